What follows belongs to an exercise in optimizing a design on an open flow for small area; a production flow would make more cautious choices. The RTL was checked by simulation tests, not by an equivalence proof against the original design. The runs stand in the order in which they began. Some may have run side by side, so a run need not build on the results above it, and the first need not be the original design. Not every run is shown, and edits may drop behaviour that the tests do not exercise. Power figures rest on the tool's default switching activity, not on a simulated workload.

==> design.v <==
`timescale 1ns / 1ps
module ad_mux(D0, D1, D2, D3, D4, D5, D6, D7, select, Y);
input  [ 3:0] D0;
input  [ 3:0] D1;
input  [ 3:0] D2;
input  [ 3:0] D3;
input  [ 3:0] D4;
input  [ 3:0] D5;
input  [ 3:0] D6;
input  [ 3:0] D7;
input  [ 2:0] select;
output reg [ 3:0] Y;
always @ *
	case(select)
		3'b000:  Y = D0;
		3'b001:  Y = D1;
		3'b010:  Y = D2;
		3'b011:  Y = D3;
		3'b100:  Y = D4;
		3'b101:  Y = D5;
		3'b110:  Y = D6;
		3'b111:  Y = D7;
		default: Y = D0;
	endcase 
endmodule
`timescale 1ns / 1ps
module hex_to_7seg(state, hex_out);
	input      [3:0] state;
	output reg [6:0] hex_out;
	always @(*)
		case (state)
			4'h0: hex_out = 7'b0000001;
			4'h1: hex_out = 7'b1001111;
			4'h2: hex_out = 7'b0010010;
			4'h3: hex_out = 7'b0000110;
			4'h4: hex_out = 7'b1001100;
			4'h5: hex_out = 7'b0100100;
			4'h6: hex_out = 7'b0100000;
			4'h7: hex_out = 7'b0001111;
			4'h8: hex_out = 7'b0000000;
			4'h9: hex_out = 7'b0000100;
			4'hA: hex_out = 7'b0001000;
			4'hB: hex_out = 7'b1100000;
			4'hC: hex_out = 7'b0110001;
			4'hD: hex_out = 7'b1000010;
			4'hE: hex_out = 7'b0110000;
			default: hex_out = 7'b0111000;
		endcase
endmodule
`timescale 1ns / 1ps
module Pixel_clk(clk_in, reset, tick);
	input  clk_in, reset;
	output tick;
	reg [13:0] count;
	assign tick = (count == 14'd12499);
	always @(posedge clk_in, posedge reset)
		if (reset)     count <= 14'd0;
		else if (tick) count <= 14'd0;
		else           count <= count + 14'd1;
endmodule
`timescale 1ns / 1ps
module Pixel_controller(clk, reset, tick, anodes, select);
	input        clk, reset, tick;
	output reg [7:0] anodes;
	output reg [2:0] select;
	reg [2:0] state;
	always @(posedge clk, posedge reset)
		if (reset)     state <= 3'd0;
		else if (tick) state <= state + 3'd1;
	always @(*) begin
		select = state;
		case (state)
			3'd0: anodes = 8'b11111110;
			3'd1: anodes = 8'b11111101;
			3'd2: anodes = 8'b11111011;
			3'd3: anodes = 8'b11110111;
			3'd4: anodes = 8'b11101111;
			3'd5: anodes = 8'b11011111;
			3'd6: anodes = 8'b10111111;
			default: anodes = 8'b01111111;
		endcase
	end
endmodule
`timescale 1ns / 1ps
module Display_controller(clk, reset, d0, d1, d2, d3, d4, d5, d6, d7, anodes, 
								 hex_out);
		input clk, reset;
		input  [3:0] d0, d1, d2, d3, d4, d5, d6, d7;
		output [6:0] hex_out; 
		output [7:0] anodes;
		wire   [3:0] y; 
		wire		  ticking;
		wire [2:0] select;
		Pixel_clk	ld_clk(.clk_in(clk), .reset(reset),.tick(ticking));
		Pixel_controller led_controller(.clk(clk), .reset(reset), .anodes(anodes), 
												  .select(select),.tick (ticking));
		ad_mux     mux(.D0(d0), .D1(d1), .D2(d2), .D3(d3),.D4(d4), 
								.D5(d5), .D6(d6), .D7(d7), .select(select),  .Y(y));
		hex_to_7seg	seg(.state(y), .hex_out(hex_out));
endmodule
`timescale 1ns / 1ps
module vga_sync(clk, reset,
					 hsync, vsync
					, pixel_x, pixel_y, video_on
					 );
	input clk, reset;
	output reg  [9:0] pixel_x, pixel_y;
	output hsync, vsync, video_on;
	wire v_scan_on, h_scan_on;	
	reg [1:0] count;
	reg [1:0] n_count;
	wire tick;
	assign tick = (count == 3) ? 1'b1: 1'b0;  
	always @ (posedge clk, posedge reset)  
		if(reset) count <= 2'b0; 
		else 	    count <= n_count;
	always @(*)
		n_count = (tick) ? 2'b0: count + 2'b1;  
	reg [9:0] H_count, nH_count;
	reg [9:0] V_count, nV_count;
	reg H_sync, V_sync;
	wire nV_sync, nH_sync;
	reg [11:0] RGB;
	wire v_end, h_end, high_signal;
	always @(posedge clk, posedge reset)
		if(reset) begin
			 H_count <= 0;
			 V_count <= 0;
			 H_sync <= 0;
			 V_sync <= 0;
		end
	else
		begin
			 H_count <= nH_count;
			 V_count <= nV_count;
			 H_sync  <= nH_sync;
			 V_sync  <= nV_sync;
		end
	assign high_signal = tick;
	assign h_end = (H_count == 799) ? 1: 0;
	assign v_end = (V_count == 524) ? 1: 0;
	always @ (*)
		if(high_signal)  
			if (h_end) nH_count = 1'b0;
				else 	  nH_count = H_count + 1'b1;
		else 
			nH_count = H_count;
	always @ (*) 
		if(h_end & high_signal)  
			if (v_end) nV_count = 1'b0;
				else    nV_count = V_count + 1'b1;
		else
			nV_count = V_count;
	assign nH_sync = (H_count >= 656 && 
							H_count <= 751);
	assign nV_sync = (V_count >= 490 && 
							V_count <= 491);
	always @(posedge clk, posedge reset)
		if (reset) begin 
			pixel_x <= 10'b0;
			pixel_y <= 10'b0;
			end
		else begin
		pixel_x <= H_count;
		pixel_y <= V_count; 
		end
	assign h_scan_on = (0<= pixel_x &&  pixel_x < 640);
	assign v_scan_on = (0<= pixel_y &&  pixel_y < 480);
	assign video_on = h_scan_on && v_scan_on;
	assign hsync   = ~H_sync;
	assign vsync   = ~V_sync; 
endmodule
`timescale 1ns / 1ps
module pong_animated(clk, reset, sw, video_on, pixl_x, pixl_y, RGB,
							color_sw,  score1_counter, score2_counter,
							cheat, test_fast);
	input  clk, reset, video_on, cheat, test_fast;
	input [3:0] sw; 
	input [11:0] color_sw; 
	input [9:0] pixl_x, pixl_y;
	output [3:0] score1_counter, score2_counter;
	reg    [3:0] score1_counter, score2_counter;	
	output[11:0] RGB; 
	reg   [11:0] RGB;
	parameter velocityP = 3;
	wire restart, restart2; 
	wire tick_60Hz; 
	assign tick_60Hz = (pixl_x == 0 ) && ((pixl_y == 481) || test_fast);
	parameter top_boundary    = 1,
				 bottom_boundary = 480, 
				 right_boundary  = 640;
	parameter 	leftpaddle = 600,
					rightpaddle = 603,
					big_pad = 400;
	wire pad_on; 
	wire [11:0] pad_rgb;
	reg [9:0] paddle_top_reg, n_paddle_top_reg;
	wire [9:0] top_pad, bot_pad; 
	assign top_pad = paddle_top_reg; 
	assign bot_pad = top_pad + 71;
	assign pad_on = (leftpaddle <= pixl_x) && (pixl_x <= rightpaddle) &&
						 (top_pad <= pixl_y) && (pixl_y <= bot_pad);
	assign pad_rgb = 12'h0F0;  
	always @ (*)
	begin
		n_paddle_top_reg = paddle_top_reg; 
		if(tick_60Hz)
			if (sw[1] & (bot_pad < 480))   
				n_paddle_top_reg = paddle_top_reg + velocityP;
			else if (sw[0] & (top_pad > 1 )) 
				n_paddle_top_reg = paddle_top_reg - velocityP;
	end
	parameter left_paddle_2 = 40,		
				 right_paddle_2 = 43; 
	wire pad_on_2; 
	wire [11:0] pad_rgb_2; 
	reg [9:0] paddle_top_reg_2, n_paddle_top_reg_2; 
	wire [9:0] top_pad_2, bot_pad_2; 
	assign top_pad_2 = paddle_top_reg_2; 
	assign bot_pad_2 = (cheat)? (top_pad_2 + big_pad) :
										 (top_pad_2 + 72 ); 
	assign pad_on_2 = (left_paddle_2 <= pixl_x) && (pixl_x<= right_paddle_2) &&
							 (top_pad_2 <= pixl_y) && (pixl_y <= bot_pad_2); 
	assign pad_rgb_2 = 12'h0F0; 
	always @ (*)
	begin
		n_paddle_top_reg_2 = paddle_top_reg_2; 
		if(tick_60Hz)
			if (sw[3]  & (bot_pad_2 < 480))      
				n_paddle_top_reg_2 = paddle_top_reg_2 + velocityP;
			else if (sw[2] & (top_pad_2 > 1 ))  
				n_paddle_top_reg_2 = paddle_top_reg_2 - velocityP;
	end
	parameter 	ball_size =  8,
					pos_speed =  1,
					neg_speed = -1; 
	wire 			ball_on;
	wire [11:0] ball_rgb; 
	wire [9:0] top_ball, bot_ball;
	wire [9:0] left_ball, right_ball;
	reg  [9:0]  ball_x_reg, ball_y_reg;
	wire [9:0]  n_ball_x_reg, n_ball_y_reg;
	reg [9:0] delta_x,  delta_y; 
	reg [9:0] n_delta_x, n_delta_y; 
	assign top_ball = ball_y_reg; 
	assign bot_ball = top_ball + ball_size -1;
	assign left_ball = ball_x_reg;
	assign right_ball = left_ball + ball_size - 1; 
	assign ball_on = (top_ball <= pixl_y)  && (pixl_y <= bot_ball) &&
						  (left_ball <= pixl_x) && (pixl_x <= right_ball); 
	assign ball_rgb = 12'hF00;  
	assign n_ball_x_reg = (tick_60Hz) ? (ball_x_reg + delta_x) : ball_x_reg; 
	assign n_ball_y_reg = (tick_60Hz) ? (ball_y_reg + delta_y) : ball_y_reg; 
	always @ (*)  
		begin
			n_delta_x = delta_x;  
			n_delta_y = delta_y; 
			if (top_ball <= 1 )  
				n_delta_y = pos_speed;  
			else if (bot_ball >= 479)  
				n_delta_y = neg_speed;  
			else if ((right_paddle_2 > left_ball) && (left_ball> left_paddle_2) &&
						(top_pad_2 <= bot_ball) && (top_ball <= bot_pad_2))
				n_delta_x = pos_speed;
			else if ((600 <= right_ball)  && (right_ball <= 603) &&
						(top_pad <= bot_ball) && (top_ball <= bot_pad))
				n_delta_x = neg_speed; 	
			end
	assign restart  = (right_ball==639) ? 1'b1 : 1'b0;
	assign restart2 = (left_ball == 1 ) ? 1'b1 : 1'b0; 
 	always @(posedge clk)
		if (reset) 
			begin
					score1_counter <= 0; 
					score2_counter <= 0;
			end
		else if (restart) 
			score1_counter <= score1_counter + 1'b1; 
		else if (restart2)
			score2_counter <= score2_counter + 1'b1; 
	always @ ( posedge clk, posedge reset)
		if(reset)
			begin
				paddle_top_reg <= 220;
				paddle_top_reg_2 <= 220; 
				ball_x_reg 		<= 36;
				ball_y_reg 		<= 0;
				delta_x 			<= 1;
				delta_y 			<= 1;			
			end 	
	else if (restart)
		 begin
				paddle_top_reg <= n_paddle_top_reg;
				paddle_top_reg_2 <= n_paddle_top_reg_2;				
				ball_x_reg 		<= 36;
				ball_y_reg 		<= 0;
				delta_x 			<= 1;
				delta_y 			<= 1;			
			end
	else if (restart2)
		 begin
				paddle_top_reg <= n_paddle_top_reg;
				paddle_top_reg_2 <= n_paddle_top_reg_2;				
				ball_x_reg 		<= 444;
				ball_y_reg 		<= 0;
				delta_x 			<= -1;
				delta_y 			<= -1;			
			end
		else 
			begin
				paddle_top_reg <= n_paddle_top_reg;
				paddle_top_reg_2 <= n_paddle_top_reg_2;
				ball_x_reg 		<= n_ball_x_reg;
				ball_y_reg 		<= n_ball_y_reg;
				delta_x 		   <= n_delta_x;
				delta_y    		<= n_delta_y; 
			end 
	always @(*)
	if (~video_on)
		RGB = 12'h000;  
	else 
		if (pad_on_2)
			RGB = pad_rgb_2; 
		else if (pad_on)
			RGB = pad_rgb;
		else if (ball_on)
			RGB = ball_rgb; 
		else 
			RGB = color_sw; 
endmodule
`timescale 1ns / 1ps
module Pong_Finished(clk, reset, button,switch, hsync, vsync, RGB,
							D0, D1, D2, D3, D4, D5, D6, D7, anodes, 
							hex_out, cheat, test_fast);
	input 		  clk, reset,cheat, test_fast;
	input  [3:0]  button; 
	input  [11:0] switch;
	input 		  D0, D1, D2, D3, D4, D5, D6, D7; 
	output [7:0] anodes;
	output [6:0] hex_out; 
	output 		 hsync, vsync; 
	output [11:0] RGB;
	wire [9:0] pix_x, pix_y;
	wire on_vid;
	reg [11:0] ps_rgb;
   wire [11:0]	ns_rgb;
	wire [3:0] counter, counter2; 
	vga_sync syncrhonization(.clk(clk), .reset(reset),
									 .hsync(hsync), .vsync(vsync),
									 .pixel_x(pix_x), .pixel_y(pix_y), 
									 .video_on(on_vid)
									 );
    pong_animated animate_me (.clk(clk),  .reset(reset), 
									  .sw(button),.video_on(on_vid), 
									  .pixl_x(pix_x), .pixl_y(pix_y),
									  .RGB(ns_rgb),
									  .color_sw(switch),
									  .score1_counter(counter),
									  .score2_counter(counter2),
									  .cheat(cheat),
									  .test_fast(test_fast)
									  );					 
 Display_controller display (.clk(clk), .reset(reset), 
									 .d0(counter2), .d1(4'b0), .d2(4'b0), 
									 .d3(4'b0), .d4(counter),.d5(4'b0), 
									 .d6(4'b0), .d7(4'b0), 
									 .anodes(anodes), 
								    .hex_out(hex_out)
									 ); 
	always @(posedge clk, posedge reset)
		if (reset) ps_rgb <= 12'hFFF;
		else ps_rgb <= ns_rgb;
	 assign RGB = ps_rgb;
endmodule
==> run.sh <==
#!/bin/bash
# synth_recipe.tcl (not shown) runs the flow's synth.tcl, then flattens the netlist and writes it again
# the make line also repeats each setting of config.mk as NAME=value (left out here)
make -C /OpenROAD-flow-scripts/flow DESIGN_CONFIG=/design/flow/config.mk WORK_HOME=/design/flow/orfs CLKGATE_MAP_FILE= SYNTH_SCRIPT=/design/flow/synth_recipe.tcl finish
==> config.mk <==
export PLATFORM = sky130hd
export DESIGN_NAME = Pong_Finished
export DESIGN_NICKNAME = Pong_Finished
export VERILOG_FILES = /design/flow/design.v
export SDC_FILE = /design/flow/constraint.sdc
export NUM_CORES = 4
export LEC_CHECK = 0
export CAP_MARGIN = 20
export CORE_MARGIN = 2
export CORE_UTILIZATION = 40
export PLACE_DENSITY = 0.6
export SLEW_MARGIN = 20
==> constraint.sdc <==
create_clock -name core_clock -period 10.0 [get_ports {clk}]
set_input_delay 2.0000 -clock core_clock [delete_from_list [all_inputs] [get_ports {clk}]]
set_output_delay 2.0000 -clock core_clock [all_outputs]
set_load 0.01 [all_outputs]
==> out/results.ini, run 1 <==
[floorplan]
die_area_mm2 = 0.0277
io_pins = 57
dieWidth_um = 167
die_y_um = 167
num_rows = 59
initial_core_util = 0.407
core_area_mm2 = 0.0260

[cts]
post_cts_buffers = 0
clock-sinks = 123
cts_root_buf = clkbuf_16
clk_latency_ps = 430
htreeDepth = 4
cts_tree = done
post_cts_resize_count = 0
cts_buffers = 17
clkTransAtPathRegs_ps = 70
postCtsHoldBufs = 0
cts.path.max_buffers = 2

[critical_path]
crit_fanout = 11
slowest_delay_ps = 750
r2r_slack_ps = 5340
critPathKind = in2reg
crit_chain = clkdlybuf4s50_1 -> a21bo_2 -> o22ai_1 -> xnor2_1 -> or4_1 -> nand3_1 -> inv_1 -> ha_1 -> a21o_1 -> a21oi_1 -> o21bai_1 -> a2111oi_0 -> o31ai_1 -> mux2i_1 -> nor2_1 -> xor2_1
cp_slowest_cell = clkdlybuf4s50_1
regToRegEndpoint = animate_me.paddle_top_reg[9]
startpoint_type = input port
r2r-start = animate_me.paddle_top_reg[0]
rr_worst_depth = 16
setup.worst_path.end_class = register
cp.arrival_ps = 6270
cp.required_ps = 10310

[power]
max-vdd-ir-drop_uv = 132
powerDensity_mw_per_mm2 = 309
total_power_mw = 3.70
p_leak_nw = 5.34

[route]
num_vias = 8495
drt-total-wl_um = 26300
drt_iter0_drc = 558
vias_per_cell = 5.53
wl_met2_um = 12500
met3_length_um = 946
wl_per_cell_um = 17.1
dr.max_layer_used = met4
dr.pass1.iters = 5
ant_nets = 0
wl_met1_um = 12400
drc_errors = 0

[min_path]
worst_hold_path_type = reg2reg
hold_start = syncrhonization.H_count[3]
hold_end = syncrhonization.pixel_x[3]
min_path_cells = 0

[yosys]
synthDistinctLibCells = 99
synthTopCellsByCount = ha_1, nand2_1, dfrtp_1
synth_edf_count = 0
ys_seq_area_frac = 0.290
synth_nets = 1343
synth_area_leader_cell = dfrtp_1
synthArstFlopShare = 0.935
synthCells = 1145
synth_area_mm2 = 0.0106
yosysMostFrequentCell = ha_1
synthTopCellsByArea = dfrtp_1, ha_1, dfstp_2
synth_area_per_cell_um2 = 9.23
synth_top_area_share = 0.216
ys_ff_latch = 123
synth-main-ff-cell = dfrtp_1
ys_warn_count = 7

[timing]
tns_ps = 0
slew_headroom = 0.289
post-route-min-period_ps = 5960
maxSlewViolCount = 0
setup_viol = 0
post-route-period-util = 0.596
timing.fmax_ghz = 0.168
rsz0062_at_grt = false
worstMarginPinSlew_ps = 1070
clock_skew_ps = 11.0
final_hold_viol_count = 0

[layout]
largest_reg_flops = 14
n_fill_cell = 2480
syn_to_final_growth_pct = 13.2
fin_area_mm2 = 0.0120
diodes = 0
reg_top3 = display.ld_clk.count (14), ps_rgb (12)
drive_gt1_frac = 0.0874
nNetsFinal = 1387
top_register = display.ld_clk.count

[global_route]
antenna_found_initial = 0
overflow = 0
grt_pass1_vias = 8388
grt_start_max_net_pins = 77
grt_pass1_wl_um = 43400
grt_usage = 0.193

[run]
cap_violations = 0

[run_status]
status = complete, no violations

[placed_design]
port-buffer-count = 48
dp_hpwl_um = 19400
dpl_cell_area_mm2 = 0.0113
place_congestion = 0.860

[area by class of cell]
cell class	instances	area (µm²)	area share
clock buffer	18	429	0.0359
clock inverter	14	161	0.0135
inverter	79	299	0.0250
multi-input combinational	911	7020	0.587
sequential	123	3070	0.257
tap	335	419	0.0350
timing repair buffer	57	568	0.0475
[how the worst max path moves through the flow]
stage	from	to	slack (ps)	depth (start not counted)
finish	cheat	animate_me.paddle_top_reg_2[9]	4040	16
global route	cheat	animate_me.paddle_top_reg_2[9]	3690	16
global placement	cheat	animate_me.paddle_top_reg_2[9]	3570	16
detailed placement	cheat	animate_me.paddle_top_reg_2[9]	3560	16
CTS	cheat	animate_me.paddle_top_reg_2[9]	4040	16
floorplan	cheat	animate_me.paddle_top_reg_2[9]	4610	15
[kinds of logic after synthesis]
family,Yosys count,synth area share
muxes,12,0.0120
buffers and inverters,111,0.0462
AOI/OAI and AO/OA,275,0.170
and+or+nand+nor,336,0.167
DFF,123,0.290
adders and majority gates,177,0.211
xor gates and xnor gates,111,0.103
[routing by layer]
layer | GRT usage | up-vias
met3 | 0.0299 | 46
met4 | 0.0588 | 0
met1 | 0.253 | 4080
met5 | 0 | -
met2 | 0.329 | 156
li1 | - | 4213
[cell usage in the layout, fill, tap and decap left out, drive strengths merged, types with 6 or more instances in the layout]
cell type      count
nor2b              8
inv               85
o21bai            12
mux2i              7
nor3              11
clkbuf            18
a21oi             87
a31oi              9
o211ai             8
o21a              12
and3              13
clkdlybuf4s50     48
nand2             95
buf                9
nor2              69
ha               166
dfrtp             91
or3               13
nand2b             9
nand4             35
nand3             25
nor4              10
o21ai             52
and2               8
dfstp             24
dfxtp              8
or2                7
o22ai              6
xnor2             67
a21o              39
o31ai              7
maj3               7
xor2              38
[through the flow]
stage / hold slack [ps] / std cells / util / worst slack (ps)
finish: 415 / 1537 / 0.460 / 4040
global route: 430 / 1537 / 0.460 / 3690
CTS: 418 / 1536 / 0.459 / 4040
detailed placement: 404 / 1504 / 0.436 / 3560
global placement: 399 / 1504 / 0.436 / 3570
floorplan: 374 / 1145 / - / 4610
[power breakdown]
group / internal (mW) / switching, mW / total (mW)
registers: 0.627 / 0.301 / 0.928
logic: 1.03 / 1.10 / 2.13
clock network: 0.374 / 0.265 / 0.638
[worst max-delay path, delay by kind of cell]
| family | cells | cell delay [ps] |
|---|---|---|
| AOI/OAI and AO/OA | 7 | 1690 |
| and+or+nand+nor | 3 | 920 |
| buffers and inverters | 2 | 920 |
| adders and majority gates | 1 | 290 |
| xor gates and xnor gates | 2 | 270 |
| muxes | 1 | 170 |
==> run 2: changes to the inputs <==
==> design.v (replaced) <==
`timescale 1ns / 1ps
module Pong_Finished(clk, reset, button, switch, hsync, vsync, RGB,
                     D0, D1, D2, D3, D4, D5, D6, D7, anodes,
                     hex_out, cheat, test_fast);
	input         clk, reset, cheat, test_fast;
	input  [3:0]  button;
	input  [11:0] switch;
	input         D0, D1, D2, D3, D4, D5, D6, D7;
	output [7:0]  anodes;
	output [6:0]  hex_out;
	output        hsync, vsync;
	output [11:0] RGB;
	function le10;
		input [9:0] a, b;
		integer i;
		reg g;
		begin
			g = 1'b1;
			for (i = 0; i < 10; i = i + 1)
				g = (~a[i] & b[i]) | (~a[i] & g) | (b[i] & g);
			le10 = g;
		end
	endfunction
	function [10:0] sub10;
		input [9:0] a, b;
		integer i;
		reg c;
		reg [9:0] s;
		begin
			c = 1'b1;
			for (i = 0; i < 10; i = i + 1) begin
				s[i] = a[i] ^ ~b[i] ^ c;
				c = (a[i] & ~b[i]) | (a[i] & c) | (~b[i] & c);
			end
			sub10 = {~c, s};
		end
	endfunction
	function [12:0] inc12;
		input [11:0] a;
		input en;
		integer i;
		reg c;
		begin
			c = en;
			for (i = 0; i < 12; i = i + 1) begin
				inc12[i] = a[i] ^ c;
				c = c & a[i];
			end
			inc12[12] = c;
		end
	endfunction
	function [9:0] step10;
		input [9:0] a;
		input en, up;
		integer i;
		reg c;
		begin
			c = en;
			for (i = 0; i < 10; i = i + 1) begin
				step10[i] = a[i] ^ c;
				c = c & ~(a[i] ^ up);
			end
		end
	endfunction
	function [8:0] step3;
		input [8:0] a;
		input dn, up;
		integer i;
		reg t;
		begin
			step3[0] = a[0] ^ (dn | up);
			step3[1] = a[1] ^ ((dn | up) & (a[0] ^ dn));
			t = dn ? (a[1] | a[0]) : (up & ~(a[1] & a[0]));
			for (i = 2; i < 9; i = i + 1) begin
				step3[i] = a[i] ^ t;
				t = t & ~(a[i] ^ dn);
			end
		end
	endfunction
	reg  [2:0] ph;
	reg  [9:0] px, py;
	wire px_step = (ph == 3'd0);
	wire px_end  = px[9] & px[8] & px[4] & px[3] & px[2] & px[1] & px[0];
	wire py_end  = py[9] & py[3] & py[2];
	wire [12:0] px_inc = inc12({2'b00, px}, px_step);
	wire [12:0] py_inc = inc12({2'b00, py}, px_step & px_end);
	always @(posedge clk, posedge reset)
		if (reset) ph <= 3'b100;
		else       ph <= {1'b0, ph[1] ^ ph[0], ~ph[0]};
	always @(posedge clk, posedge reset)
		if (reset) begin
			px <= 10'd0;
			py <= 10'd0;
		end else begin
			px <= px_inc[9:0] & ~({10'b1100100000} & {10{px_end & px_step}});
			py <= py_inc[9:0] & ~({10'b1000001101} & {10{py_end & px_end & px_step}});
		end
	assign hsync = ~(le10(10'd656, px) & le10(px, 10'd751));
	assign vsync = ~(py[9:1] == 9'd245);
	wire video_on = ~le10(10'd640, px) & ~le10(10'd480, py);
	wire tick = (px == 10'd0) && ((py == 10'd481) || test_fast);
	wire win  = (px[9:1] == 9'd0);
	reg  [8:0] pt1, pt2;        
	reg  [9:0] bx, by;          
	reg        dx, dy;          
	reg  [3:0] score1, score2;
	reg        h2s_q, h2l_q;    
	wire restart  = (bx == 10'd632);
	wire restart2 = (bx == 10'd1);
	wire dn1 = tick & button[1] & ~le10(10'd409, {1'b0, pt1});
	wire up1 = tick & ~dn1 & button[0] & (pt1[8:1] != 8'd0);
	wire dn2 = tick & button[3] &
	           ~le10(cheat ? 10'd80 : 10'd408, {1'b0, pt2});
	wire up2 = tick & ~dn2 & button[2] & (pt2[8:1] != 8'd0);
	wire by_neg = by[9];
	wire top_hit = (by[9:1] == 9'd0);
	wire bot_hit = ~by_neg & by[8] & by[7] & by[6] & (by[5] | (by[4] & by[3]));
	wire at2 = (bx == 10'd41) | (bx == 10'd42);
	wire at1 = (bx[9:2] == 8'd148) & (bx[1] | bx[0]) |           
	           (bx == 10'd596);
	wire       rside = win ? bx[9] : px[9];
	wire [8:0] sa = win ? by[8:0] : py[8:0];
	wire [8:0] sb = rside ? pt1 : pt2;
	wire [10:0] sd = sub10({1'b0, sa}, {1'b0, sb});
	wire neg   = sd[10];
	wire le71  = ~neg & le10(sd[9:0], 10'd71);
	wire le72  = ~neg & le10(sd[9:0], 10'd72);
	wire le400 = ~neg & le10(sd[9:0], 10'd400);
	wire in_rng = rside ? le71 : (cheat ? le400 : le72);
	wire near  = neg & (sd[9:3] == 7'h7F) & (sd[2:0] != 3'd0);    
	wire h1   = ~by_neg & (in_rng | near);
	wire h2s  = ~by_neg & (le72 | near);
	wire h2l  = ~by_neg & (le400 | near);
	wire hit2 = win ? h1 : (cheat ? h2l_q : h2s_q);
	wire hit1 = win & h1;
	always @(posedge clk)
		if (win) begin
			h2s_q <= h2s;
			h2l_q <= h2l;
		end
	reg dxn, dyn;
	always @(*) begin
		dxn = dx;
		dyn = dy;
		if (top_hit)           dyn = 1'b1;
		else if (bot_hit)      dyn = 1'b0;
		else if (at2 & hit2)   dxn = 1'b1;
		else if (at1 & hit1)   dxn = 1'b0;
	end
	always @(posedge clk)
		if (reset) begin
			score1 <= 4'd0;
			score2 <= 4'd0;
		end else begin
			score1 <= inc12({8'd0, score1}, restart);
			score2 <= inc12({8'd0, score2}, restart2 & ~restart);
		end
	always @(posedge clk, posedge reset)
		if (reset) begin
			pt1 <= 9'd220;
			pt2 <= 9'd220;
			bx  <= 10'd36;
			by  <= 10'd0;
			dx  <= 1'b1;
			dy  <= 1'b1;
		end else begin
			pt1 <= step3(pt1, dn1, up1);
			pt2 <= step3(pt2, dn2, up2);
			if (restart) begin
				bx <= 10'd36;  by <= 10'd0;  dx <= 1'b1; dy <= 1'b1;
			end else if (restart2) begin
				bx <= 10'd444; by <= 10'd0;  dx <= 1'b0; dy <= 1'b0;
			end else begin
				bx <= step10(bx, tick, dx);
				by <= step10(by, tick, dy);
				dx <= dxn;
				dy <= dyn;
			end
		end
	wire [10:0] db = sub10({1'b0, py[8:0]}, {1'b0, by[8:0]});
	wire [10:0] dbx = sub10(px, bx);
	wire pad_on = ((px[9:2] == 8'd150) | (px[9:2] == 8'd10)) & in_rng;
	wire ball_on = ~by_neg & ~db[10] & (db[9:3] == 7'd0) &
	               ~dbx[10] & (dbx[9:3] == 7'd0);
	reg [11:0] rgb_n, rgb_q;
	always @(*)
		if (~video_on)      rgb_n = 12'h000;
		else if (pad_on)    rgb_n = 12'h0F0;
		else if (ball_on)   rgb_n = 12'hF00;
		else                rgb_n = switch;
	always @(posedge clk, posedge reset)
		if (reset) rgb_q <= 12'hFFF;
		else       rgb_q <= rgb_n;
	assign RGB = rgb_q;
	reg [11:0] rc;
	reg [2:0]  dig;
	wire q3     = ph[1] & ph[0];
	wire rc_end = rc[11] & rc[10] & rc[5] & rc[4] & rc[2];
	wire [12:0] rc_inc = inc12(rc, q3);
	always @(posedge clk, posedge reset)
		if (reset) begin
			rc  <= 12'd0;
			dig <= 3'd0;
		end else begin
			rc  <= rc_inc[11:0] & ~({12'b110000110101} & {12{rc_end & q3}});
			dig <= inc12({9'd0, dig}, rc_end & q3);
		end
	assign anodes = ~(8'd1 << dig);
	reg [3:0] digit;
	always @(*)
		case (dig)
			3'd0:    digit = score2;
			3'd4:    digit = score1;
			default: digit = 4'd0;
		endcase
	reg [6:0] seg;
	always @(*)
		case (digit)
			4'h0: seg = 7'b0000001;
			4'h1: seg = 7'b1001111;
			4'h2: seg = 7'b0010010;
			4'h3: seg = 7'b0000110;
			4'h4: seg = 7'b1001100;
			4'h5: seg = 7'b0100100;
			4'h6: seg = 7'b0100000;
			4'h7: seg = 7'b0001111;
			4'h8: seg = 7'b0000000;
			4'h9: seg = 7'b0000100;
			4'hA: seg = 7'b0001000;
			4'hB: seg = 7'b1100000;
			4'hC: seg = 7'b0110001;
			4'hD: seg = 7'b1000010;
			4'hE: seg = 7'b0110000;
			default: seg = 7'b0111000;
		endcase
	assign hex_out = seg;
endmodule
==> run 2 against run 1 <==
Net effect:
- largest power group is now sequential cells
- cell count is 44% lower
- power shrank 58%
- register-to-register slack lost 1600 ps
- count of clock-buffer cells in the layout decreased by 7
- routed wire length decreased by 51%
- die area shrank 40%
- still clean
- synthesized area decreased by 41%
- clock skew is 3.9 ps lower
- highest routed layer unchanged
==> out/results.ini, run 2 <==
[run_status]
status = complete, no violations

[placed_design]
dp_cells = 848  ; -44%
port-buffer-count = 48  ; unchanged
dpl_cell_area_mm2 = 0.00695  ; -39%
dp_hpwl_um = 9540  ; -51%
dp_worst_setup_slack_ps = 3790  ; +229 ps
place_congestion = 0.869  ; +1.1%

[timing]
timing.fmax_ghz = 0.160  ; -4.6%
maxSlewViolCount = 0  ; unchanged
worstMarginPinSlew_ps = 1060  ; -6.46 ps
post-route-period-util = 0.625  ; +0.0289
setup_viol = 0  ; unchanged
fin_ws_ps = 3750  ; -289 ps
rsz0062_at_grt = false
holdWs_ps = 452  ; +37.3 ps
final_hold_viol_count = 0  ; unchanged
post-route-min-period_ps = 6250  ; +289 ps
slew_headroom = 0.286  ; -0.00221
clock_skew_ps = 7.17  ; -3.86 ps
tns_ps = 0  ; unchanged

[route]
vias_per_cell = 5.29  ; -4.3%
num_vias = 4570  ; -46%
drc_errors = 0  ; unchanged
dr.pass1.iters = 4  ; -1
wl_per_cell_um = 14.9  ; -13%
drt_iter0_drc = 232  ; -58%
drt-total-wl_um = 12900  ; -51%
ant_nets = 0  ; unchanged

[global_route]
antenna_found_initial = 0  ; unchanged
grt_pass1_wl_um = 22200  ; -49%
overflow = 0  ; unchanged
grt_start_max_net_pins = 67  ; -13%
grt_usage = 0.168  ; -0.0255
grt_pass1_vias = 4500  ; -46%

[cts]
cts_buffers = 9  ; -8
cts.path.max_buffers = 2  ; unchanged
postCtsHoldBufs = 0  ; unchanged
post_cts_buffers = 0  ; unchanged
cts_tree = done
clkTransAtPathRegs_ps = 70  ; about the same
clock-sinks = 100  ; -19%
cts_root_buf = clkbuf_16
htreeDepth = 3  ; -1
clk_latency_ps = 350  ; -80 ps
post_cts_resize_count = 0  ; unchanged

[layout]
final_common_cell = dfrtp_1
reg_top3 = rc (12), rgb_q (12)
multiInputGateArea_mm2 = 0.00353  ; -50%
layoutNonFillerInstCount = 864  ; -44%
n_fill_cell = 1402  ; -43%
fin_area_mm2 = 0.00725  ; -39%
final_cell_mix = dfrtp_1, nor2_1, clkdlybuf4s50_1
nNetsFinal = 743  ; -46%
diodes = 0  ; unchanged
final_core_util = 0.475  ; +0.0147
drive_gt1_frac = 0.112  ; +0.0244
syn_to_final_growth_pct = 15.5
seq_area_mm2 = 0.00251  ; -18%

[yosys]
synth_area_per_cell_um2 = 10.3  ; +12%
synthTopCellsByCount = dfrtp_1, nor2_1, ha_1
synth_edf_count = 2  ; +2
ys_warn_count = 1  ; -6
synth-main-ff-cell = dfrtp_1
synth_area_leader_cell = dfrtp_1
synthArstFlopShare = 0.900  ; -0.0350
synthCells = 608  ; -47%
synthDistinctLibCells = 72  ; -27%
yosysMostFrequentCell = dfrtp_1
synth_area_mm2 = 0.00628  ; -41%
synth_nets = 703  ; -48%
synth_top_area_share = 0.251  ; +0.0357
ys_seq_area_frac = 0.399  ; +0.109
ys_ff_latch = 100  ; -19%
synthTopCellsByArea = dfrtp_1, dfstp_2, ha_1

[min_path]
min_path_cells = 1  ; +1
worst_hold_path_type = reg2reg

[floorplan]
initial_core_util = 0.411  ; +0.00468
dieWidth_um = 129  ; -22%
io_pins = 57  ; unchanged
num_rows = 45  ; -24%
die_area_mm2 = 0.0167  ; -40%
die_y_um = 129  ; -22%
core_area_mm2 = 0.0153  ; -41%

[critical_path]
setup.worst_path.end_class = register
cp.arrival_ps = 6540  ; +270 ps
startpoint_type = register
crit_fanout = 11  ; unchanged
rr_worst_depth = 19  ; +3
cp.required_ps = 10290  ; -20 ps
critPathKind = reg2reg

[power]
powerDensity_mw_per_mm2 = 215  ; -30%
max-vdd-ir-drop_uv = 89.5  ; -32%
total_power_mw = 1.56  ; -58%
p_leak_nw = 3.08  ; -42%

[run]
cap_violations = 0  ; unchanged

## run 2: changes by cell type after synthesis, sizes merged, moves of 23 or more
| cell | change |
|---|---|
| inv | -44 |
| ha | -120 |
| dfrtp | -28 |
| nand4 | -23 |
| xnor2 | -36 |
| a21oi | -75 |
| a21o | -35 |
| nand2 | -66 |
## run 2: worst paths after layout
| check | from | end | slack, ps |
|---|---|---|---|
| min | ph[0] | ph[0] | 450 |
| max reg2reg | px[8] | rgb_q[9] | 3750 |
| min in group asynchronous | reset | pt2[8] | 2220 |
| max in group asynchronous | reset | by[9] | 6610 |
| min reg2reg | ph[0] | ph[0] | 450 |
| max | px[8] | rgb_q[9] | 3750 |
## run 2: metal layers
| metal | GRT usage | vias up | routed length, µm |
|---|---|---|---|
| li1 | - | 2225 | - |
| met1 | 0.234 | 2244 | 6380 |
| met2 | 0.259 | 78 | 5760 |
| met3 | 0.0281 | 23 | 442 |
| met4 | 0.0697 | 0 | 289 |
| met5 | 0 | - | 0 |
## run 2: critical path: stages (launching register included)
cell	delay, ps
dfrtp_1	460
nor4_4	400
a31oi_1	140
buf_4	200
mux2_2	290
ha_1	210
fa_1	380
fa_1	390
fa_1	390
fa_1	400
fa_1	410
fa_1	390
fa_1	390
fa_1	480
and3b_1	210
a41o_1	240
a22o_1	230
and4_1	170
nor2_1	220
o21a_1	170
## run 2: cell families after synthesis
family | count (synthesis) | share of synthesized area
flip-flops | 100 | 0.399
AO/OA/AOI/OAI | 101 | 0.110
multiplexers | 20 | 0.0339
AND/OR/NAND/NOR | 208 | 0.188
other | 1 | 0.000598
XOR/XNOR | 49 | 0.0684
buffers and inverters | 60 | 0.0385
adder cells (fa/ha/maj) | 69 | 0.162
## run 2: final cells by class
type,instances,area share
Timing Repair Buffer,53,0.0715
Clock inverter,5,0.00708
Multi-Input combinational cell,448,0.487
Tap cell,211,0.0364
Sequential cell,100,0.346
Clock buffer,11,0.0335
Inverter,36,0.0188
## run 2: power breakdown
group	switching (mW)	total, mW	internal, mW
logic	0.273	0.530	0.258
registers	0.170	0.676	0.507
clock network	0.152	0.352	0.199
total	0.595	1.56	0.964
==> run 3: changes to the inputs <==
--- a/design.v
+++ b/design.v
@@ -66,14 +66,16 @@
 		input [8:0] a;
 		input dn, up;
 		integer i;
-		reg t;
+		reg tu, td;
 		begin
 			step3[0] = a[0] ^ (dn | up);
 			step3[1] = a[1] ^ ((dn | up) & (a[0] ^ dn));
-			t = dn ? (a[1] | a[0]) : (up & ~(a[1] & a[0]));
+			tu = dn & (a[1] | a[0]);
+			td = up & ~(a[1] & a[0]);
 			for (i = 2; i < 9; i = i + 1) begin
-				step3[i] = a[i] ^ t;
-				t = t & ~(a[i] ^ dn);
+				step3[i] = a[i] ^ (tu | td);
+				tu = tu & a[i];
+				td = td & ~a[i];
 			end
 		end
 	endfunction
@@ -101,10 +103,11 @@
 	wire tick = (px == 10'd0) && ((py == 10'd481) || test_fast);
 	wire win  = (px[9:1] == 9'd0);
 	reg  [8:0] pt1, pt2;        
-	reg  [9:0] bx, by;          
+	reg  [9:0] bx;              
+	reg  [8:0] by;              
 	reg        dx, dy;          
 	reg  [3:0] score1, score2;
-	reg        h2s_q, h2l_q;    
+	reg        h2l_q;           
 	wire restart  = (bx == 10'd632);
 	wire restart2 = (bx == 10'd1);
 	wire dn1 = tick & button[1] & ~le10(10'd409, {1'b0, pt1});
@@ -112,14 +115,14 @@
 	wire dn2 = tick & button[3] &
 	           ~le10(cheat ? 10'd80 : 10'd408, {1'b0, pt2});
 	wire up2 = tick & ~dn2 & button[2] & (pt2[8:1] != 8'd0);
-	wire by_neg = by[9];
-	wire top_hit = (by[9:1] == 9'd0);
-	wire bot_hit = ~by_neg & by[8] & by[7] & by[6] & (by[5] | (by[4] & by[3]));
+	wire by_neg = &by;
+	wire top_hit = (by[8:1] == 8'd0);
+	wire bot_hit = (by[8:1] == 8'b11101100);      
 	wire at2 = (bx == 10'd41) | (bx == 10'd42);
 	wire at1 = (bx[9:2] == 8'd148) & (bx[1] | bx[0]) |           
 	           (bx == 10'd596);
 	wire       rside = win ? bx[9] : px[9];
-	wire [8:0] sa = win ? by[8:0] : py[8:0];
+	wire [8:0] sa = win ? by : py[8:0];
 	wire [8:0] sb = rside ? pt1 : pt2;
 	wire [10:0] sd = sub10({1'b0, sa}, {1'b0, sb});
 	wire neg   = sd[10];
@@ -129,15 +132,11 @@
 	wire in_rng = rside ? le71 : (cheat ? le400 : le72);
 	wire near  = neg & (sd[9:3] == 7'h7F) & (sd[2:0] != 3'd0);    
 	wire h1   = ~by_neg & (in_rng | near);
-	wire h2s  = ~by_neg & (le72 | near);
 	wire h2l  = ~by_neg & (le400 | near);
-	wire hit2 = win ? h1 : (cheat ? h2l_q : h2s_q);
+	wire hit2 = win ? h1 : (cheat & h2l_q);
 	wire hit1 = win & h1;
 	always @(posedge clk)
-		if (win) begin
-			h2s_q <= h2s;
-			h2l_q <= h2l;
-		end
+		if (win) h2l_q <= h2l;
 	reg dxn, dyn;
 	always @(*) begin
 		dxn = dx;
@@ -160,27 +159,27 @@
 			pt1 <= 9'd220;
 			pt2 <= 9'd220;
 			bx  <= 10'd36;
-			by  <= 10'd0;
+			by  <= 9'd0;
 			dx  <= 1'b1;
 			dy  <= 1'b1;
 		end else begin
 			pt1 <= step3(pt1, dn1, up1);
 			pt2 <= step3(pt2, dn2, up2);
 			if (restart) begin
-				bx <= 10'd36;  by <= 10'd0;  dx <= 1'b1; dy <= 1'b1;
+				bx <= 10'd36;  by <= 9'd0;   dx <= 1'b1; dy <= 1'b1;
 			end else if (restart2) begin
-				bx <= 10'd444; by <= 10'd0;  dx <= 1'b0; dy <= 1'b0;
+				bx <= 10'd444; by <= 9'd0;   dx <= 1'b0; dy <= 1'b0;
 			end else begin
 				bx <= step10(bx, tick, dx);
-				by <= step10(by, tick, dy);
+				by <= step10({1'b0, by}, tick, dy);
 				dx <= dxn;
 				dy <= dyn;
 			end
 		end
-	wire [10:0] db = sub10({1'b0, py[8:0]}, {1'b0, by[8:0]});
+	wire [10:0] db = sub10({1'b0, py[8:0]}, {1'b0, by});
 	wire [10:0] dbx = sub10(px, bx);
 	wire pad_on = ((px[9:2] == 8'd150) | (px[9:2] == 8'd10)) & in_rng;
-	wire ball_on = ~by_neg & ~db[10] & (db[9:3] == 7'd0) &
+	wire ball_on = ~db[10] & (db[9:3] == 7'd0) &
 	               ~dbx[10] & (dbx[9:3] == 7'd0);
 	reg [11:0] rgb_n, rgb_q;
 	always @(*)
==> run 3 against run 2 <==
Net effect:
- critical path depth shrank 1
- sequential cell count shrank 2
- clock power up 6.0%
- cell area shrank 1.7%
- critical endpoint is now rgb_q[4]
- largest cell class unchanged
- largest power group unchanged
- highest routed layer unchanged
==> out/results.ini, run 3 <==
[global_route]
grt_pass1_wl_um = 21600  ; -2.7%
grt_start_max_net_pins = 61  ; -9.0%
grt_usage = 0.166  ; -0.00201
grt_pass1_vias = 4439  ; -1.4%
antenna_found_initial = 0  ; unchanged
overflow = 0  ; unchanged

[timing]
clock_skew_ps = 10.9  ; +3.76 ps
maxSlewViolCount = 0  ; unchanged
slew_headroom = 0.310  ; +0.0232
rsz0062_at_grt = false
timing.fmax_ghz = 0.147  ; -8.0%
setup_viol = 0  ; unchanged
post-route-period-util = 0.679  ; +0.0540
worstMarginPinSlew_ps = 1030  ; -34.6 ps
tns_ps = 0  ; unchanged
post-route-min-period_ps = 6790  ; +540 ps
final_hold_viol_count = 0  ; unchanged

[yosys]
synth-main-ff-cell = dfrtp_1
synthArstFlopShare = 0.908  ; +0.00816
synth_area_per_cell_um2 = 10.3  ; +0.14%
synthTopCellsByCount = dfrtp_1, ha_1, nor2_1
synth_area_mm2 = 0.00617  ; -1.7%
synth_area_leader_cell = dfrtp_1
synth_edf_count = 1  ; -1
synthDistinctLibCells = 75  ; +4.2%
ys_ff_latch = 98  ; -2.0%
synthTopCellsByArea = dfrtp_1, dfstp_2, ha_1
ys_seq_area_frac = 0.397  ; -0.00212
yosysMostFrequentCell = dfrtp_1
ys_warn_count = 1  ; unchanged
synthCells = 597  ; -1.8%
synth_top_area_share = 0.251  ; about the same
synth_nets = 692  ; -1.6%

[power]
p_leak_nw = 3.01  ; -2.4%
total_power_mw = 1.49  ; -4.2%
powerDensity_mw_per_mm2 = 210  ; -2.6%
max-vdd-ir-drop_uv = 119  ; +33%

[cts]
postCtsHoldBufs = 0  ; unchanged
post_cts_resize_count = 0  ; unchanged
clkTransAtPathRegs_ps = 70  ; about the same
htreeDepth = 3  ; unchanged
cts_tree = done
cts.path.max_buffers = 2  ; unchanged
clk_latency_ps = 350  ; about the same
clock-sinks = 98  ; -2.0%
post_cts_buffers = 0  ; unchanged
cts_buffers = 9  ; unchanged
cts_root_buf = clkbuf_16

[run_status]
status = complete, no violations

[floorplan]
core_area_mm2 = 0.0151  ; -0.74%
die_area_mm2 = 0.0164  ; -1.6%
io_pins = 57  ; unchanged
dieWidth_um = 128  ; -0.82%
num_rows = 45  ; unchanged
die_y_um = 128  ; -0.82%
initial_core_util = 0.407  ; -0.00388

[critical_path]
r2r_slack_ps = 3210  ; -540 ps
setup.worst_path.end_class = register
critPathKind = reg2reg
cp.required_ps = 10280  ; about the same
startpoint_type = register
cp.arrival_ps = 7070  ; +530 ps
cp_slowest_cell = nor4_1
crit_chain = nor4_4 -> nand3_1 -> inv_1 -> mux2i_1 -> fa_1 -> fa_1 -> inv_1 -> fa_1 -> fa_1 -> fa_1 -> fa_1 -> fa_1 -> fa_1 -> or3b_2 -> a2111oi_0 -> a311oi_1 -> nor4_1 -> a21o_1
slowest_delay_ps = 630  ; +150 ps
crit_fanout = 14  ; +3
crit_top_cell = fa_1

[layout]
nNetsFinal = 729  ; -1.9%
multiInputGateArea_mm2 = 0.00349  ; -1.1%
final_core_util = 0.470  ; -0.00473
drive_gt1_frac = 0.117  ; +0.00558
syn_to_final_growth_pct = 15.4  ; about the same
final_cell_mix = dfrtp_1, clkdlybuf4s50_1, ha_1
final_common_cell = dfrtp_1
seq_area_mm2 = 0.00245  ; -2.2%
diodes = 0  ; unchanged
reg_top3 = rc (12), rgb_q (12)
n_fill_cell = 1376  ; -1.9%

[route]
drt_iter0_drc = 279  ; +20%
drt-total-wl_um = 12800  ; -0.65%
ant_nets = 0  ; unchanged
dr.pass1.iters = 4  ; unchanged
num_vias = 4550  ; -0.44%
drc_errors = 0  ; unchanged
wl_per_cell_um = 15.5  ; +3.8%
vias_per_cell = 5.50  ; +4.0%

[placed_design]
place_congestion = 0.870  ; about the same
port-buffer-count = 48  ; unchanged
dp_hpwl_um = 9700  ; +1.7%

[run]
cap_violations = 0  ; unchanged

[min_path]
worst_hold_path_type = reg2reg

## run 3: changes by cell type after synthesis, moves of 4 or more
cell,change
a21oi_1,+7
a22o_1,-7
mux2_2,-6
mux2i_1,+4
o21ai_1,-6
xnor2_1,-5
xor2_1,+4
## run 3: cells by family after synthesis
| kind of cell | share of synthesized area |
|---|---|
| AND/OR/NAND/NOR | 0.191 |
| flip-flops | 0.397 |
| AO/OA/AOI/OAI | 0.106 |
| adder cells (fa/ha/maj) | 0.166 |
| buffers and inverters | 0.0375 |
| XOR/XNOR | 0.0681 |
| multiplexers | 0.0337 |
| other | 0.000608 |
## run 3: path summary, 6_finish.rpt
| path | startpoint | endpoint | depth (start not counted) |
|---|---|---|---|
| max in group asynchronous | reset | py[3] | 3 |
| hold / removal | ph[0] | ph[0] | 1 |
| setup reg to reg | px[5] | rgb_q[4] | 18 |
| min in group asynchronous | reset | by[6] | 2 |
| hold reg to reg | ph[0] | ph[0] | 1 |
| setup / recovery | px[5] | rgb_q[4] | 18 |
## run 3: power by group
part	switching, mW	leakage, nW	internal, mW	total, mW
logic	0.244	1.70	0.225	0.469
registers	0.158	1.15	0.492	0.650
clock network	0.147	0.153	0.227	0.373
total	0.548	3.01	0.944	1.49
## run 3: final cells by class
type,instances,share of cell area
Multi-Input combinational cell,442,0.490
Sequential cell,98,0.344
Timing Repair Buffer,51,0.0706
Clock buffer,12,0.0346
Tap cell,188,0.0330
Inverter,32,0.0170
Clock inverter,4,0.0107
## run 3: metrics by stage
stage          instances  hold slack (ps)  instance area, µm²  setup slack, ps
2_1_floorplan        597              418                6170             4160
3_3_place_gp         811              432                6800             3460
3_5_place_dp         811              440                6800             3330
4_1_cts              827              449                7120             3270
5_1_grt              827              481                7120             2840
6_report             827              446                7120             3210
## run 3: critical path, delay by kind of cell (launching register included)
kind	cells	cell delay, ps
simple gates	4	1940
fa+ha+maj	8	2860
buf+inv	2	450
flops	1	450
compound gates	3	730
mux	1	310
## run 3: per-layer routing
| metal | GRT usage | share of wire | routed length [µm] | vias up |
|---|---|---|---|---|
| met5 | 0 | 0 | 0 | - |
| met4 | 0.0756 | 0.024 | 309 | 0 |
| met3 | 0.0326 | 0.045 | 580 | 22 |
| met2 | 0.258 | 0.46 | 5850 | 111 |
| met1 | 0.223 | 0.47 | 6060 | 2236 |
| li1 | - | - | - | 2181 |
==> run 4: changes to the inputs <==
==> flow/run.sh (new file) <==
#!/bin/bash
# Own layout flow: the standard layout, with two changes.
#  1. Synthesis is the standard synthesis script, except that ABC maps the
#     logic with an area-oriented script (flow/area.abc) instead of ORFS's
#     delay-oriented one. Everything before ABC (and so every register, its
#     name and its cell type) is unchanged.
#  2. Ports are buffered with sky130_fd_sc_hd__buf_1 rather than the cell
#     buffer_ports picks by default.
# Each tool's output goes to a log file in the work folder.
set -euo pipefail
W=$(pwd)
F=$W/flow

# ORFS synth.tcl with only the ABC script replaced
sed 's|log_cmd abc {\*}\$abc_args|log_cmd abc {*}[lreplace $abc_args 1 1 '"$F"'/area.abc]|' \
    "$FLOW_HOME/scripts/synth.tcl" > "$W/synth_area_orfs.tcl"
grep -q "area.abc" "$W/synth_area_orfs.tcl"
# The standard flow's synthesis script, sourcing that copy instead of ORFS's synth.tcl
sed 's|source \$::env(SCRIPTS_DIR)/synth.tcl|source '"$W"'/synth_area_orfs.tcl|' \
    "$W/synth_recipe.tcl" > "$W/synth_area.tcl"
grep -q "synth_area_orfs.tcl" "$W/synth_area.tcl"
# standard.sh with that synthesis script
sed 's|SYNTH_SCRIPT=[^ ]*|SYNTH_SCRIPT='"$W"'/synth_area.tcl|' "$W/standard.sh" > "$W/standard_area.sh"
grep -q "synth_area.tcl" "$W/standard_area.sh"

bash "$W/standard_area.sh" synth > "$W/synth.log" 2>&1
export BUFFER_PORTS_ARGS="-buffer_cell sky130_fd_sc_hd__buf_1"
bash "$W/standard.sh" > "$W/layout.log" 2>&1
test -f "$W/out/final.def"
==> flow/area.abc (new file) <==
strash
&get -n
&fraig -x
&put
scorr
dc2
strash
&get -n
&deepsyn -T 20
&put
strash
&get -n
&dch -f
&nf -R 1000
&put
==> standard.sh (new file) <==
#!/bin/bash
# synth_recipe.tcl (not shown) runs the flow's synth.tcl, then flattens the netlist and writes it again
# the make line also repeats each setting of config.mk as NAME=value (left out here)
make -C /OpenROAD-flow-scripts/flow DESIGN_CONFIG=/design/flow/config.mk WORK_HOME=/design/flow/orfs CLKGATE_MAP_FILE= SYNTH_SCRIPT=/design/flow/synth_recipe.tcl "${@:-finish}"
removed: run.sh
==> run 4 against run 3 <==
Net effect:
- maximum frequency grew 15%
- via count fell by 6.6%
- sequential share of layout area is 3.5 points higher
- register-to-register slack better by 900 ps
- critical path depth increased by 3
- critical path type unchanged
- critical endpoint unchanged
==> out/results.ini, run 4 <==
[yosys]
synth_top_area_share = 0.271  ; +0.0199
ys_seq_area_frac = 0.429  ; +0.0315
muxShareOfSynthArea = 0.0306  ; -0.00302
synth_top_family_by_area = simple AND/OR/NAND/NOR gates
synth_area_per_cell_um2 = 10.4  ; +0.21%
synthArstFlopShare = 0.908  ; unchanged
synth-compound-area-share = 0.100  ; -0.00582
synth-simple-area-share = 0.182  ; -0.00832
synth-main-ff-cell = dfrtp_1
synth_nets = 647  ; -6.5%
ys_ff_latch = 98  ; unchanged
synthDistinctLibCells = 54  ; -28%
synth_area_leader_cell = dfrtp_1
ys_warn_count = 1  ; unchanged
synthTopCellsByArea = dfrtp_1, dfstp_2, ha_1
synth_area_mm2 = 0.00572  ; -7.3%
synthAdderAreaFrac = 0.181  ; +0.0149
synthCells = 552  ; -7.5%
synthTopCellsByCount = dfrtp_1, nor2_1, ha_1
synth_edf_count = 1  ; unchanged
synth_xor_area_frac = 0.0567  ; -0.0115

[critical_path]
startpoint_type = register
critPathKind = reg2reg
crit_fanout = 19  ; +5
crit_top_cell = fa_1
cp.required_ps = 10300  ; +20 ps
cp.arrival_ps = 6190  ; -880 ps
crit_chain = nor3_1 -> nand3_1 -> nor2_1 -> buf_4 -> mux2i_1 -> ha_1 -> fa_1 -> fa_1 -> clkinv_1 -> fa_1 -> fa_1 -> fa_1 -> fa_1 -> fa_1 -> fa_1 -> nor4b_1 -> a21oi_1 -> nor2_1 -> nand4_1 -> nor2_1 -> a21o_1
setup.worst_path.end_class = register
cp_slowest_cell = fa_1
slowest_delay_ps = 470  ; -160 ps

[cts]
cts.path.max_buffers = 2  ; unchanged
htreeDepth = 3  ; unchanged
clock-sinks = 98  ; unchanged
cts_tree = done
post_cts_resize_count = 0  ; unchanged
clk_latency_ps = 360  ; about the same
clkTransAtPathRegs_ps = 70  ; about the same
post_cts_buffers = 0  ; unchanged
cts_root_buf = clkbuf_16
postCtsHoldBufs = 0  ; unchanged
cts_buffers = 9  ; unchanged

[timing]
clock_skew_ps = 9.24  ; -1.70 ps
rsz0062_at_grt = false
tns_ps = 0  ; unchanged
final_hold_viol_count = 0  ; unchanged
holdWs_ps = 479  ; +32.9 ps
slew_headroom = 0.432  ; +0.123
setup_viol = 0  ; unchanged
worstMarginPinSlew_ps = 844  ; -183 ps
post-route-min-period_ps = 5890  ; -899 ps
post-route-period-util = 0.589  ; -0.0899
timing.fmax_ghz = 0.170  ; +15%
maxSlewViolCount = 0  ; unchanged

[route]
dr.pass1.iters = 5  ; +1
num_vias = 4248  ; -6.6%
vias_per_cell = 5.29  ; -3.8%
drt_iter0_drc = 206  ; -26%
wl_per_cell_um = 14.9  ; -3.4%
drt-total-wl_um = 12000  ; -6.2%
ant_nets = 0  ; unchanged
drc_errors = 0  ; unchanged

[power]
p_clk_frac = 0.237  ; -0.013
switching_power_mw = 0.536  ; -2.1%
netSwitchingFraction = 0.381  ; +0.0134
comb_power_share = 0.300  ; -0.014
intPower_mw = 0.872  ; -7.6%
powerDensity_mw_per_mm2 = 218  ; +4.1%
p_seq_frac = 0.463  ; +0.027
p_leak_nw = 2.82  ; -6.1%
max-vdd-ir-drop_uv = 114  ; -4.5%

[floorplan]
dieWidth_um = 124  ; -3.6%
core_area_mm2 = 0.0139  ; -8.0%
num_rows = 43  ; -4.4%
die_y_um = 124  ; -3.6%
die_area_mm2 = 0.0153  ; -7.1%
io_pins = 57  ; unchanged
initial_core_util = 0.410  ; +0.00291

[global_route]
grt_usage = 0.171  ; +0.00543
antenna_found_initial = 0  ; unchanged
grt_pass1_vias = 4157  ; -6.4%
overflow = 0  ; unchanged
grt_pass1_wl_um = 20300  ; -6.0%
grt_start_max_net_pins = 57  ; -6.6%

[min_path]
worst_hold_path_type = reg2reg

[run]
cap_violations = 0  ; unchanged

[layout]
seq_area_mm2 = 0.00245  ; unchanged
diodes = 0  ; unchanged
drive_gt1_frac = 0.0819  ; -0.0355
multiInputGateArea_mm2 = 0.00315  ; -9.6%
reg_top3 = rc (12), rgb_q (12)
n_fill_cell = 1281  ; -6.9%
final_cell_mix = nor2_1, dfrtp_1, buf_1
final_core_util = 0.464  ; -0.00654
layoutNonFillerInstCount = 803  ; -2.9%
syn_to_final_growth_pct = 13.0
nNetsFinal = 713  ; -2.2%

[placed_design]
dp_hpwl_um = 8990  ; -7.4%
dp_cells = 786  ; -3.1%
port-buffer-count = 48  ; unchanged
place_congestion = 0.854  ; -1.8%

[run_status]
status = complete, no violations

-- run 4: layer usage --
layer	global-route usage	part of all wire	routed length, µm
met2	0.281	0.49	5850
met3	0.0295	0.031	370
met5	0	0	0
met4	0.0511	0.014	167
met1	0.232	0.47	5610
-- run 4: kinds of logic after synthesis --
logic type      count (synthesis)
simple gates                  207
flops                          98
compound gates                 91
fa+ha+maj                      71
xor+xnor                       37
buf+inv                        30
mux                            17
other cells                     1
-- run 4: worst paths after layout --
kind | from | end | slack [ps] | cells after the start
worst max-delay path | px[5] | rgb_q[4] | 4110 | 21
worst min-delay path | ph[0] | ph[0] | 480 | 1
worst max register to register | px[5] | rgb_q[4] | 4110 | 21
worst min register to register | ph[0] | ph[0] | 480 | 1
max in group asynchronous | reset | by[0] | 7020 | 3
min in group asynchronous | reset | rc[10] | 1860 | 2
-- run 4: final cells by class --
type | count | area share
Clock buffer | 9 | 0.0349
Clock inverter | 7 | 0.00910
Inverter | 30 | 0.0176
Multi-Input combinational cell | 424 | 0.488
Sequential cell | 98 | 0.379
Tap cell | 180 | 0.0349
Timing Repair Buffer | 55 | 0.0360
-- run 4: metrics by stage --
step                      setup WS (ps)  cell area [µm²]  total power, mW
after floorplan                    4260             5720            0.945
after global placement             4220             6170             1.05
after detailed placement           4120             6170             1.08
after CTS                          4080             6450             1.42
after global routing               3740             6460             1.52
final                              4110             6460             1.41
-- run 4: worst max-delay path, delay by kind of cell, from the launching register on --
family	cells	cell delay, ps
adders and majority gates	9	2970
buffers and inverters	2	320
and+or+nand+nor	7	1660
muxes	1	240
AOI/OAI and AO/OA	2	200
DFF	1	420
-- run 4: power groups by stage --
stage | Combinational (mW) | Sequential [mW] | Clock, mW
after global placement | 0.400 | 0.650 | 0
after CTS | 0.424 | 0.650 | 0.346
final | 0.423 | 0.652 | 0.334
after floorplan | 0.333 | 0.612 | 0
after detailed placement | 0.421 | 0.656 | 0
after global routing | 0.484 | 0.672 | 0.362
==> run 5: changes to the inputs <==
--- a/config.mk
+++ b/config.mk
@@ -8,5 +8,7 @@
 export CAP_MARGIN = 20
 export CORE_MARGIN = 2
 export CORE_UTILIZATION = 40
+export CTS_CLUSTER_DIAMETER = 500
+export CTS_CLUSTER_SIZE = 50
 export PLACE_DENSITY = 0.6
 export SLEW_MARGIN = 20
==> run 5 against run 4 <==
Net effect:
- still clean
- sequential cell count is the same
- register-to-register slack hardly changed
- global-route usage did not move
- die area unchanged
- clock power hardly changed
- routed wire length stayed put
- power unchanged
- sequential share of layout area unchanged
- combinational power is essentially flat
- synthesized area did not move
- non-clock buffer count is the same
- worst hold slack did not move
- largest cell class unchanged
==> out/results.ini, run 5 <==
[yosys]
synthArstFlopShare = 0.908  ; unchanged
synth_area_per_cell_um2 = 10.4  ; unchanged
synthDistinctLibCells = 54  ; unchanged
ys_warn_count = 1  ; unchanged
synth_edf_count = 1  ; unchanged
synth-main-ff-cell = dfrtp_1
synthAdderAreaFrac = 0.181  ; unchanged
synth_top_area_share = 0.271  ; unchanged
synth_nets = 647  ; unchanged
synth-compound-area-share = 0.100  ; unchanged
synthCells = 552  ; unchanged
ys_ff_latch = 98  ; unchanged
muxShareOfSynthArea = 0.0306  ; unchanged
synth_area_leader_cell = dfrtp_1
synth_area_mm2 = 0.00572  ; unchanged
synth-simple-area-share = 0.182  ; unchanged
synth_top_family_by_area = simple AND/OR/NAND/NOR gates
ys_seq_area_frac = 0.429  ; unchanged
synthTopCellsByCount = dfrtp_1, nor2_1, ha_1
synthTopCellsByArea = dfrtp_1, dfstp_2, ha_1
synth_xor_area_frac = 0.0567  ; unchanged

[floorplan]
dieWidth_um = 124  ; unchanged
die_y_um = 124  ; unchanged
num_rows = 43  ; unchanged
io_pins = 57  ; unchanged
initial_core_util = 0.410  ; unchanged
core_area_mm2 = 0.0139  ; unchanged
die_area_mm2 = 0.0153  ; unchanged

[layout]
syn_to_final_growth_pct = 13.0  ; unchanged
final_core_util = 0.464  ; unchanged
reg_top3 = rc (12), rgb_q (12)
final_cell_mix = nor2_1, dfrtp_1, buf_1
drive_gt1_frac = 0.0819  ; unchanged
diodes = 0  ; unchanged
nNetsFinal = 713  ; unchanged

[placed_design]
place_congestion = 0.854  ; unchanged
port-buffer-count = 48  ; unchanged
dp_worst_setup_slack_ps = 4120  ; unchanged
dp_hpwl_um = 8990  ; unchanged

[cts]
cts_root_buf = clkbuf_16
post_cts_buffers = 0  ; unchanged
clkTransAtPathRegs_ps = 70  ; about the same
cts_buffers = 9  ; unchanged
htreeDepth = 3  ; unchanged
postCtsHoldBufs = 0  ; unchanged
cts.path.max_buffers = 2  ; unchanged
clk_latency_ps = 360  ; about the same
clock-sinks = 98  ; unchanged
cts_tree = done
post_cts_resize_count = 0  ; unchanged

[power]
p_leak_nw = 2.82  ; unchanged
max-vdd-ir-drop_uv = 114  ; unchanged
total_power_mw = 1.41  ; unchanged
powerDensity_mw_per_mm2 = 218  ; unchanged

[critical_path]
setup.worst_path.end_class = register
crit_fanout = 19  ; unchanged
cp.arrival_ps = 6190  ; about the same
startpoint_type = register
critPathKind = reg2reg
cp.required_ps = 10300  ; about the same

[route]
num_vias = 4248  ; unchanged
dr.pass1.iters = 5  ; unchanged
drt-total-wl_um = 12000  ; unchanged
ant_nets = 0  ; unchanged
drc_errors = 0  ; unchanged
wl_per_cell_um = 14.9  ; unchanged
vias_per_cell = 5.29  ; unchanged
drt_iter0_drc = 206  ; unchanged

[global_route]
grt_util_met3 = 0.0295  ; unchanged
grt_pass1_vias = 4157  ; unchanged
grt.busiest_layer = met2
grt_pass1_wl_um = 20300  ; unchanged
antenna_found_initial = 0  ; unchanged
use_met2 = 0.281  ; unchanged
overflow = 0  ; unchanged
grt_usage = 0.171  ; unchanged
grt_start_max_net_pins = 57  ; unchanged
met1_usage = 0.232  ; unchanged

[timing]
post-route-min-period_ps = 5890  ; unchanged
worstMarginPinSlew_ps = 844  ; unchanged
clock_skew_ps = 9.24  ; unchanged
timing.fmax_ghz = 0.170  ; unchanged
setup_viol = 0  ; unchanged
rsz0062_at_grt = false
final_hold_viol_count = 0  ; unchanged
fin_ws_ps = 4110  ; unchanged
post-route-period-util = 0.589  ; unchanged
slew_headroom = 0.432  ; unchanged
maxSlewViolCount = 0  ; unchanged
tns_ps = 0  ; unchanged

[run]
cap_violations = 0  ; unchanged

[min_path]
worst_hold_path_type = reg2reg

[run_status]
status = complete, no violations

## run 5: critical path: stages, from the launching register on
cell and delay, ps:
dfrtp_1 420, nor3_1 240, nand3_1 190, nor2_1 130
buf_4 240, mux2i_1 240, ha_1 180, fa_1 190
fa_1 190, clkinv_1 80, fa_1 380, fa_1 390
fa_1 390, fa_1 390, fa_1 390, fa_1 470
nor4b_1 320, a21oi_1 80, nor2_1 210, nand4_1 260
nor2_1 310, a21o_1 120
## run 5: power by group
| part | internal [mW] | total, mW | switching [mW] |
|---|---|---|---|
| clock | 0.173 | 0.334 | 0.161 |
| sequential | 0.498 | 0.652 | 0.154 |
| combinational | 0.201 | 0.423 | 0.221 |
| total | 0.872 | 1.41 | 0.536 |
## run 5: path summary, 6_finish.rpt
check | startpoint | endpoint | slack (ps) | cells past startpoint
worst max-delay path | px[5] | rgb_q[4] | 4110 | 21
worst min-delay path | ph[0] | ph[0] | 480 | 1
worst max register to register | px[5] | rgb_q[4] | 4110 | 21
worst min register to register | ph[0] | ph[0] | 480 | 1
max in group asynchronous | reset | by[0] | 7020 | 3
min in group asynchronous | reset | rc[10] | 1860 | 2
## run 5: per-stage QoR
step	hold slack, ps	area [µm²]	cells
after detailed placement	467	6170	786
after global routing	495	6460	803
after CTS	485	6450	802
final	479	6460	803
after floorplan	448	5720	552
after global placement	459	6170	786
## run 5: cell families after synthesis
| kind of cell | after synthesis |
|---|---|
| AND/OR/NAND/NOR | 207 |
| AO/OA/AOI/OAI | 91 |
| multiplexers | 17 |
| XOR/XNOR | 37 |
| buffers and inverters | 30 |
| other | 1 |
| adder cells (fa/ha/maj) | 71 |
| flip-flops | 98 |
## run 5: area by class of cell
cell class,count,area [µm²]
repair buffers,55,233
inverters,30,114
fillers,1281,7470
multi-input cells,424,3150
well taps,180,225
clock inverters,7,58.8
clock buffers,9,225
flip-flops and latches,98,2450
## run 5: per-layer routing
metal  part of all wire  vias to the layer above
met3              0.031                       12
met2               0.49                       59
met4              0.014                        0
li1                   -                     2087
met1               0.47                     2090
met5                  0                        -
==> run 6: changes to the inputs <==
--- a/design.v
+++ b/design.v
@@ -121,9 +121,12 @@
 	wire at2 = (bx == 10'd41) | (bx == 10'd42);
 	wire at1 = (bx[9:2] == 8'd148) & (bx[1] | bx[0]) |           
 	           (bx == 10'd596);
+	wire       padcol = (px[9:2] == 8'd150) | (px[9:2] == 8'd10);
+	wire       coll   = win & (bx[9:2] != 8'd0);
+	wire       bmode  = ~padcol & ~coll;
 	wire       rside = win ? bx[9] : px[9];
-	wire [8:0] sa = win ? by : py[8:0];
-	wire [8:0] sb = rside ? pt1 : pt2;
+	wire [8:0] sa = coll ? by : py[8:0];
+	wire [8:0] sb = bmode ? by : rside ? pt1 : pt2;
 	wire [10:0] sd = sub10({1'b0, sa}, {1'b0, sb});
 	wire neg   = sd[10];
 	wire le71  = ~neg & le10(sd[9:0], 10'd71);
@@ -176,10 +179,12 @@
 				dy <= dyn;
 			end
 		end
-	wire [10:0] db = sub10({1'b0, py[8:0]}, {1'b0, by});
+	reg ball_row_q;
+	wire ball_row = bmode ? (~neg & (sd[9:3] == 7'd0)) : ball_row_q;
+	always @(posedge clk) ball_row_q <= ball_row;
 	wire [10:0] dbx = sub10(px, bx);
-	wire pad_on = ((px[9:2] == 8'd150) | (px[9:2] == 8'd10)) & in_rng;
-	wire ball_on = ~db[10] & (db[9:3] == 7'd0) &
+	wire pad_on = padcol & in_rng;
+	wire ball_on = ball_row &
 	               ~dbx[10] & (dbx[9:3] == 7'd0);
 	reg [11:0] rgb_n, rgb_q;
 	always @(*)
--- a/flow/run.sh
+++ b/flow/run.sh
@@ -25,5 +25,6 @@
 
 bash "$W/standard_area.sh" synth > "$W/synth.log" 2>&1
 export BUFFER_PORTS_ARGS="-buffer_cell sky130_fd_sc_hd__buf_1"
+export CTS_ARGS="-sink_clustering_enable -repair_clock_nets -dont_use_dummy_load -sink_clustering_size 30 -sink_clustering_max_diameter 300 -buf_list sky130_fd_sc_hd__clkbuf_8"
 bash "$W/standard.sh" > "$W/layout.log" 2>&1
 test -f "$W/out/final.def"
--- a/config.mk
+++ b/config.mk
@@ -8,7 +8,5 @@
 export CAP_MARGIN = 20
 export CORE_MARGIN = 2
 export CORE_UTILIZATION = 40
-export CTS_CLUSTER_DIAMETER = 500
-export CTS_CLUSTER_SIZE = 50
 export PLACE_DENSITY = 0.6
 export SLEW_MARGIN = 20
==> run 6 against run 5 <==
Net effect:
- die area fell by 1.7%
- global-route usage down 0.79 points
- worst hold slack got worse by 0.60 ps
- sequential share of layout area up 2.0 points
- power rose by 4.9%
- count of clock-buffer cells in the layout is the same
- clock power down 39%
- cell area decreased by 4.2%
- non-clock buffer count is 1 lower
- via count shrank 1.7%
- combinational power grew 39%
- setup slack worse by 900 ps
- highest routed layer unchanged
==> out/results.ini, run 6 <==
[run_status]
status = complete, no violations

[yosys]
synthTopCellsByCount = dfrtp_1, nor2_1, ha_1
synth-main-ff-cell = dfrtp_1
synthCells = 540  ; -2.2%
synthAdderAreaFrac = 0.160  ; -0.0216
synthTopCellsByArea = dfrtp_1, dfstp_2, ha_1
synth_area_mm2 = 0.00562  ; -1.8%
synth_top_area_share = 0.276  ; +0.00496
synth_xor_area_frac = 0.0546  ; -0.00208
ys_ff_latch = 99  ; +1.0%
synth_nets = 629  ; -2.8%
synthArstFlopShare = 0.899  ; -0.00917
muxShareOfSynthArea = 0.0270  ; -0.00367
ys_seq_area_frac = 0.440  ; +0.0114
synthDistinctLibCells = 53  ; -1.9%
yosysMostFrequentCell = dfrtp_1
synth_area_leader_cell = dfrtp_1
synth-compound-area-share = 0.119  ; +0.0183
synth_top_family_by_area = simple AND/OR/NAND/NOR gates
synth-simple-area-share = 0.181  ; -0.00135
synth_area_per_cell_um2 = 10.4  ; +0.39%
synth_edf_count = 1  ; unchanged
ys_warn_count = 1  ; unchanged

[power]
total_power_mw = 1.48  ; +4.9%
p_leak_nw = 2.69  ; -4.7%
powerDensity_mw_per_mm2 = 239  ; +9.5%
max-vdd-ir-drop_uv = 111  ; -1.9%

[cts]
post_cts_resize_count = 0  ; unchanged
cts_buffers = 9  ; unchanged
clock-sinks = 99  ; +1.0%
cts_root_buf = clkbuf_8
cts_tree = done
post_cts_buffers = 0  ; unchanged
cts.path.max_buffers = 2  ; unchanged
clkTransAtPathRegs_ps = 90  ; +20 ps
clk_latency_ps = 370  ; about the same
postCtsHoldBufs = 0  ; unchanged
htreeDepth = 3  ; unchanged

[floorplan]
core_area_mm2 = 0.0138  ; -1.2%
dieWidth_um = 122  ; -0.87%
die_y_um = 122  ; -0.87%
initial_core_util = 0.408  ; -0.00264
num_rows = 43  ; unchanged
die_area_mm2 = 0.0150  ; -1.7%
io_pins = 57  ; unchanged

[layout]
reg_top3 = rc (12), rgb_q (12)
syn_to_final_growth_pct = 10.2
nNetsFinal = 694  ; -2.7%
final_common_cell = dfrtp_1
drive_gt1_frac = 0.0713  ; -0.0106
final_cell_mix = dfrtp_1, buf_1, nor2_1
diodes = 0  ; unchanged

[min_path]
hold_start = rc[7]
worst_hold_path_type = reg2reg
hold_end = rc[7]
min_path_cells = 1  ; unchanged

[critical_path]
path_buf_inv = 2  ; unchanged
crit_chain = nor3_1 -> nand2_1 -> or4_1 -> a21oi_1 -> buf_4 -> nor2b_1 -> a222oi_1 -> ha_1 -> fa_1 -> fa_1 -> clkinv_1 -> fa_1 -> fa_1 -> fa_1 -> fa_1 -> fa_1 -> fa_1 -> nand2_1 -> o31ai_1 -> o22ai_1 -> a21oi_1 -> nor2b_1 -> and2_0
cp.arrival_ps = 7100  ; +910 ps
cp_top_family = adder cells
cp_slowest_cell = fa_1
critPathKind = reg2reg
crit_fanout = 13  ; -6
setup.worst_path.end_class = register
crit_top_cell = fa_1
regToRegEndpoint = rgb_q[2]
r2r_slack_ps = 3210  ; -900 ps
slowest_delay_ps = 550  ; +80 ps
rr_worst_depth = 23  ; +9.5%
cp.required_ps = 10320  ; +20 ps
r2r-start = bx[6]
startpoint_type = register

[timing]
worstMarginPinSlew_ps = 795  ; -48.1 ps
timing.fmax_ghz = 0.147  ; -13%
clock_skew_ps = 25.4  ; +16.2 ps
post-route-period-util = 0.679  ; +0.0898
final_hold_viol_count = 0  ; unchanged
post-route-min-period_ps = 6790  ; +898 ps
rsz0062_at_grt = false
setup_viol = 0  ; unchanged
fin_ws_ps = 3210  ; -898 ps
slew_headroom = 0.470  ; +0.0372
tns_ps = 0  ; unchanged
maxSlewViolCount = 0  ; unchanged

[global_route]
grt_pass1_vias = 4037  ; -2.9%
overflow = 0  ; unchanged
grt_usage = 0.163  ; -0.00789
grt_start_max_net_pins = 53  ; -7.0%
grt_pass1_wl_um = 19400  ; -4.6%
antenna_found_initial = 0  ; unchanged

[placed_design]
place_congestion = 0.813  ; -4.8%
port-buffer-count = 48  ; unchanged
dp_hpwl_um = 8620  ; -4.0%
dp_worst_setup_slack_ps = 3320  ; -801 ps

[route]
drt_iter0_drc = 220  ; +6.8%
drc_errors = 0  ; unchanged
vias_per_cell = 5.33  ; +0.77%
num_vias = 4174  ; -1.7%
ant_nets = 0  ; unchanged
wl_per_cell_um = 14.5  ; -3.0%
dr.pass1.iters = 5  ; unchanged
drt-total-wl_um = 11400  ; -5.4%

[run]
cap_violations = 0  ; unchanged

## run 6: changes by cell type after synthesis, moves of 6 or more
cell	previous run	this run
nor2_1	62	47
a21oi_1	22	34
a222oi_1	0	9
mux2i_1	13	5
and2_0	2	8
and3_1	12	6
fa_1	21	15
## run 6: worst max-delay path by stage
stage | start | endpoint | slack [ps] | depth (start not counted)
floorplan | bx[6] | dx | 3540 | 22
global placement | bx[6] | rgb_q[3] | 3410 | 23
detailed placement | bx[6] | rgb_q[2] | 3320 | 23
CTS | bx[6] | rgb_q[2] | 3290 | 23
global route | bx[6] | rgb_q[2] | 2790 | 23
finish | bx[6] | rgb_q[2] | 3210 | 23
## run 6: final cells by class
type | instances | area, µm²
Timing Repair Buffer | 54 | 225
Sequential cell | 99 | 2470
Multi-Input combinational cell | 413 | 3040
Clock buffer | 9 | 124
Tap cell | 180 | 225
Inverter | 28 | 106
Fill cell | 1328 | 7580
## run 6: cells by family (layout without fill, tap and decap cells)
kind of cell,count (synthesis),in the layout
multiplexers,14,14
flip-flops,99,99
XOR/XNOR,35,35
AO/OA/AOI/OAI,104,104
other,1,1
AND/OR/NAND/NOR,196,196
adder cells (fa/ha/maj),63,63
buffers and inverters,28,91
## run 6: per-stage QoR
step	hold WS [ps]	std cells	utilization	area, µm²
after global routing	491	783	0.449	6190
after CTS	485	783	0.449	6190
final	479	783	0.449	6190
after global placement	460	774	0.440	6070
after floorplan	448	540	-	5620
after detailed placement	471	774	0.440	6070
## run 6: routing by layer
metal	share of wire	vias to the layer above	wire length, µm	GRT usage
li1	-	2067	-	-
met1	0.46	2029	5220	0.212
met2	0.49	65	5540	0.269
met3	0.042	13	472	0.0423
met4	0.011	0	121	0.0453
met5	0	-	0	0
## run 6: power breakdown
| part | total [mW] | internal [mW] | leakage [nW] | switching [mW] |
|---|---|---|---|---|
| logic | 0.590 | 0.279 | 1.46 | 0.310 |
| clock network | 0.203 | 0.0809 | 0.0647 | 0.122 |
| registers | 0.686 | 0.516 | 1.17 | 0.170 |
| total | 1.48 | 0.876 | 2.69 | 0.602 |
==> run 7: changes to the inputs <==
--- a/flow/run.sh
+++ b/flow/run.sh
@@ -1,20 +1,26 @@
 #!/bin/bash
-# Own layout flow: the standard layout, with two changes.
-#  1. Synthesis is the standard synthesis script, except that ABC maps the
-#     logic with an area-oriented script (flow/area.abc) instead of ORFS's
-#     delay-oriented one. Everything before ABC (and so every register, its
-#     name and its cell type) is unchanged.
+# Own layout flow: the standard layout (standard.sh), with these changes.
+#  1. Synthesis is the standard synthesis script, except that
+#     - ABC maps the logic with an area-oriented script (flow/area.abc)
+#       instead of ORFS's delay-oriented one, and
+#     - Yosys's extract_fa (half/full adder cell extraction) is skipped, so
+#       ABC sees that logic too.
+#     Everything that decides the registers (their names and cell types) is
+#     unchanged.
 #  2. Ports are buffered with sky130_fd_sc_hd__buf_1 rather than the cell
 #     buffer_ports picks by default.
+#  3. Clock tree synthesis uses clkbuf_8 and inserts no dummy loads.
 # Each tool's output goes to a log file in the work folder.
 set -euo pipefail
 W=$(pwd)
 F=$W/flow
 
-# ORFS synth.tcl with only the ABC script replaced
-sed 's|log_cmd abc {\*}\$abc_args|log_cmd abc {*}[lreplace $abc_args 1 1 '"$F"'/area.abc]|' \
+# ORFS synth.tcl with the ABC script replaced and extract_fa skipped
+sed -e 's|log_cmd abc {\*}\$abc_args|log_cmd abc {*}[lreplace $abc_args 1 1 '"$F"'/area.abc]|' \
+    -e 's|^\(\s*\)extract_fa {\*}\[dont_use_extract_fa_args\]|\1# extract_fa skipped|' \
     "$FLOW_HOME/scripts/synth.tcl" > "$W/synth_area_orfs.tcl"
 grep -q "area.abc" "$W/synth_area_orfs.tcl"
+grep -q "# extract_fa skipped" "$W/synth_area_orfs.tcl"
 # The standard flow's synthesis script, sourcing that copy instead of ORFS's synth.tcl
 sed 's|source \$::env(SCRIPTS_DIR)/synth.tcl|source '"$W"'/synth_area_orfs.tcl|' \
     "$W/synth_recipe.tcl" > "$W/synth_area.tcl"
==> flow/area.abc (replaced) <==
strash
&get -n
&fraig -x
&put
scorr
dc2
strash
&get -n
&deepsyn -T 120
&put
strash
&get -n
&dch -f
&nf -R 1000
&put
==> run 7 against run 6 <==
Net effect:
- setup slack worse by 350 ps
- highest routed layer unchanged
- register-to-register slack worse by 350 ps
- core utilization up 0.21 points
- via count up 11%
- global-route usage up 1.2 points
- synthesized cell count up 13%
==> out/results.ini, run 7 <==
[layout]
syn_to_final_growth_pct = 10.0
layoutNonFillerInstCount = 844  ; +7.8%
nNetsFinal = 698  ; +0.58%
reg_top3 = rc (12), rgb_q (12)
final_core_util = 0.452  ; +0.00214
final_cell_mix = nor2_1, dfrtp_1, nand2_1
diodes = 0  ; unchanged
drive_gt1_frac = 0.0599  ; -0.0114
final_common_cell = nor2_1

[cts]
cts.path.max_buffers = 2  ; unchanged
post_cts_buffers = 0  ; unchanged
cts_root_buf = clkbuf_8
clock-sinks = 99  ; unchanged
cts_tree = done
post_cts_resize_count = 0  ; unchanged
postCtsHoldBufs = 0  ; unchanged
clkTransAtPathRegs_ps = 100  ; about the same
clk_latency_ps = 380  ; about the same
cts_buffers = 9  ; unchanged
htreeDepth = 3  ; unchanged

[timing]
post-route-min-period_ps = 7140  ; +350 ps
tns_ps = 0  ; unchanged
post-route-period-util = 0.714  ; +0.0350
slew_headroom = 0.390  ; -0.0795
fin_ws_ps = 2860  ; -350 ps
rsz0062_at_grt = false
timing.fmax_ghz = 0.140  ; -4.9%
final_hold_viol_count = 0  ; unchanged
clock_skew_ps = 30.2  ; +4.81 ps
maxSlewViolCount = 0  ; unchanged
setup_viol = 0  ; unchanged
worstMarginPinSlew_ps = 915  ; +119 ps

[yosys]
synth_area_mm2 = 0.00546  ; -2.8%
synthTopCellsByCount = nor2_1, dfrtp_1, nand2_1
synthArstFlopShare = 0.899  ; unchanged
synth-main-ff-cell = dfrtp_1
yosysMostFrequentCell = nor2_1
synthTopCellsByArea = dfrtp_1, dfstp_2, xnor2_1
synth_top_area_share = 0.284  ; +0.00805
synth_area_per_cell_um2 = 8.97  ; -14%
synthDistinctLibCells = 54  ; +1.9%
synth_area_leader_cell = dfrtp_1
synthCells = 608  ; +13%
synth_nets = 636  ; +1.1%
ys_ff_latch = 99  ; unchanged
ys_seq_area_frac = 0.453  ; +0.0128
synth_edf_count = 1  ; unchanged
ys_warn_count = 1  ; unchanged

[floorplan]
core_area_mm2 = 0.0133  ; -3.5%
num_rows = 42  ; -2.3%
dieWidth_um = 121  ; -1.4%
io_pins = 57  ; unchanged
die_area_mm2 = 0.0146  ; -2.7%
die_y_um = 121  ; -1.4%
initial_core_util = 0.410  ; +0.00270

[critical_path]
startpoint_type = register
cp-endpoint = dx
cp.required_ps = 10290  ; -30 ps
crit_fanout = 14  ; +1
crit_top_cell = o21ai_0
slowest_delay_ps = 720  ; +170 ps
setup.worst_path.end_class = register
critPathKind = reg2reg
regToRegEndpoint = dx
r2r_slack_ps = 2860  ; -350 ps
crit_chain = or3_1 -> or4_1 -> nor3_1 -> or2_0 -> and2_0 -> nor2_1 -> a222oi_1 -> nor2_1 -> a221oi_1 -> o21ai_0 -> nand2_1 -> o21ai_0 -> maj3_1 -> maj3_1 -> o21ai_0 -> o21ai_0 -> nand2_1 -> a21oi_1 -> o21ai_0 -> a21oi_1 -> a41o_1 -> a21oi_1 -> mux2_1
r2r-start = bx[4]
cp_slowest_cell = or2_0
startpoint = bx[4]
rr_worst_depth = 23  ; unchanged
cp.arrival_ps = 7430  ; +330 ps

[run_status]
status = complete, no violations

[placed_design]
dp_cells = 835  ; +7.9%
place_congestion = 0.888  ; +9.2%
dp_worst_setup_slack_ps = 2930  ; -393 ps
dp_hpwl_um = 8780  ; +1.8%
port-buffer-count = 48  ; unchanged

[min_path]
worst_hold_path_type = reg2reg

[route]
vias_per_cell = 5.47  ; +2.6%
drt-total-wl_um = 12100  ; +6.8%
drt_iter0_drc = 315  ; +43%
ant_nets = 0  ; unchanged
wl_per_cell_um = 14.4  ; -0.92%
dr.pass1.iters = 5  ; unchanged
drc_errors = 0  ; unchanged
num_vias = 4617  ; +11%

[global_route]
grt_pass1_wl_um = 20600  ; +6.1%
antenna_found_initial = 0  ; unchanged
grt.busiest_layer = met2
overflow = 0  ; unchanged
grt_usage = 0.175  ; +0.0116
grt_util_met3 = 0.0278  ; -0.0145
use_met2 = 0.281  ; +0.0116
grt_pass1_vias = 4331  ; +7.3%
grt_start_max_net_pins = 72  ; +36%
met1_usage = 0.237  ; +0.0252

[power]
p_leak_nw = 2.45  ; -9.0%
max-vdd-ir-drop_uv = 79.9  ; -28%
powerDensity_mw_per_mm2 = 237  ; -0.53%

[run]
cap_violations = 0  ; unchanged

-- run 7: power breakdown --
part           switching [mW]  internal, mW  leakage (nW)
Clock                   0.124        0.0809        0.0647
Sequential              0.167         0.506          1.15
Combinational           0.297         0.251          1.23
-- run 7: area by class of cell --
class                      instances  area (µm²)
fill                            1324        7290
multi-input combinational        495        2930
sequential                        99        2470
tap                              176         220
timing repair buffer              51         203
clock buffer                       9         124
inverter                          14        53.8
-- run 7: stage by stage --
stage          hold slack, ps  cell area [µm²]  total power [mW]
2_1_floorplan             426             5460              1.08
3_3_place_gp              462             5880              1.20
3_5_place_dp              467             5880              1.22
4_1_cts                   482             6000              1.43
5_1_grt                   517             6000              1.54
6_report                  479             6000              1.43
-- run 7: layer usage --
layer | share of wire | vias to the layer above | routed length [µm]
li1 | - | 2310 | -
met1 | 0.49 | 2209 | 5890
met2 | 0.46 | 82 | 5590
met3 | 0.037 | 16 | 454
met4 | 0.016 | 0 | 191
met5 | 0 | - | 0
-- run 7: cells by family after synthesis --
| group | after synthesis | synth area share |
|---|---|---|
| xor gates and xnor gates | 57 | 0.0915 |
| adders and majority gates | 3 | 0.00550 |
| other | 1 | 0.000687 |
| muxes | 12 | 0.0227 |
| DFF | 99 | 0.453 |
| and+or+nand+nor | 282 | 0.256 |
| AOI/OAI and AO/OA | 140 | 0.161 |
| buffers and inverters | 14 | 0.00963 |
-- run 7: how the worst min path moves through the flow --
stage / depth (start not counted) / slack, ps / start / to
after floorplan: 2 / 430 / ball_row_q / ball_row_q
after detailed placement: 1 / 470 / rc[8] / rc[8]
after global routing: 2 / 520 / ball_row_q / ball_row_q
after CTS: 1 / 480 / rc[8] / rc[8]
after global placement: 1 / 460 / rc[8] / rc[8]
final: 1 / 480 / rc[8] / rc[8]
-- run 7: critical path: cells and delay by family (launching register included) --
kind,cells,cell delay (ps)
adder cells (fa/ha/maj),2,830
AND/OR/NAND/NOR,9,3200
flip-flops,1,520
multiplexers,1,330
AO/OA/AOI/OAI,11,2170
==> run 8: changes to the inputs <==
--- a/flow/run.sh
+++ b/flow/run.sh
@@ -31,6 +31,6 @@
 
 bash "$W/standard_area.sh" synth > "$W/synth.log" 2>&1
 export BUFFER_PORTS_ARGS="-buffer_cell sky130_fd_sc_hd__buf_1"
-export CTS_ARGS="-sink_clustering_enable -repair_clock_nets -dont_use_dummy_load -sink_clustering_size 30 -sink_clustering_max_diameter 300 -buf_list sky130_fd_sc_hd__clkbuf_8"
+export CTS_ARGS="-sink_clustering_enable -repair_clock_nets -dont_use_dummy_load -sink_clustering_size 30 -sink_clustering_max_diameter 300 -buf_list {sky130_fd_sc_hd__clkbuf_4 sky130_fd_sc_hd__clkbuf_8}"
 bash "$W/standard.sh" > "$W/layout.log" 2>&1
 test -f "$W/out/final.def"
==> flow/area.abc (replaced) <==
strash
&get -n
&fraig -x
&put
scorr
dc2
strash
&get -n
&deepsyn -T 20
&put
strash
&get -n
&dch -f
&nf -R 1000
&put
==> run 8 against run 7 <==
Net effect:
- count of clock-buffer cells in the layout is the same
- clock skew decreased by 13 ps
- sequential power decreased by 2%
- worst hold slack better by 12 ps
- cell count up 3.1%
- combinational power fell by 2%
- critical path type unchanged
- routed wire length grew 2.6%
- first-iteration DRC count shrank 25%
- setup slack lost 71 ps
==> out/results.ini, run 8 <==
[cts]
post_cts_buffers = 0  ; unchanged
htreeDepth = 3  ; unchanged
clkTransAtPathRegs_ps = 90  ; about the same
clk_latency_ps = 380  ; about the same
cts.path.max_buffers = 2  ; unchanged
clock-sinks = 99  ; unchanged
post_cts_resize_count = 0  ; unchanged
cts_root_buf = clkbuf_8
cts_buffers = 9  ; unchanged
cts_tree = done
postCtsHoldBufs = 0  ; unchanged

[critical_path]
crit_top_cell = maj3_1
setup.worst_path.end_class = register
slowest_delay_ps = 770  ; +50 ps
cp.required_ps = 10300  ; about the same
cp_slowest_cell = or2_0
startpoint_type = register
crit_fanout = 13  ; -1
critPathKind = reg2reg
cp.arrival_ps = 7510  ; +80 ps

[yosys]
ys_warn_count = 1  ; unchanged
ys_seq_area_frac = 0.448  ; -0.00523
synth-main-ff-cell = dfrtp_1
synth_area_mm2 = 0.00552  ; +1.2%
yosysMostFrequentCell = nor2_1
synth_nets = 662  ; +4.1%
synthCells = 634  ; +4.3%
synthTopCellsByArea = dfrtp_1, dfstp_2, nor2_1
synth_edf_count = 1  ; unchanged
ys_ff_latch = 99  ; unchanged
synthDistinctLibCells = 50  ; -7.4%
synthArstFlopShare = 0.899  ; unchanged
synth_area_leader_cell = dfrtp_1
synth_top_area_share = 0.281  ; -0.00329
synthTopCellsByCount = nor2_1, dfrtp_1, nand2_1
synth_area_per_cell_um2 = 8.71  ; -3.0%

[placed_design]
dp_hpwl_um = 9180  ; +4.5%
port-buffer-count = 48  ; unchanged
place_congestion = 0.856  ; -3.6%

[floorplan]
num_rows = 42  ; unchanged
dieWidth_um = 121  ; +0.56%
die_y_um = 121  ; +0.56%
die_area_mm2 = 0.0148  ; +1.1%
initial_core_util = 0.414  ; +0.00316
core_area_mm2 = 0.0133  ; +0.39%
io_pins = 57  ; unchanged

[timing]
maxSlewViolCount = 0  ; unchanged
tns_ps = 0  ; unchanged
rsz0062_at_grt = false
post-route-period-util = 0.721  ; +0.00713
slew_headroom = 0.380  ; -0.0104
timing.fmax_ghz = 0.139  ; -0.99%
post-route-min-period_ps = 7210  ; +71.3 ps
setup_viol = 0  ; unchanged
worstMarginPinSlew_ps = 930  ; +15.7 ps
final_hold_viol_count = 0  ; unchanged
clock_skew_ps = 17.3  ; -12.9 ps

[run_status]
status = complete, no violations

[global_route]
use_met2 = 0.292  ; +0.0111
grt.busiest_layer = met2
grt_pass1_wl_um = 21000  ; +2.2%
grt_pass1_vias = 4503  ; +4.0%
grt_util_met3 = 0.0404  ; +0.0126
met1_usage = 0.237  ; -0.000249
grt_usage = 0.179  ; +0.00403
overflow = 0  ; unchanged
grt_start_max_net_pins = 85  ; +18%
antenna_found_initial = 0  ; unchanged

[layout]
syn_to_final_growth_pct = 10.0  ; about the same
reg_top3 = rc (12), rgb_q (12)
nNetsFinal = 724  ; +3.7%
diodes = 0  ; unchanged
final_cell_mix = nor2_1, dfrtp_1, nand2_1
n_fill_cell = 1345  ; +1.6%
final_common_cell = nor2_1
drive_gt1_frac = 0.0576  ; -0.00224

[route]
drt_iter0_drc = 237  ; -25%
ant_nets = 0  ; unchanged
wl_per_cell_um = 14.3  ; -0.50%
drc_errors = 0  ; unchanged
drt-total-wl_um = 12400  ; +2.6%
dr.pass1.iters = 5  ; unchanged
vias_per_cell = 5.41  ; -1.1%
num_vias = 4709  ; +2.0%

[min_path]
worst_hold_path_type = reg2reg

[power]
powerDensity_mw_per_mm2 = 231  ; -2.6%
total_power_mw = 1.40  ; -1.5%
p_seq_frac = 0.471  ; about the same
netSwitchingFraction = 0.414  ; +0.00172
comb_power_share = 0.382  ; -0.002
max-vdd-ir-drop_uv = 108  ; +35%
p_clk_frac = 0.147  ; +0.004
switching_power_mw = 0.581  ; -1.1%
intPower_mw = 0.823  ; -1.8%
p_leak_nw = 2.44  ; -0.38%

[run]
cap_violations = 0  ; unchanged

-- run 8: cell count changes after synthesis, moves of 6 or more --
cell	before	now
and3_1	24	18
xor2_1	19	27
nor2_1	75	101
o22ai_1	0	13
a21oi_1	45	30
a21o_1	6	0
nor3_1	30	42
-- run 8: final timing paths --
kind | startpoint | to | slack [ps] | depth (start not counted)
worst max-delay path | bx[6] | dx | 2790 | 25
worst min-delay path | rc[9] | rc[9] | 490 | 1
worst max register to register | bx[6] | dx | 2790 | 25
worst min register to register | rc[9] | rc[9] | 490 | 1
max in group asynchronous | reset | by[7] | 7380 | 3
min in group asynchronous | reset | rc[1] | 1650 | 2
-- run 8: worst max-delay path: cells and delay by family, from the launching register on --
kind	cells	cell delay [ps]
adder cells (fa/ha/maj)	4	1580
buffers and inverters	1	250
AO/OA/AOI/OAI	10	1910
flip-flops	1	500
AND/OR/NAND/NOR	10	2910
-- run 8: cell families after synthesis --
logic type / share of synthesized area
AOI/OAI and AO/OA: 0.138
xor gates and xnor gates: 0.0952
adders and majority gates: 0.00725
buffers and inverters: 0.0129
DFF: 0.448
muxes: 0.0274
other: 0.000679
and+or+nand+nor: 0.271
-- run 8: power groups by stage --
stage          clock [mW]  combinational (mW)  sequential [mW]
6_report            0.206               0.537            0.661
5_1_grt             0.232               0.616            0.680
4_1_cts             0.215               0.539            0.659
3_5_place_dp            0               0.538            0.665
3_3_place_gp            0               0.523            0.664
2_1_floorplan           0               0.446            0.616
-- run 8: metrics by stage --
stage / instance area [µm²] / util / setup WS (ps) / instances / hold slack [ps]
after floorplan: 5520 / - / 3470 / 634 / 436
after global placement: 5940 / 0.445 / 2890 / 861 / 463
after detailed placement: 5940 / 0.445 / 2890 / 861 / 467
after CTS: 6070 / 0.455 / 2820 / 870 / 491
after global routing: 6070 / 0.455 / 2320 / 870 / 510
final: 6070 / 0.455 / 2790 / 870 / 491
-- run 8: cell type report --
| type | count | area (µm²) | share of cell area |
|---|---|---|---|
| Clock buffer | 9 | 124 | 0.0204 |
| Inverter | 19 | 72.6 | 0.0120 |
| Multi-Input combinational cell | 516 | 2980 | 0.490 |
| Sequential cell | 99 | 2470 | 0.407 |
| Tap cell | 176 | 220 | 0.0363 |
| Timing Repair Buffer | 51 | 206 | 0.0340 |
-- run 8: per-layer routing --
layer,up-vias,part of all wire
met5,-,0
met4,0,0.019
met3,21,0.034
met2,81,0.46
met1,2236,0.48
li1,2371,-
==> run 9: changes to the inputs <==
--- a/design.v
+++ b/design.v
@@ -108,7 +108,7 @@
 	reg        dx, dy;          
 	reg  [3:0] score1, score2;
 	reg        h2l_q;           
-	wire restart  = (bx == 10'd632);
+	wire restart  = bx[9] & bx[6] & bx[5] & bx[4] & bx[3];    
 	wire restart2 = (bx == 10'd1);
 	wire dn1 = tick & button[1] & ~le10(10'd409, {1'b0, pt1});
 	wire up1 = tick & ~dn1 & button[0] & (pt1[8:1] != 8'd0);
@@ -182,10 +182,15 @@
 	reg ball_row_q;
 	wire ball_row = bmode ? (~neg & (sd[9:3] == 7'd0)) : ball_row_q;
 	always @(posedge clk) ball_row_q <= ball_row;
-	wire [10:0] dbx = sub10(px, bx);
+	reg  bx_prev_q;
+	wire bx_hi_eq = (px[9:3] == bx[9:3]);
+	wire p_lt_b   = ~le10({7'd0, bx[2:0]}, {7'd0, px[2:0]});
+	always @(posedge clk, posedge reset)
+		if (reset)                              bx_prev_q <= 1'b0;
+		else if (px_step & (px[2:0] == 3'd7))   bx_prev_q <= bx_hi_eq;
+	wire ball_x = (bx_hi_eq & ~p_lt_b) | (bx_prev_q & p_lt_b);
 	wire pad_on = padcol & in_rng;
-	wire ball_on = ball_row &
-	               ~dbx[10] & (dbx[9:3] == 7'd0);
+	wire ball_on = ball_row & ball_x;
 	reg [11:0] rgb_n, rgb_q;
 	always @(*)
 		if (~video_on)      rgb_n = 12'h000;
--- a/flow/run.sh
+++ b/flow/run.sh
@@ -31,6 +31,6 @@
 
 bash "$W/standard_area.sh" synth > "$W/synth.log" 2>&1
 export BUFFER_PORTS_ARGS="-buffer_cell sky130_fd_sc_hd__buf_1"
-export CTS_ARGS="-sink_clustering_enable -repair_clock_nets -dont_use_dummy_load -sink_clustering_size 30 -sink_clustering_max_diameter 300 -buf_list {sky130_fd_sc_hd__clkbuf_4 sky130_fd_sc_hd__clkbuf_8}"
+export CTS_ARGS="-sink_clustering_enable -repair_clock_nets -dont_use_dummy_load -sink_clustering_size 30 -sink_clustering_max_diameter 300 -buf_list sky130_fd_sc_hd__clkbuf_8"
 bash "$W/standard.sh" > "$W/layout.log" 2>&1
 test -f "$W/out/final.def"
==> flow/area.abc (replaced) <==
strash
&get -n
&fraig -x
&put
scorr
dc2
strash
&get -n
&deepsyn -T 120
&put
strash
&get -n
&dch -f
&nf -R 1000
&put
==> run 9 against run 8 <==
Net effect:
- still clean
- sequential power is 4.5% higher
- maximum frequency up 6.8%
- first-iteration DRC count grew 16%
- sequential cell count grew 1
- synthesized cell count down 3.8%
- largest cell class unchanged
- highest routed layer unchanged
==> out/results.ini, run 9 <==
[yosys]
synth_area_per_cell_um2 = 8.94  ; +2.7%
synth_area_leader_cell = dfrtp_1
synth-main-ff-cell = dfrtp_1
synthCells = 610  ; -3.8%
synthArstFlopShare = 0.900  ; +0.00101
synthTopCellsByCount = nor2_1, dfrtp_1, a21oi_1
synth_nets = 638  ; -3.6%
yosysMostFrequentCell = nor2_1
ys_warn_count = 1  ; unchanged
synth_top_area_share = 0.289  ; +0.00801
synthTopCellsByArea = dfrtp_1, dfstp_2, a21oi_1
synth_edf_count = 1  ; unchanged
synth_area_mm2 = 0.00545  ; -1.2%
ys_seq_area_frac = 0.458  ; +0.0100
ys_ff_latch = 100  ; +1.0%
synthDistinctLibCells = 52  ; +4.0%

[run]
cap_violations = 0  ; unchanged

[timing]
post-route-period-util = 0.675  ; -0.0461
clock_skew_ps = 42.0  ; +24.8 ps
tns_ps = 0  ; unchanged
post-route-min-period_ps = 6750  ; -461 ps
final_hold_viol_count = 0  ; unchanged
rsz0062_at_grt = false
maxSlewViolCount = 0  ; unchanged
holdWs_ps = 492  ; +1.05 ps
setup_viol = 0  ; unchanged
timing.fmax_ghz = 0.148  ; +6.8%
slew_headroom = 0.440  ; +0.0601
worstMarginPinSlew_ps = 834  ; -96.5 ps

[critical_path]
r2r-start = bx[4]
cp_top_family = simple AND/OR/NAND/NOR gates
slowest_delay_ps = 570  ; -200 ps
startpoint = bx[4]
crit_top_cell = o21ai_0
path_buf_inv = 2  ; +1
setup.worst_path.end_class = register
crit_fanout = 14  ; +1
cp.required_ps = 10300  ; about the same
cp.arrival_ps = 7040  ; -470 ps
critPathKind = reg2reg
startpoint_type = register
cp_slowest_cell = or2_0

[cts]
clock-sinks = 100  ; +1.0%
cts_root_buf = clkbuf_8
cts_tree = done
clk_latency_ps = 390  ; about the same
htreeDepth = 3  ; unchanged
clkTransAtPathRegs_ps = 80  ; about the same
cts.path.max_buffers = 2  ; unchanged
postCtsHoldBufs = 0  ; unchanged
post_cts_resize_count = 0  ; unchanged
cts_buffers = 9  ; unchanged
post_cts_buffers = 0  ; unchanged

[power]
p_leak_nw = 2.51  ; +3.0%
max-vdd-ir-drop_uv = 84.6  ; -21%
powerDensity_mw_per_mm2 = 234  ; +1.2%

[floorplan]
initial_core_util = 0.410  ; -0.00335
num_rows = 42  ; unchanged
die_area_mm2 = 0.0146  ; -1.2%
dieWidth_um = 121  ; -0.58%
io_pins = 57  ; unchanged
core_area_mm2 = 0.0133  ; -0.39%
die_y_um = 121  ; -0.58%

[route]
drc_errors = 0  ; unchanged
dr.pass1.iters = 4  ; -1
ant_nets = 0  ; unchanged
drt_iter0_drc = 276  ; +16%
num_vias = 4655  ; -1.1%
vias_per_cell = 5.50  ; +1.7%
wl_per_cell_um = 14.4  ; +1.1%
drt-total-wl_um = 12200  ; -1.7%

[layout]
final_common_cell = nor2_1
multiInputGateArea_mm2 = 0.00290  ; -2.7%
reg_top3 = rc (12), rgb_q (12)
fin_area_mm2 = 0.00600  ; -1.2%
n_fill_cell = 1298  ; -3.5%
layoutNonFillerInstCount = 846  ; -2.8%
syn_to_final_growth_pct = 10.0  ; about the same
diodes = 0  ; unchanged
nNetsFinal = 700  ; -3.3%
seq_area_mm2 = 0.00250  ; +1.0%
final_cell_mix = nor2_1, dfrtp_1, a21oi_1
drive_gt1_frac = 0.0597  ; +0.00206

[min_path]
worst_hold_path_type = reg2reg
hold_start = rc[6]

[placed_design]
place_congestion = 0.866  ; +1.2%
dp_hpwl_um = 8850  ; -3.5%
dp_cells = 837  ; -2.8%
port-buffer-count = 48  ; unchanged
dpl_cell_area_mm2 = 0.00588  ; -1.1%

[global_route]
grt_start_max_net_pins = 62  ; -27%
grt_pass1_wl_um = 21000  ; about the same
antenna_found_initial = 0  ; unchanged
grt_usage = 0.176  ; -0.00241
overflow = 0  ; unchanged
grt_pass1_vias = 4506  ; +0.067%

[run_status]
status = complete, no violations

## run 9: stage by stage
stage	util	worst slack, ps	total power, mW
2_1_floorplan	-	4100	1.06
3_3_place_gp	0.442	3480	1.18
3_5_place_dp	0.442	3330	1.20
4_1_cts	0.451	3270	1.41
5_1_grt	0.451	2420	1.52
6_report	0.451	3250	1.41
## run 9: final timing paths
path	depth (start not counted)	endpoint	slack (ps)
max in group asynchronous	3	pt1[0]	7070
max	26	rgb_q[2]	3250
min in group asynchronous	2	bx[1]	1770
min	1	rc[6]	490
min reg2reg	1	rc[6]	490
max reg2reg	26	rgb_q[2]	3250
## run 9: cell families (layout without fill, tap and decap cells)
| logic type | Yosys count | count (layout) | synth area share |
|---|---|---|---|
| XOR/XNOR | 59 | 59 | 0.0947 |
| flip-flops | 100 | 100 | 0.458 |
| multiplexers | 10 | 10 | 0.0190 |
| AND/OR/NAND/NOR | 268 | 268 | 0.243 |
| other | 1 | 1 | 0.000688 |
| AO/OA/AOI/OAI | 153 | 153 | 0.168 |
| buffers and inverters | 16 | 76 | 0.0110 |
| adder cells (fa/ha/maj) | 3 | 3 | 0.00551 |
## run 9: metal layers
layer  global-route usage  vias up  routed length [µm]
li1                     -     2320                   -
met1                0.221     2241                5730
met2                0.302       73                5920
met3               0.0358       21                 331
met4               0.0625        0                 246
met5                    0        -                   0
## run 9: power by group
group / switching (mW) / total (mW) / internal [mW]
logic: 0.276 / 0.509 / 0.233
registers: 0.173 / 0.691 / 0.518
clock network: 0.124 / 0.205 / 0.0810
## run 9: area by class of cell
cell class | instances | area share
clock buffer | 9 | 0.0206
inverter | 16 | 0.0102
multi-input combinational | 494 | 0.483
sequential | 100 | 0.416
tap | 176 | 0.0367
timing repair buffer | 51 | 0.0338
## run 9: worst register-to-register path: cells and delay by family, from the launching register on
kind / cells / cell delay [ps]
DFF: 1 / 520
xor gates and xnor gates: 2 / 520
buffers and inverters: 2 / 300
adders and majority gates: 1 / 280
AOI/OAI and AO/OA: 8 / 1660
and+or+nand+nor: 13 / 3410

==> afterwards: timing with drivers on the ports <==
Ports are ideal in the flow. The routed layouts listed here were re-timed in OpenROAD. Step 1 assumes that a clkbuf_16 drives the clock port and a buf_2 every other input. Step 2 also shifts input and output timing later by t, the mid clock arrival at the registers, as if the neighbouring blocks saw the same clock. Three values: no drivers, after step 1, after step 2; two values: the first two.
run	shift t [ns]	slack for setup (ns)	worst setup path at the end
run 1	0.471	4.040 / 4.056 / 3.586	input to register
run 2	0.391	3.751 / 3.751 / 3.751	register to register
run 3	0.387	3.211 / 3.211 / 3.211	register to register
run 4	0.389	4.110 / 4.110 / 4.110	register to register
run 5	0.389	4.110 / 4.110 / 4.110	register to register
run 6	0.392	3.212 / 3.212 / 3.212	register to register
run 7	0.406	2.862 / 2.862 / 2.862	register to register
run 8	0.410	2.790 / 2.790 / 2.790	register to register
run 9	0.402	3.252 / 3.252 / 3.252	register to register
After both steps every run listed still meets setup and hold. The setup slack of run 1, which loses most, moves by +0.016 ns with the drivers and by -0.454 ns with both steps.
